Background: an optimization exercise with open tools, aiming at small area. Do not read the settings as production practice. The RTL was checked by simulation tests, not by an equivalence proof against the original design. Runs are listed by start time; runs that overlapped did not see each other's results, and the first one shown may already differ from the original design. The series may have gaps, and a smaller design here may also do less where the tests do not look. Power figures rest on the tool's default switching activity, not on a simulated workload.

===== flow/constraint.sdc =====
create_clock -name core_clock -period 14.0 [get_ports {clk}]
set_input_delay 2.8000 -clock core_clock [delete_from_list [all_inputs] [get_ports {clk}]]
set_output_delay 2.8000 -clock core_clock [all_outputs]
set_load 0.01 [all_outputs]

===== flow/config.mk =====
export PLATFORM = sky130hd
export DESIGN_NAME = datapath_legv8
export DESIGN_NICKNAME = datapath_legv8
export VERILOG_FILES = /design/flow/design.v
export SDC_FILE = /design/flow/constraint.sdc
export NUM_CORES = 8
export LEC_CHECK = 0
export CAP_MARGIN = 20
export CORE_MARGIN = 2
export CORE_UTILIZATION = 50
export SETUP_SLACK_MARGIN = 0
export SLEW_MARGIN = 20
export SYNTH_HIERARCHICAL = 1

===== flow/design.v =====
module datapath_legv8(
	input [4:0] DA, SA, SB, FS,
	input W_reg, W_ram, c_out, B_sel, B_en, ram_en, alu_en, D_en, clk, rst,
	input [63:0] k,
	input [7:0] addr,
	output [3:0] stat,
	output [63:0] f,
	output [15:0] r0, r1, r2, r3, r4, r5, r6, r7,
	output [7:0] ram_addr,
	output ram_we,
	output [63:0] ram_wdata,
	input [63:0] ram_rdata
	);
	wire [63:0] A_bus, B_bus, D_bus, Bm_n;
	wire [127:0] r_low;
	regfile_32x64 regfile (.rdA(A_bus), .rdB(B_bus), .raA(SA), .raB(SB), .w(W_reg), .wd(D_bus),
		.wa(DA), .rst(rst), .clk(clk), .low(r_low));
	assign {r7, r6, r5, r4, r3, r2, r1, r0} = r_low;
	wire bsel_n = ~B_sel;
	genvar i;
	generate
		for (i = 0; i < 64; i = i + 1) begin : bm
			muxi u (B_sel, bsel_n, B_bus[i], k[i], Bm_n[i]);
		end
	endgenerate
	alu_legv8 alu (.A(A_bus), .Bmn(Bm_n), .FS(FS), .C0(c_out), .F(f), .status(stat));
	generate
		for (i = 0; i < 64; i = i + 1) begin : db
			wire dn;
			aoi222 u (B_en, B_bus[i], alu_en, f[i], D_en, ram_rdata[i], dn);
			invg v (dn, D_bus[i]);
		end
	endgenerate
	wire ren_n = ~ram_en;
	generate
		for (i = 0; i < 8; i = i + 1) begin : ra
			wire an;
			muxi u (ram_en, ren_n, addr[i], f[i], an);
			invg v (an, ram_addr[i]);
		end
	endgenerate
	assign ram_we = W_ram;
	assign ram_wdata = D_bus;
endmodule
module regfile_32x64(
	output [63:0] rdA,
	output [63:0] rdB,
	input [4:0] raA,
	input [4:0] raB,
	input w,
	input [63:0] wd,
	input [4:0] wa,
	input rst,
	input clk,
	output [127:0] low);
	reg [30:0] valid;
	reg [63:0] R [0:30];
	wire [30:0] we, sA, sB;
	decoder_5to32 dw (we, wa, {31{1'b1}}, w);
	decoder_5to32 da (sA, raA, valid, 1'b1);
	decoder_5to32 db (sB, raB, valid, 1'b1);
	genvar i, b;
	generate
		for (i = 0; i < 31; i = i + 1) begin : g
			always @(posedge clk)
				if (we[i]) R[i] <= wd;
			always @(posedge clk or posedge rst)
				if (rst) valid[i] <= 1'b0;
				else if (we[i]) valid[i] <= 1'b1;
		end
		for (i = 0; i < 8; i = i + 1) begin : t
			for (b = 0; b < 16; b = b + 1) begin : tb
				and2g u (valid[i], R[i][b], low[16*i + b]);
			end
		end
		for (b = 0; b < 64; b = b + 1) begin : rb
			wire [30:0] col;
			for (i = 0; i < 31; i = i + 1) begin : c
				assign col[i] = R[i][b];
			end
			rdbit ma (sA, col, rdA[b]);
			rdbit mb (sB, col, rdB[b]);
		end
	endgenerate
endmodule
module decoder_5to32(o, i, e, ce);
	input [4:0] i;
	input [30:0] e;
	input ce;
	output [30:0] o;
	wire [3:0] lo = {i[1] & i[0], i[1] & ~i[0], ~i[1] & i[0], ~i[1] & ~i[0]};
	wire [7:0] hi;
	genvar j;
	generate
		for (j = 0; j < 8; j = j + 1) begin : h
			assign hi[j] = ce & (i[4:2] == j);
		end
		for (j = 0; j < 31; j = j + 1) begin : d
			and3g u (lo[j % 4], hi[j / 4], e[j], o[j]);
		end
	endgenerate
endmodule
module rdbit(input [30:0] s, input [30:0] d, output y);
	wire [10:0] n;
	genvar i;
	generate
		for (i = 0; i < 10; i = i + 1) begin : a
			aoi222 g (s[3*i], d[3*i], s[3*i+1], d[3*i+1], s[3*i+2], d[3*i+2], n[i]);
		end
	endgenerate
	nand2g g30 (s[30], d[30], n[10]);
	wire p0, p1, p2;
	nand4g q0 (n[0], n[1], n[2], n[3], p0);
	nand4g q1 (n[4], n[5], n[6], n[7], p1);
	nand3g q2 (n[8], n[9], n[10], p2);
	or3g q3 (p0, p1, p2, y);
endmodule
module muxi(input s, sn, a, b, output y);
	assign y = ~((s | a) & (sn | b));
endmodule
module aoi222(input a0, a1, b0, b1, c0, c1, output y);
	assign y = ~((a0 & a1) | (b0 & b1) | (c0 & c1));
endmodule
module oa22(input a0, a1, b0, b1, output y);
	assign y = (a0 | a1) & (b0 | b1);
endmodule
module ao21(input a0, a1, b, output y);
	assign y = (a0 & a1) | b;
endmodule
module nand2g(input a, b, output y);
	assign y = ~(a & b);
endmodule
module nand3g(input a, b, c, output y);
	assign y = ~(a & b & c);
endmodule
module nand4g(input a, b, c, d, output y);
	assign y = ~(a & b & c & d);
endmodule
module nor2g(input a, b, output y);
	assign y = ~(a | b);
endmodule
module or3g(input a, b, c, output y);
	assign y = a | b | c;
endmodule
module or4g(input a, b, c, d, output y);
	assign y = a | b | c | d;
endmodule
module and2g(input a, b, output y);
	assign y = a & b;
endmodule
module and3g(input a, b, c, output y);
	assign y = a & b & c;
endmodule
module and4g(input a, b, c, d, output y);
	assign y = a & b & c & d;
endmodule
module xor2g(input a, b, output y);
	assign y = a ^ b;
endmodule
module invg(input a, output y);
	assign y = ~a;
endmodule
module zero64(input [63:0] f, output z);
	wire [15:0] a;
	wire [3:0] b;
	genvar j;
	generate
		for (j = 0; j < 16; j = j + 1) begin : l1
			or4g u (f[4*j], f[4*j+1], f[4*j+2], f[4*j+3], a[j]);
		end
		for (j = 0; j < 4; j = j + 1) begin : l2
			or4g u (a[4*j], a[4*j+1], a[4*j+2], a[4*j+3], b[j]);
		end
	endgenerate
	wire o;
	or4g u3 (b[0], b[1], b[2], b[3], o);
	invg u4 (o, z);
endmodule
module alu_legv8(A, Bmn, FS, C0, F, status);
	input [63:0] A;
	input [63:0] Bmn;	 
	input [4:0] FS;
	input C0;
	output [63:0] F;
	output [3:0] status;  
	wire [63:0] As, Bs, g, p, sum;
	wire C;
	wire nfs0 = ~FS[0];
	genvar i;
	generate
		for (i = 0; i < 64; i = i + 1) begin : pre
			xor2g u1 (A[i], FS[1], As[i]);
			xor2g u2 (Bmn[i], nfs0, Bs[i]);
			and2g u3 (As[i], Bs[i], g[i]);
			xor2g u4 (As[i], Bs[i], p[i]);
		end
	endgenerate
	adder_64 adder (g, p, C0, sum, C);
	wire [63:0] xn, sn;
	wire [5:0] amt = ~Bmn[5:0];
	wire fs2n = ~FS[2];
	generate
		for (i = 0; i < 64; i = i + 1) begin : rv
			muxi u (FS[2], fs2n, A[i], A[63-i], xn[i]);
		end
	endgenerate
	shifter_64 shifter (xn, amt, sn);
	wire eg = ~FS[4] & ~FS[3];
	wire ep = ~FS[4] & FS[2];
	wire es = ~FS[4] & FS[3] & ~FS[2];
	wire eln = ~(FS[4] & ~FS[3] & ~FS[2]);
	wire ern = ~(FS[4] & ~FS[3] & FS[2]);
	generate
		for (i = 0; i < 64; i = i + 1) begin : om
			wire y1, y2;
			aoi222 u1 (eg, g[i], ep, p[i], es, sum[i], y1);
			oa22 u2 (eln, sn[i], ern, sn[63-i], y2);
			nand2g u3 (y1, y2, F[i]);
		end
	endgenerate
	wire Z;
	zero64 zf (F, Z);
	wire N = F[63];
	wire V = ~(As[63] ^ Bs[63]) & (F[63] ^ As[63]);
	assign status = {V, C, N, Z};
endmodule
module gp4(input [3:0] g, p, output G, P);
	wire t1, t2;
	ao21 u1 (p[1], g[0], g[1], t1);
	ao21 u2 (p[2], t1, g[2], t2);
	ao21 u3 (p[3], t2, g[3], G);
	and4g u4 (p[0], p[1], p[2], p[3], P);
endmodule
module pfx(input G, P, Gl, Pl, output Go, Po);
	ao21 u1 (P, Gl, G, Go);
	and2g u2 (P, Pl, Po);
endmodule
module sum4(input [3:0] g, p, input c, output [3:0] s);
	wire c1, c2, c3;
	ao21 u1 (p[0], c, g[0], c1);
	ao21 u2 (p[1], c1, g[1], c2);
	ao21 u3 (p[2], c2, g[2], c3);
	xor2g x0 (p[0], c, s[0]);
	xor2g x1 (p[1], c1, s[1]);
	xor2g x2 (p[2], c2, s[2]);
	xor2g x3 (p[3], c3, s[3]);
endmodule
module adder_64(g, p, Cin, S, Cout);
	input [63:0] g, p;	 
	input Cin;
	output [63:0] S;
	output Cout;
	wire [15:0] G0, P0;
	genvar j;
	generate
		for (j = 0; j < 16; j = j + 1) begin : blk
			gp4 u (g[4*j +: 4], p[4*j +: 4], G0[j], P0[j]);
		end
	endgenerate
	wire [7:0] G1, P1;    
	wire [3:0] G2, P2;    
	wire [1:0] G3, P3;    
	wire G4, P4;          
	generate
		for (j = 0; j < 8; j = j + 1) begin : l1
			pfx u (G0[2*j+1], P0[2*j+1], G0[2*j], P0[2*j], G1[j], P1[j]);
		end
		for (j = 0; j < 4; j = j + 1) begin : l2
			pfx u (G1[2*j+1], P1[2*j+1], G1[2*j], P1[2*j], G2[j], P2[j]);
		end
		for (j = 0; j < 2; j = j + 1) begin : l3
			pfx u (G2[2*j+1], P2[2*j+1], G2[2*j], P2[2*j], G3[j], P3[j]);
		end
	endgenerate
	pfx u4 (G3[1], P3[1], G3[0], P3[0], G4, P4);
	wire [16:0] C;
	assign C[0] = Cin;
	ao21 c1  (P0[0], C[0], G0[0], C[1]);
	ao21 c2  (P1[0], C[0], G1[0], C[2]);
	ao21 c4  (P2[0], C[0], G2[0], C[4]);
	ao21 c8  (P3[0], C[0], G3[0], C[8]);
	ao21 c16 (P4, C[0], G4, C[16]);
	ao21 c3  (P0[2], C[2], G0[2], C[3]);
	ao21 c6  (P1[2], C[4], G1[2], C[6]);
	ao21 c5  (P0[4], C[4], G0[4], C[5]);
	ao21 c7  (P0[6], C[6], G0[6], C[7]);
	ao21 c12 (P2[2], C[8], G2[2], C[12]);
	ao21 c10 (P1[4], C[8], G1[4], C[10]);
	ao21 c14 (P1[6], C[12], G1[6], C[14]);
	ao21 c9  (P0[8], C[8], G0[8], C[9]);
	ao21 c11 (P0[10], C[10], G0[10], C[11]);
	ao21 c13 (P0[12], C[12], G0[12], C[13]);
	ao21 c15 (P0[14], C[14], G0[14], C[15]);
	generate
		for (j = 0; j < 16; j = j + 1) begin : sm
			sum4 u (g[4*j +: 4], p[4*j +: 4], C[j], S[4*j +: 4]);
		end
	endgenerate
	assign Cout = C[16];
endmodule
module shl_stage #(parameter D = 1, parameter POL = 0) (input [63:0] i, input s, sn, output [63:0] o);
	genvar j;
	generate
		for (j = 0; j < 64; j = j + 1) begin : b
			if (j >= D) begin : m
				muxi u (s, sn, i[j], i[j-D], o[j]);
			end else if (POL == 0) begin : f0
				nand2g u (sn, i[j], o[j]);
			end else begin : f1
				nor2g u (s, i[j], o[j]);
			end
		end
	endgenerate
endmodule
module shifter_64(An, shift_amount, Ln);
	input [63:0] An;
	input [5:0] shift_amount;
	output [63:0] Ln;
	wire [5:0] n = ~shift_amount;
	wire [63:0] t0, t1, t2, t3, t4;
	shl_stage #(1, 1)  s0 (An, shift_amount[0], n[0], t0);
	shl_stage #(2, 0)  s1 (t0, shift_amount[1], n[1], t1);
	shl_stage #(4, 1)  s2 (t1, shift_amount[2], n[2], t2);
	shl_stage #(8, 0)  s3 (t2, shift_amount[3], n[3], t3);
	shl_stage #(16, 1) s4 (t3, shift_amount[4], n[4], t4);
	shl_stage #(32, 0) s5 (t4, shift_amount[5], n[5], Ln);
endmodule

===== flow/run.sh =====
#!/bin/bash
# synth_recipe.tcl (not shown) runs the flow's synth.tcl, then flattens the netlist and writes it again
# the make line also repeats each setting of config.mk as NAME=value (left out here)
make -C /OpenROAD-flow-scripts/flow DESIGN_CONFIG=/design/flow/config.mk WORK_HOME=/design/flow/orfs CLKGATE_MAP_FILE= SYNTH_SCRIPT=/design/flow/synth_recipe.tcl finish

==> flow_metrics.env, run 1 <==
export IMPL_cts_made_buffers=203
export IMPL_die_y_um=424.1
export IMPL_pre_cts_slack_ns=-0.2540
export IMPL_core_area_mm2=0.1757
export IMPL_die_area_mm2=0.1798
export IMPL_path_clk_slew_ns=0.06
export IMPL_grt_pass1_vias=72630
export IMPL_finish_utilization=0.6312
export IMPL_fillers=13180
export IMPL_nets=7246
export IMPL_syn_area_mm2=0.08823
export IMPL_via_count=77440
export IMPL_drt_first_pass_iters=17
export IMPL_fin_crit_ns=13.61
export IMPL_hp_class="register to register"
export IMPL_cts_hold_buf=0
export IMPL_initial_core_util=0.5021
export IMPL_finClkSkew_ns=0.07552
export IMPL_ys_seq_area_frac=0.6840
export IMPL_dp_hpwl_mm=283.1
export IMPL_num_io_pins=435
export IMPL_fin_setup_tns_ns=0
export IMPL_critPathMaxFanout=23
export IMPL_synthFlopType="edfxtp_1"
export IMPL_critPathArrivalTime_ns=10.81
export IMPL_status="finished clean"
export IMPL_period_share=0.9724
export IMPL_synth_edf_count=1984
export IMPL_critPathRequiredTime_ns=11.20
export IMPL_drc=0
export IMPL_root_buffer="clkbuf_16"
export IMPL_grt_ovfl_total=0
export IMPL_syn_inst=5603
export IMPL_synth_seq_cells=2015
export IMPL_endpoint_kind="output port"
export IMPL_final_common_cell="edfxtp_1"
export IMPL_finalWirelength_mm=415.8
export IMPL_place_gp_congestion=1.019
export IMPL_cts_path_max_buffers=3
export IMPL_grt_pass1_wl_mm=563.0
export IMPL_critPathKind="primary input to output port"
export IMPL_worstMarginPinSlew_ns=1.145
export IMPL_ir_drop_uv=192.7
export IMPL_power_density_mw_per_mm2=131.0
export IMPL_area_delta_synth_final_pct=25.71
export IMPL_routedWlPerCell_um=43.28
export IMPL_track_usage=0.4472
export IMPL_final_setup_viol_count=0
export IMPL_setup_ws_ns=0.3858
export IMPL_rsz0062_at_grt="no"
export IMPL_htreeDepth=4
export IMPL_viasPerCell=8.061
export IMPL_clk_latency_ns=0.90
export IMPL_drt_iter0_drc=20340
export IMPL_die_x_um=424.1
export IMPL_maxCapViolations=0
export IMPL_io_buffers=432
export IMPL_yosys_warnings=9
export IMPL_slew_headroom=0.2366
export IMPL_numClockSinks=2015
export IMPL_yosys_cell_types_count=30
export IMPL_startpoint_type="primary input"
export IMPL_final_cell_mix="edfxtp_1 (1984), a222oi_1 (1408), buf_4 (676)"
export IMPL_max_freq_ghz=0.07345
export IMPL_finish_instance_area_mm2=0.1109
export IMPL_hold_viol_final=0
export IMPL_antenna_found_initial=22
export IMPL_async_flop_share=0.01538
export IMPL_avgSynthCellArea_um2=15.75
export IMPL_drive_gt1_frac=0.1766
export IMPL_slew_viol_final=0
export IMPL_holdWs_ns=0.5123
export IMPL_grt_max_degree=67
export IMPL_placed_area_mm2=0.1036
export IMPL_num_rows=154
export IMPL_cts_tree="done"
export IMPL_ant_nets=0
export IMPL_p_leak_uw=0.03824
worst paths after layout:
check | from | to | slack [ns] | cells past startpoint
setup / recovery | SA[4] | stat[0] | 0.39 | 28
hold / removal | regfile.valid[29]$_DFFE_PP0P_ | regfile.valid[29]$_DFFE_PP0P_ | 0.51 | 1
setup reg to reg | regfile.valid[0]$_DFFE_PP0P_ | regfile.R[12][27]$_DFFE_PP_ | 6.55 | 25
hold reg to reg | regfile.valid[29]$_DFFE_PP0P_ | regfile.valid[29]$_DFFE_PP0P_ | 0.51 | 1
max in group asynchronous | rst | regfile.valid[4]$_DFFE_PP0P_ | 11.32 | 3
min in group asynchronous | rst | regfile.valid[22]$_DFFE_PP0P_ | 2.32 | 3
metal layers:
| metal | track usage | up-vias | share of wire |
|---|---|---|---|
| met5 | 0 | - | 0.00032 |
| met4 | 0.3029 | 18 | 0.084 |
| met3 | 0.1459 | 1655 | 0.15 |
| met2 | 0.6699 | 7730 | 0.43 |
| met1 | 0.5526 | 38260 | 0.33 |
| li1 | - | 29780 | - |
per-stage QoR:
stage | instances | power (µW)
detailed placement | 9211 | 8924
global route | 9593 | 14850
finish | 9607 | 14540
CTS | 9588 | 14460
floorplan | 5649 | 7833
global placement | 9211 | 8911
modules after synthesis, one instance, submodules excluded, a selection:
module | times used | cells inside | area, µm² | flops+latches
regfile_32x64 | 1 | 2048 | 60550 | 2015
decoder_5to32 | 3 | 12 | 118.9 | 0
shifter_64 | 1 | 6 | 22.52 | 0
aoi222 | 1408 | 1 | 10.01 | 0
xor2g | 256 | 1 | 8.758 | 0
or4g | 21 | 1 | 7.507 | 0
ao21 | 127 | 1 | 7.507 | 0
muxi | 457 | 1 | 6.256 | 0
and3g | 93 | 1 | 6.256 | 0
or3g | 128 | 1 | 6.256 | 0
nand4g | 256 | 1 | 6.256 | 0
nand3g | 128 | 1 | 5.005 | 0
nor2g | 21 | 1 | 3.754 | 0
invg | 73 | 1 | 3.754 | 0
sequential cells by signal, summed over array words and instances, names as in the netlist:
register and cells:
regfile.R 1984, regfile.valid 31
power by group:
group	switching [µW]	internal [µW]	leakage, µW
logic	1240	768	0.0166
clock network	2400	3260	0.00336
registers	57.9	6810	0.0183
critical path: stages:
cell             delay (ns)
clkdlybuf4s50_1        0.68
and4bb_2               0.32
and3_4                 0.23
buf_4                  0.36
a222oi_1               0.62
nand4_1                0.36
or3_1                  0.58
xor2_1                 0.27
xor2_1                 0.14
and4_1                 0.23
and2_1                 0.17
and2_1                 0.18
a21o_1                 0.19
a21o_1                 0.19
a21o_4                 0.27
a21o_1                 0.19
a21o_1                 0.18
a21o_1                 0.17
a21o_1                 0.17
a21o_1                 0.16
xor2_1                 0.16
a222oi_1               0.30
nand2_1                0.10
or4_1                  0.51
or4_1                  0.49
or4_4                  0.49
inv_1                  0.08
dlymetal6s2s_1         0.16
Yosys cell counts (all sizes together), types with 19 or more instances:
library cell,count,area share
nor2,26,0.0011
or2,31,0.0022
dfrtp,31,0.0088
a222oi,1408,0.16
and3,93,0.0066
nand3,128,0.0073
nand4,256,0.018
o22a,64,0.0064
xor2,256,0.025
o22ai,458,0.033
and2,210,0.015
or3,128,0.0091
and4,19,0.0019
or4,21,0.0018
nand2,235,0.010
a21o,127,0.011
edfxtp,1984,0.68
inv,90,0.0038
layout make-up:
cell class,instances,area (µm²),area share
Clock inverter,121,1495,0.01348
Sequential cell,2015,60350,0.5441
Inverter,90,341.6,0.003079
Tap cell,2340,2928,0.02640
Multi-Input combinational cell,3538,28430,0.2563
Clock buffer,256,5411,0.04879
Antenna cell,15,37.54,0.0003384
Timing Repair Buffer,1232,11920,0.1075
timing repair:
action | in CTS | in global routing
setup buffers | 0 | 3
pin swaps | 2 | 32
endpoints found under the hold margin | 0 | 0
resized for setup | 11 | 37
endpoints found under the setup margin | 1 | 1
logic make-up after synthesis:
family	after synthesis	synth area share
DFF	2015	0.6840
buffers and inverters	96	0.004339
AOI/OAI and AO/OA	2057	0.2094
xor gates and xnor gates	256	0.02541
and+or+nand+nor	1178	0.07676
other	1	0.00004250
==> run 2: changes to the inputs <==
==> flow/design.v (replaced) <==
module datapath_legv8(
	input [4:0] DA, SA, SB, FS,
	input W_reg, W_ram, c_out, B_sel, B_en, ram_en, alu_en, D_en, clk, rst,
	input [63:0] k,
	input [7:0] addr,
	output [3:0] stat,
	output [63:0] f,
	output [15:0] r0, r1, r2, r3, r4, r5, r6, r7,
	output [7:0] ram_addr,
	output ram_we,
	output [63:0] ram_wdata,
	input [63:0] ram_rdata
	);
	wire [63:0] A_bus, B_bus, D_bus, Bm_n;
	wire [127:0] r_low;
	regfile_32x64 regfile (.rdA(A_bus), .rdB(B_bus), .raA(SA), .raB(SB), .w(W_reg), .wd(D_bus),
		.wa(DA), .rst(rst), .clk(clk), .low(r_low));
	assign {r7, r6, r5, r4, r3, r2, r1, r0} = r_low;
	wire bsel_n = ~B_sel;
	genvar i;
	generate
		for (i = 0; i < 64; i = i + 1) begin : bm
			muxi u (B_sel, bsel_n, B_bus[i], k[i], Bm_n[i]);
		end
	endgenerate
	wire [11:0] Ss, Ssn;
	generate
		for (i = 0; i < 12; i = i + 1) begin : ss
			ao22 u (B_sel, k[i / 2], bsel_n, B_bus[i / 2], Ss[i]);
			muxi v (B_sel, bsel_n, B_bus[i / 2], k[i / 2], Ssn[i]);
		end
	endgenerate
	alu_legv8 alu (.A(A_bus), .Bmn(Bm_n), .Ss(Ss), .Ssn(Ssn), .FS(FS), .C0(c_out), .F(f), .status(stat));
	generate
		for (i = 0; i < 64; i = i + 1) begin : db
			wire dn;
			aoi222 u (B_en, B_bus[i], alu_en, f[i], D_en, ram_rdata[i], dn);
			invg v (dn, ram_wdata[i]);
			invg w (dn, D_bus[i]);
		end
	endgenerate
	wire ren_n = ~ram_en;
	generate
		for (i = 0; i < 8; i = i + 1) begin : ra
			wire an;
			muxi u (ram_en, ren_n, addr[i], f[i], an);
			invg v (an, ram_addr[i]);
		end
	endgenerate
	assign ram_we = W_ram;
endmodule
module regfile_32x64(
	output [63:0] rdA,
	output [63:0] rdB,
	input [4:0] raA,
	input [4:0] raB,
	input w,
	input [63:0] wd,
	input [4:0] wa,
	input rst,
	input clk,
	output [127:0] low);
	reg [30:0] valid;
	reg [63:0] R [0:30];
	wire [30:0] we0, we1, sA0, sA1, sB0, sB1;
	dec_we dw (wa, w, we0, we1);
	dec_rd da (raA, valid, sA0, sA1);
	dec_rd db (raB, valid, sB0, sB1);
	genvar i, b;
	generate
		for (i = 0; i < 31; i = i + 1) begin : g
			always @(posedge clk)
				if (we0[i]) R[i][31:0] <= wd[31:0];
			always @(posedge clk)
				if (we1[i]) R[i][63:32] <= wd[63:32];
			always @(posedge clk or posedge rst)
				if (rst) valid[i] <= 1'b0;
				else if (we0[i]) valid[i] <= 1'b1;
		end
		for (i = 0; i < 8; i = i + 1) begin : t
			for (b = 0; b < 16; b = b + 1) begin : tb
				and2g u (valid[i], R[i][b], low[16*i + b]);
			end
		end
		for (b = 0; b < 64; b = b + 1) begin : rb
			wire [30:0] col;
			for (i = 0; i < 31; i = i + 1) begin : c
				assign col[i] = R[i][b];
			end
			if (b < 32) begin : l
				rdbit ma (sA0, col, rdA[b]);
				rdbit mb (sB0, col, rdB[b]);
			end else begin : h
				rdbit ma (sA1, col, rdA[b]);
				rdbit mb (sB1, col, rdB[b]);
			end
		end
	endgenerate
endmodule
module dec_we(input [4:0] i, input w, output [30:0] o0, o1);
	wire [3:0] lo = {i[1] & i[0], i[1] & ~i[0], ~i[1] & i[0], ~i[1] & ~i[0]};
	wire [7:0] hi;
	genvar j;
	generate
		for (j = 0; j < 8; j = j + 1) begin : h
			assign hi[j] = w & (i[4:2] == j);
		end
		for (j = 0; j < 31; j = j + 1) begin : d
			wire n;
			nand2g u (lo[j % 4], hi[j / 4], n);
			invg v0 (n, o0[j]);
			invg v1 (n, o1[j]);
		end
	endgenerate
endmodule
module dec_rd(input [4:0] i, input [30:0] v, output [30:0] o0, o1);
	wire [3:0] lo = {i[1] & i[0], i[1] & ~i[0], ~i[1] & i[0], ~i[1] & ~i[0]};
	wire [7:0] hi;
	genvar j;
	generate
		for (j = 0; j < 8; j = j + 1) begin : h
			assign hi[j] = (i[4:2] == j);
		end
		for (j = 0; j < 31; j = j + 1) begin : d
			wire n;
			nand3g u (lo[j % 4], hi[j / 4], v[j], n);
			invg v0 (n, o0[j]);
			invg v1 (n, o1[j]);
		end
	endgenerate
endmodule
module rdbit(input [30:0] s, input [30:0] d, output y);
	wire [10:0] n;
	genvar i;
	generate
		for (i = 0; i < 10; i = i + 1) begin : a
			aoi222 g (s[3*i], d[3*i], s[3*i+1], d[3*i+1], s[3*i+2], d[3*i+2], n[i]);
		end
	endgenerate
	nand2g g30 (s[30], d[30], n[10]);
	wire p0, p1, p2;
	nand4g q0 (n[0], n[1], n[2], n[3], p0);
	nand4g q1 (n[4], n[5], n[6], n[7], p1);
	nand3g q2 (n[8], n[9], n[10], p2);
	or3g q3 (p0, p1, p2, y);
endmodule
module muxi(input s, sn, a, b, output y);
	assign y = ~((s | a) & (sn | b));
endmodule
module aoi222(input a0, a1, b0, b1, c0, c1, output y);
	assign y = ~((a0 & a1) | (b0 & b1) | (c0 & c1));
endmodule
module oa22(input a0, a1, b0, b1, output y);
	assign y = (a0 | a1) & (b0 | b1);
endmodule
module ao22(input a0, a1, b0, b1, output y);
	assign y = (a0 & a1) | (b0 & b1);
endmodule
module ao21(input a0, a1, b, output y);
	assign y = (a0 & a1) | b;
endmodule
module nand2g(input a, b, output y);
	assign y = ~(a & b);
endmodule
module nand3g(input a, b, c, output y);
	assign y = ~(a & b & c);
endmodule
module nand4g(input a, b, c, d, output y);
	assign y = ~(a & b & c & d);
endmodule
module nor2g(input a, b, output y);
	assign y = ~(a | b);
endmodule
module or3g(input a, b, c, output y);
	assign y = a | b | c;
endmodule
module or4g(input a, b, c, d, output y);
	assign y = a | b | c | d;
endmodule
module and2g(input a, b, output y);
	assign y = a & b;
endmodule
module and3g(input a, b, c, output y);
	assign y = a & b & c;
endmodule
module and4g(input a, b, c, d, output y);
	assign y = a & b & c & d;
endmodule
module xor2g(input a, b, output y);
	assign y = a ^ b;
endmodule
module invg(input a, output y);
	assign y = ~a;
endmodule
module zero64(input [63:0] f, output z);
	assign z = ~|f;
endmodule
module alu_legv8(A, Bmn, Ss, Ssn, FS, C0, F, status);
	input [63:0] A;
	input [63:0] Bmn;	 
	input [11:0] Ss, Ssn;	 
	input [4:0] FS;
	input C0;
	output [63:0] F;
	output [3:0] status;  
	wire [63:0] As, Bs, g, p, sum;
	wire C;
	wire nfs0 = ~FS[0];
	genvar i;
	generate
		for (i = 0; i < 64; i = i + 1) begin : pre
			xor2g u1 (A[i], FS[1], As[i]);
			xor2g u2 (Bmn[i], nfs0, Bs[i]);
			and2g u3 (As[i], Bs[i], g[i]);
			xor2g u4 (As[i], Bs[i], p[i]);
		end
	endgenerate
	adder_64 adder (g, p, C0, sum, C);
	wire [63:0] xn, sn;
	wire fs2n = ~FS[2];
	generate
		for (i = 0; i < 64; i = i + 1) begin : rv
			muxi u (FS[2], fs2n, A[i], A[63-i], xn[i]);
		end
	endgenerate
	shifter_64 shifter (xn, Ss, Ssn, sn);
	wire eg = ~FS[4] & ~FS[3];
	wire ep = ~FS[4] & FS[2];
	wire es = ~FS[4] & FS[3] & ~FS[2];
	wire eln = ~(FS[4] & ~FS[3] & ~FS[2]);
	wire ern = ~(FS[4] & ~FS[3] & FS[2]);
	generate
		for (i = 0; i < 64; i = i + 1) begin : om
			wire y1, y2;
			aoi222 u1 (eg, g[i], ep, p[i], es, sum[i], y1);
			oa22 u2 (eln, sn[i], ern, sn[63-i], y2);
			nand2g u3 (y1, y2, F[i]);
		end
	endgenerate
	wire Z;
	zero64 zf (F, Z);
	wire N = F[63];
	wire V = ~(As[63] ^ Bs[63]) & (F[63] ^ As[63]);
	assign status = {V, C, N, Z};
endmodule
module adder_64(g, p, Cin, S, Cout);
	input [63:0] g, p;	 
	input Cin;
	output [63:0] S;
	output Cout;
	wire g0c;
	assign g0c = g[0] | (p[0] & Cin);
	wire [63:0] gc = {g[63:1], g0c};
	wire [15:0] G [0:4];
	wire [15:0] P [0:4];
	wire [15:0] G10, P10;
	genvar j, l;
	generate
		for (j = 0; j < 16; j = j + 1) begin : blk
			wire [3:0] gg = gc[4*j +: 4], pp = p[4*j +: 4];
			assign G10[j] = gg[1] | (pp[1] & gg[0]);
			assign P10[j] = pp[1] & pp[0];
			assign G[0][j] = gg[3] | (pp[3] & gg[2]) | (pp[3] & pp[2] & G10[j]);
			assign P[0][j] = &pp;
		end
		for (l = 1; l <= 4; l = l + 1) begin : lv
			for (j = 0; j < 16; j = j + 1) begin : b
				if (((j >> (l - 1)) & 1) == 1) begin : c
					if (j < (1 << l)) begin : z
						assign G[l][j] = G[l-1][j] | (P[l-1][j] & G[l-1][((j >> (l-1)) << (l-1)) - 1]);
						assign P[l][j] = 1'b0;
					end else begin : n
						assign G[l][j] = G[l-1][j] | (P[l-1][j] & G[l-1][((j >> (l-1)) << (l-1)) - 1]);
						assign P[l][j] = P[l-1][j] & P[l-1][((j >> (l-1)) << (l-1)) - 1];
					end
				end else begin : t
					assign G[l][j] = G[l-1][j];
					assign P[l][j] = P[l-1][j];
				end
			end
		end
	endgenerate
	wire [16:0] C = {G[4], Cin};
	generate
		for (j = 0; j < 16; j = j + 1) begin : sm
			wire [3:0] gg = gc[4*j +: 4], pp = p[4*j +: 4];
			wire c1 = gg[0] | (pp[0] & C[j]);
			wire c2 = G10[j] | (P10[j] & C[j]);
			wire c3 = gg[2] | (pp[2] & c2);
			assign S[4*j +: 4] = pp ^ {c3, c2, c1, C[j]};
		end
	endgenerate
	assign Cout = C[16];
endmodule
module shl_stage #(parameter D = 1, parameter POL = 0) (input [63:0] i, input [1:0] s, sn, output [63:0] o);
	genvar j;
	generate
		for (j = 0; j < 64; j = j + 1) begin : b
			if (j >= D) begin : m
				muxi u (s[j / 32], sn[j / 32], i[j], i[j-D], o[j]);
			end else if (POL == 0) begin : f0
				nand2g u (sn[j / 32], i[j], o[j]);
			end else begin : f1
				nor2g u (s[j / 32], i[j], o[j]);
			end
		end
	endgenerate
endmodule
module shifter_64(An, s, sn, Ln);
	input [63:0] An;
	input [11:0] s, sn;
	output [63:0] Ln;
	wire [63:0] t0, t1, t2, t3, t4;
	shl_stage #(1, 1)  s0 (An, s[1:0],   sn[1:0],   t0);
	shl_stage #(2, 0)  s1 (t0, s[3:2],   sn[3:2],   t1);
	shl_stage #(4, 1)  s2 (t1, s[5:4],   sn[5:4],   t2);
	shl_stage #(8, 0)  s3 (t2, s[7:6],   sn[7:6],   t3);
	shl_stage #(16, 1) s4 (t3, s[9:8],   sn[9:8],   t4);
	shl_stage #(32, 0) s5 (t4, s[11:10], sn[11:10], Ln);
endmodule
==> flow/flow/run.sh (new file) <==
#!/bin/bash
# Layout flow: the standard ORFS flow (standard.sh, standard synthesis),
# with these changes to how the layout is made:
#  - ports are buffered with buf_1 instead of the default delay-cell buffer;
#  - repair_design (3_4) may use buffers up to buf_4 only (flow/pre_resize.tcl);
#  - timing-driven global placement keeps none of its trial buffering
#    (GPL_KEEP_OVERFLOW=0): it only steers the placement;
#  - the flow estimates wire capacitance 30% higher than the platform's
#    setRC.tcl (flow/setRC_pess.tcl), to match the extracted parasitics;
#  - CTS uses clkbuf_8 with sinks clustered 16 per 50 um and no dummy loads.
# Each ORFS step writes its own log under orfs/logs; make's output goes to
# make_finish.log here.
set -euo pipefail
here=$(pwd)
export BUFFER_PORTS_ARGS="-buffer_cell sky130_fd_sc_hd__buf_1"
export GPL_KEEP_OVERFLOW=0
export LAYER_PARASITICS_FILE="$here/flow/setRC_pess.tcl"
export PRE_RESIZE_TCL="$here/flow/pre_resize.tcl"
export CTS_ARGS="-sink_clustering_enable -repair_clock_nets -dont_use_dummy_load -buf_list sky130_fd_sc_hd__clkbuf_8 -sink_clustering_size 16 -sink_clustering_max_diameter 50"
bash standard.sh > make_finish.log 2>&1
==> flow/flow/pre_resize.tcl (new file) <==
# Sourced by ORFS's resize step (3_4) before repair_design: keep repair_design
# from buffering the long register-file select and enable nets with the
# largest buffers; buf_4 and smaller are enough to meet the slew and
# capacitance limits.
set_dont_use {sky130_fd_sc_hd__buf_6 sky130_fd_sc_hd__buf_8 sky130_fd_sc_hd__buf_12 sky130_fd_sc_hd__buf_16 sky130_fd_sc_hd__bufbuf_8 sky130_fd_sc_hd__bufbuf_16 sky130_fd_sc_hd__bufinv_8 sky130_fd_sc_hd__bufinv_16 sky130_fd_sc_hd__clkbuf_8 sky130_fd_sc_hd__clkbuf_16}
==> flow/flow/setRC_pess.tcl (new file) <==
set_layer_rc -layer li1 -capacitance [expr {1.499e-04 * 1.3}] -resistance 7.176e-02
set_layer_rc -layer met1 -capacitance [expr {1.72375E-04 * 1.3}] -resistance 8.929e-04
set_layer_rc -layer met2 -capacitance [expr {1.36233E-04 * 1.3}] -resistance 8.929e-04
set_layer_rc -layer met3 -capacitance [expr {2.14962E-04 * 1.3}] -resistance 1.567e-04
set_layer_rc -layer met4 -capacitance [expr {1.48128E-04 * 1.3}] -resistance 1.567e-04
set_layer_rc -layer met5 -capacitance [expr {1.54087E-04 * 1.3}] -resistance 1.781e-05

set_layer_rc -via mcon -resistance 9.249146E-3
set_layer_rc -via via -resistance 4.5E-3
set_layer_rc -via via2 -resistance 3.368786E-3
set_layer_rc -via via3 -resistance 0.376635E-3
set_layer_rc -via via4 -resistance 0.00580E-3

set_wire_rc -signal -layer met1
set_wire_rc -clock -layer met3
==> flow/standard.sh (new file) <==
#!/bin/bash
# synth_recipe.tcl (not shown) runs the flow's synth.tcl, then flattens the netlist and writes it again
# the make line also repeats each setting of config.mk as NAME=value (left out here)
make -C /OpenROAD-flow-scripts/flow DESIGN_CONFIG=/design/flow/config.mk WORK_HOME=/design/flow/orfs CLKGATE_MAP_FILE= SYNTH_SCRIPT=/design/flow/synth_recipe.tcl "${@:-finish}"
--- a/flow/config.mk
+++ b/flow/config.mk
@@ -6,8 +6,9 @@
 export NUM_CORES = 8
 export LEC_CHECK = 0
-export CAP_MARGIN = 20
+export CAP_MARGIN = 5
 export CORE_MARGIN = 2
-export CORE_UTILIZATION = 50
-export SETUP_SLACK_MARGIN = 0
-export SLEW_MARGIN = 20
+export CORE_UTILIZATION = 55
+export GPL_TIMING_DRIVEN = 1
+export SETUP_SLACK_MARGIN = 0.1
+export SLEW_MARGIN = 5
 export SYNTH_HIERARCHICAL = 1
removed: flow/run.sh
==> run 2 against run 1 <==
- synthesized area up 0.89%
- die area shrank 8.2%
- utilization fell by 1.5 points
- sequential share of layout area up 6.6 points
- combinational power is 46% higher
- final cell count is 6.9% lower
- largest cell class unchanged
- fmax is 2.7% higher
- count of clock-buffer cells in the layout is 84 lower
- highest routed layer unchanged
- first-iteration DRC count is 2.6% higher
- power fell by 11%
- sequential power increased by 3%
- still clean on timing, DRC and antenna
- via count down 2.3%
==> flow_metrics.env, run 2 <==
export IMPL_finClkSkew_ns=0.1838
export IMPL_critPathMaxFanout=18
export IMPL_critPathArrivalTime_ns=10.45
export IMPL_finalWirelength_mm=405.2
export IMPL_drt_iter0_drc=20870
export IMPL_num_rows=147
export IMPL_drc=0
export IMPL_track_usage=0.4758
export IMPL_io_buffers=432
export IMPL_routedWlPerCell_um=45.32
export IMPL_drive_gt1_frac=0.1222
export IMPL_yosys_warnings=10
export IMPL_endpoint_kind="output port"
export IMPL_viasPerCell=8.466
export IMPL_final_cell_mix="edfxtp_1 (1984), a222oi_1 (1408), o22ai_1 (432)"
export IMPL_path_clk_slew_ns=0.05
export IMPL_syn_area_mm2=0.08902
export IMPL_max_freq_ghz=0.07544
export IMPL_maxCapViolations=0
export IMPL_numClockSinks=2015
export IMPL_num_io_pins=435
export IMPL_die_y_um=406.3
export IMPL_dp_cells=8702
export IMPL_largest_register_ffs=1984
export IMPL_clk_latency_ns=1.03
export IMPL_core_area_mm2=0.1606
export IMPL_htreeDepth=4
export IMPL_fin_setup_tns_ns=0
export IMPL_hold_viol_final=0
export IMPL_syn_inst=5885
export IMPL_dp_hpwl_mm=281.4
export IMPL_cts_path_max_buffers=3
export IMPL_grt_pass1_vias=68590
export IMPL_final_setup_viol_count=0
export IMPL_place_gp_congestion=1.032
export IMPL_antenna_found_initial=50
export IMPL_area_delta_synth_final_pct=11.12
export IMPL_critPathRequiredTime_ns=11.20
export IMPL_root_buffer="clkbuf_8"
export IMPL_pre_cts_slack_ns=-0.3616
export IMPL_fin_crit_ns=13.25
export IMPL_period_share=0.9468
export IMPL_reg_largest_list="regfile.R: 1984 flops, regfile.valid: 31 flops"
export IMPL_via_count=75690
export IMPL_slew_viol_final=0
export IMPL_setup_ws_ns=0.7451
export IMPL_grt_max_degree=56
export IMPL_worstMarginPinSlew_ns=1.280
export IMPL_critPathKind="primary input to output port"
export IMPL_startpoint_type="primary input"
export IMPL_ir_drop_uv=98.75
export IMPL_grt_ovfl_total=0
export IMPL_status="finished clean"
export IMPL_rsz0062_at_grt="no"
export IMPL_cts_tree="done"
export IMPL_die_x_um=406.3
export IMPL_p_leak_uw=0.03242
export IMPL_drt_first_pass_iters=15
export IMPL_avgSynthCellArea_um2=15.13
export IMPL_final_common_cell="edfxtp_1"
export IMPL_initial_core_util=0.5544
export IMPL_largest_register="regfile.R"
export IMPL_die_area_mm2=0.1651
export IMPL_stdcell_count=8941
export IMPL_grt_pass1_wl_mm=542.9
export IMPL_power_density_mw_per_mm2=131.0
export IMPL_holdWs_ns=0.5020
export IMPL_nets=6944
export IMPL_ant_nets=0
export IMPL_cts_made_buffers=172
export IMPL_slew_headroom=0.1468
export IMPL_hp_class="register to register"
run 2: changes by cell type in the layout (fill, tap and decap cells not counted), moves of 47 or more:
cell	change
conb_1	-47
a21o_1	-111
buf_4	-457
buf_12	-125
nand3_1	+63
and3_4	-93
inv_2	+168
xor2_1	-68
clkbuf_8	+163
clkbuf_16	-205
inv_1	+53
buf_1	+416
clkdlybuf4s50_1	-424
run 2: worst paths after layout:
path	startpoint	endpoint	slack (ns)	cells past startpoint
setup / recovery	SB[4]	stat[0]	0.75	27
hold / removal	regfile.valid[19]$_DFFE_PP0P_	regfile.valid[19]$_DFFE_PP0P_	0.50	1
setup reg to reg	regfile.valid[5]$_DFFE_PP0P_	regfile.R[20][15]$_DFFE_PP_	4.83	27
hold reg to reg	regfile.valid[19]$_DFFE_PP0P_	regfile.valid[19]$_DFFE_PP0P_	0.50	1
max in group asynchronous	rst	regfile.valid[17]$_DFFE_PP0P_	11.37	3
min in group asynchronous	rst	regfile.valid[3]$_DFFE_PP0P_	1.77	2
run 2: worst max-delay path: stages:
cell	delay, ns
clkbuf_2	0.21
and3b_2	0.28
nand3_1	0.20
inv_4	0.16
buf_6	0.23
a222oi_1	0.36
nand4_1	0.73
or3_4	0.70
o22ai_1	0.20
xor2_1	0.27
xor2_2	0.25
o211ai_1	0.17
a21oi_2	0.19
o2111ai_2	0.16
a211o_2	0.39
o21a_2	0.23
inv_1	0.09
a21o_1	0.15
a31o_2	0.16
ha_1	0.22
a222oi_1	0.45
nand2_4	0.16
nor4_2	0.31
buf_4	0.23
nand4_1	0.46
nor4_2	0.43
buf_4	0.22
run 2: through the flow:
| step | utilization | total power, µW | cell area [µm²] |
|---|---|---|---|
| global route | 0.6156 | 13920 | 98850 |
| CTS | 0.6091 | 13250 | 97800 |
| floorplan | - | 8549 | 89020 |
| global placement | 0.5810 | 10130 | 93300 |
| finish | 0.6160 | 12960 | 98910 |
| detailed placement | 0.5927 | 9831 | 95170 |
run 2: where the power goes:
group | internal (µW) | switching (µW) | total, µW
Clock | 1090 | 1860 | 2950
Sequential | 6970 | 92.0 | 7060
Combinational | 764 | 2180 | 2940
Total | 8830 | 4130 | 13000
run 2: layer usage:
| layer | vias to the layer above | part of all wire | wire length (µm) | track usage |
|---|---|---|---|---|
| met2 | 8118 | 0.41 | 167300 | 0.6764 |
| met4 | 40 | 0.11 | 44120 | 0.3944 |
| met5 | - | 0.0012 | 472 | 0.01070 |
| li1 | 28980 | - | - | - |
| met1 | 36890 | 0.31 | 126800 | 0.5881 |
| met3 | 1666 | 0.16 | 66540 | 0.1597 |
run 2: cell type report:
class | instances | area, µm²
Tap cell | 2160 | 2703
Clock buffer | 172 | 2367
Multi-Input combinational cell | 3530 | 28340
Inverter | 334 | 1306
Antenna cell | 38 | 95.09
Timing Repair Buffer | 692 | 3746
Fill cell | 12410 | 61660
Sequential cell | 2015 | 60360
run 2: repair_timing:
item | 4_1_cts | 5_1_grt
pin swaps | 14 | 71
buffers inserted | 9 | 16
setup endpoints to repair | 44 | 49
gates resized for setup | 45 | 181
hold buffers | 0 | 0
==> run 3: changes to the inputs <==
--- a/flow/flow/run.sh
+++ b/flow/flow/run.sh
@@ -6,5 +6,5 @@
 #  - timing-driven global placement keeps none of its trial buffering
 #    (GPL_KEEP_OVERFLOW=0): it only steers the placement;
-#  - the flow estimates wire capacitance 30% higher than the platform's
+#  - the flow estimates wire capacitance 15% higher than the platform's
 #    setRC.tcl (flow/setRC_pess.tcl), to match the extracted parasitics;
 #  - CTS uses clkbuf_8 with sinks clustered 16 per 50 um and no dummy loads.
==> flow/flow/setRC_pess.tcl (replaced) <==
set_layer_rc -layer li1 -capacitance [expr {1.499e-04 * 1.15}] -resistance 7.176e-02
set_layer_rc -layer met1 -capacitance [expr {1.72375E-04 * 1.15}] -resistance 8.929e-04
set_layer_rc -layer met2 -capacitance [expr {1.36233E-04 * 1.15}] -resistance 8.929e-04
set_layer_rc -layer met3 -capacitance [expr {2.14962E-04 * 1.15}] -resistance 1.567e-04
set_layer_rc -layer met4 -capacitance [expr {1.48128E-04 * 1.15}] -resistance 1.567e-04
set_layer_rc -layer met5 -capacitance [expr {1.54087E-04 * 1.15}] -resistance 1.781e-05

set_layer_rc -via mcon -resistance 9.249146E-3
set_layer_rc -via via -resistance 4.5E-3
set_layer_rc -via via2 -resistance 3.368786E-3
set_layer_rc -via via3 -resistance 0.376635E-3
set_layer_rc -via via4 -resistance 0.00580E-3

set_wire_rc -signal -layer met1
set_wire_rc -clock -layer met3
==> run 3 against run 2 <==
- non-clock buffer count shrank 7
- largest power group unchanged
- clock skew decreased by 0.079 ns
- synthesized cell count unchanged
- sequential share of layout area up 0.26 points
- combinational power is essentially flat
- register-to-register slack worse by 0.22 ns
- wire length is 1.7% higher
- die area did not move
- synthesized area unchanged
- sequential power is essentially flat
- largest cell class unchanged
- final cell count up 0.11%
- worst setup slack lost 0.52 ns
==> flow_metrics.env, run 3 <==
export IMPL_status="finished clean"
export IMPL_max_freq_ghz=0.07261
export IMPL_endpoint_kind="output port"
export IMPL_cts_hold_buf=0
export IMPL_pre_cts_slack_ns=-0.4413
export IMPL_num_rows=147
export IMPL_grt_ovfl_total=0
export IMPL_p_leak_uw=0.03235
export IMPL_r2r_end="regfile.R[16][18]$_DFFE_PP_"
export IMPL_cts_made_buffers=176
export IMPL_critPathRequiredTime_ns=11.20
export IMPL_rsz0062_at_grt="yes"
export IMPL_clk_latency_ns=0.99
export IMPL_drt_first_pass_iters=15
export IMPL_fin_crit_ns=13.77
export IMPL_startpoint_type="primary input"
export IMPL_final_cell_mix="edfxtp_1 (1984), a222oi_1 (1408), o22ai_1 (452)"
export IMPL_drt_iter0_drc=22730
export IMPL_yosys_warnings=10
export IMPL_reg_largest_list="regfile.R: 1984 flops, regfile.valid: 31 flops"
export IMPL_cts_path_max_buffers=3
export IMPL_drc=0
export IMPL_grt_pass1_wl_mm=548.7
export IMPL_root_buffer="clkbuf_8"
export IMPL_hold_end="regfile.valid[27]$_DFFE_PP0P_"
export IMPL_routedWlPerCell_um=46.06
export IMPL_die_y_um=406.3
export IMPL_worstMarginPinSlew_ns=1.393
export IMPL_syn_area_mm2=0.08902
export IMPL_dp_cells=8687
export IMPL_via_count=76360
export IMPL_r2r_start="regfile.valid[1]$_DFFE_PP0P_"
export IMPL_critPathArrivalTime_ns=10.97
export IMPL_io_buffers=432
export IMPL_ir_drop_uv=105.5
export IMPL_initial_core_util=0.5544
export IMPL_htreeDepth=4
export IMPL_path_buf_inv=5
export IMPL_area_delta_synth_final_pct=10.64
export IMPL_die_x_um=406.3
export IMPL_crit_path_max_incr_delay_ns=1.11
export IMPL_period_share=0.9837
export IMPL_finish_utilization=0.6134
export IMPL_largest_register="regfile.R"
export IMPL_slew_headroom=0.07158
export IMPL_final_common_cell="edfxtp_1"
export IMPL_avgSynthCellArea_um2=15.13
export IMPL_finClkSkew_ns=0.1051
export IMPL_ff2ff_path_depth=18
export IMPL_critPathKind="primary input to output port"
export IMPL_grt_pass1_vias=68100
export IMPL_core_area_mm2=0.1606
export IMPL_syn_inst=5885
export IMPL_power_density_mw_per_mm2=131.9
export IMPL_crit_slowest_cell="nand4_1"
export IMPL_drive_gt1_frac=0.1120
export IMPL_ant_nets=0
export IMPL_grt_max_degree=63
export IMPL_viasPerCell=8.531
export IMPL_cts_tree="done"
export IMPL_dp_hpwl_mm=277.3
export IMPL_r2r_setup_slack_ns=4.61
export IMPL_hold_viol_final=0
export IMPL_die_area_mm2=0.1651
export IMPL_hp_class="register to register"
export IMPL_hold_start="regfile.valid[27]$_DFFE_PP0P_"
export IMPL_place_gp_congestion=1.048
export IMPL_maxCapViolations=0
export IMPL_nets=6941
export IMPL_slew_viol_final=0
export IMPL_num_io_pins=435
export IMPL_final_setup_viol_count=0
export IMPL_largest_register_ffs=1984
export IMPL_hold_depth=1
export IMPL_setup_ws_ns=0.2278
export IMPL_finalWirelength_mm=412.2
export IMPL_stdcell_count=8951
export IMPL_critPathMaxFanout=19
export IMPL_track_usage=0.4821
export IMPL_numClockSinks=2015
export IMPL_fin_setup_tns_ns=0
export IMPL_path_clk_slew_ns=0.05
export IMPL_antenna_found_initial=52
export IMPL_critical_path_top_delay_family="simple AND/OR/NAND/NOR gates"
## run 3: metal layers
layer	GRT usage	share of wire
met1	0.6032	0.32
met2	0.6814	0.41
met3	0.1712	0.17
met4	0.3774	0.11
met5	0	0.00058
## run 3: how the worst max path moves through the flow
| stage | from | endpoint | slack (ns) | depth (start not counted) |
|---|---|---|---|---|
| 6_report | SB[4] | stat[0] | 0.23 | 29 |
| 5_1_grt | SB[4] | stat[0] | 0.02 | 26 |
| 4_1_cts | SB[3] | stat[0] | -0.22 | 24 |
| 3_5_place_dp | SB[2] | stat[0] | -0.44 | 31 |
| 3_3_place_gp | B_sel | stat[0] | -9.18 | 15 |
| 2_1_floorplan | FS[0] | stat[0] | 2.60 | 23 |
## run 3: where the power goes
part	internal, µW	switching [µW]	total [µW]
clock network	1120	1880	3000
registers	6970	95.2	7070
logic	743	2180	2920
total	8830	4150	13000
## run 3: worst reg2reg max path, delay by kind of cell, from the launching register on
kind,cells,cell delay [ns]
compound gates,10,4.35
buf+inv,4,1.75
flops,1,1.21
simple gates,4,1.62
## run 3: repair_timing
| item | 4_1_cts | 5_1_grt |
|---|---|---|
| buffers inserted | 13 | 21 |
| endpoints found under the setup margin | 24 | 38 |
| gates cloned | 0 | 0 |
| gates resized for setup | 17 | 119 |
| pin swaps | 12 | 48 |
## run 3: cell type report
| type | count | area, µm² |
|---|---|---|
| sequential | 2015 | 60360 |
| clock buffer | 176 | 2422 |
| tap | 2160 | 2703 |
| fill | 12380 | 62080 |
| timing repair buffer | 685 | 3622 |
| inverter | 334 | 1294 |
| multi-input combinational | 3530 | 27960 |
| antenna | 51 | 127.6 |
## run 3: through the flow
| stage | cell area, µm² | hold slack (ns) | power [µW] |
|---|---|---|---|
| global route | 98410 | 0.5265 | 13570 |
| floorplan | 89020 | 0.4575 | 8549 |
| detailed placement | 95050 | 0.4782 | 9825 |
| CTS | 97670 | 0.4958 | 12980 |
| global placement | 93300 | 0.4861 | 9962 |
| finish | 98490 | 0.4916 | 12990 |
==> run 4: changes to the inputs <==
--- a/flow/design.v
+++ b/flow/design.v
@@ -63,6 +63,6 @@
 	reg [30:0] valid;
 	reg [63:0] R [0:30];
-	wire [30:0] we0, we1, sA0, sA1, sB0, sB1;
-	dec_we dw (wa, w, we0, we1);
+	wire [30:0] we0, we1, wen0, wen1, sA0, sA1, sB0, sB1;
+	dec_we dw (wa, w, we0, we1, wen0, wen1);
 	dec_rd da (raA, valid, sA0, sA1);
 	dec_rd db (raB, valid, sB0, sB1);
@@ -70,8 +70,14 @@
 	generate
 		for (i = 0; i < 31; i = i + 1) begin : g
+			wire [63:0] nx;
+			for (b = 0; b < 64; b = b + 1) begin : m
+				if (b < 32) begin : l
+					ao22 u (we0[i], wd[b], wen0[i], R[i][b], nx[b]);
+				end else begin : h
+					ao22 u (we1[i], wd[b], wen1[i], R[i][b], nx[b]);
+				end
+			end
 			always @(posedge clk)
-				if (we0[i]) R[i][31:0] <= wd[31:0];
-			always @(posedge clk)
-				if (we1[i]) R[i][63:32] <= wd[63:32];
+				R[i] <= nx;
 			always @(posedge clk or posedge rst)
 				if (rst) valid[i] <= 1'b0;
@@ -98,5 +104,5 @@
 	endgenerate
 endmodule
-module dec_we(input [4:0] i, input w, output [30:0] o0, o1);
+module dec_we(input [4:0] i, input w, output [30:0] o0, o1, on0, on1);
 	wire [3:0] lo = {i[1] & i[0], i[1] & ~i[0], ~i[1] & i[0], ~i[1] & ~i[0]};
 	wire [7:0] hi;
@@ -111,4 +117,8 @@
 			invg v0 (n, o0[j]);
 			invg v1 (n, o1[j]);
+			wire p;
+			and2g x (lo[j % 4], hi[j / 4], p);
+			invg w0 (p, on0[j]);
+			invg w1 (p, on1[j]);
 		end
 	endgenerate
--- a/flow/flow/run.sh
+++ b/flow/flow/run.sh
@@ -6,5 +6,5 @@
 #  - timing-driven global placement keeps none of its trial buffering
 #    (GPL_KEEP_OVERFLOW=0): it only steers the placement;
-#  - the flow estimates wire capacitance 15% higher than the platform's
+#  - the flow estimates wire capacitance 30% higher than the platform's
 #    setRC.tcl (flow/setRC_pess.tcl), to match the extracted parasitics;
 #  - CTS uses clkbuf_8 with sinks clustered 16 per 50 um and no dummy loads.
==> flow/flow/setRC_pess.tcl (replaced) <==
set_layer_rc -layer li1 -capacitance [expr {1.499e-04 * 1.3}] -resistance 7.176e-02
set_layer_rc -layer met1 -capacitance [expr {1.72375E-04 * 1.3}] -resistance 8.929e-04
set_layer_rc -layer met2 -capacitance [expr {1.36233E-04 * 1.3}] -resistance 8.929e-04
set_layer_rc -layer met3 -capacitance [expr {2.14962E-04 * 1.3}] -resistance 1.567e-04
set_layer_rc -layer met4 -capacitance [expr {1.48128E-04 * 1.3}] -resistance 1.567e-04
set_layer_rc -layer met5 -capacitance [expr {1.54087E-04 * 1.3}] -resistance 1.781e-05

set_layer_rc -via mcon -resistance 9.249146E-3
set_layer_rc -via via -resistance 4.5E-3
set_layer_rc -via via2 -resistance 3.368786E-3
set_layer_rc -via via3 -resistance 0.376635E-3
set_layer_rc -via via4 -resistance 0.00580E-3

set_wire_rc -signal -layer met1
set_wire_rc -clock -layer met3
==> run 4 against run 3 <==
- still clean
- register-to-register slack worse by 0.11 ns
- final area shrank 1.8%
- power increased by 18%
- combinational power rose by 41%
- sequential power is 15% higher
- sequential cell count unchanged
- final cell count up 22%
- synthesized cell count grew 35%
- die area is 2.3% lower
- clock skew up 0.027 ns
- via count increased by 25%
- largest power group unchanged
- highest routed layer unchanged
==> flow_metrics.env, run 4 <==
export IMPL_grt_pass1_wl_mm=634.2
export IMPL_io_buffers=432
export IMPL_die_area_mm2=0.1613
export IMPL_cts_tree="done"
export IMPL_setup_ws_ns=0.7413
export IMPL_r2r_setup_slack_ns=4.50
export IMPL_root_buffer="clkbuf_8"
export IMPL_cts_made_buffers=173
export IMPL_hold_viol_final=0
export IMPL_pwr_share_clk=0.198
export IMPL_finalWirelength_mm=455.7
export IMPL_die_x_um=401.6
export IMPL_place_gp_congestion=1.089
export IMPL_syn_area_mm2=0.08696
export IMPL_finish_utilization=0.6177
export IMPL_status="finished clean"
export IMPL_num_rows=145
export IMPL_holdWs_ns=0.4983
export IMPL_seqPwrFrac=0.531
export IMPL_via_count=95660
export IMPL_cts_path_max_buffers=3
export IMPL_track_usage=0.5294
export IMPL_largest_register_ffs=1984
export IMPL_p_leak_uw=0.03879
export IMPL_core_area_mm2=0.1566
export IMPL_area_delta_synth_final_pct=11.22
export IMPL_numClockSinks=2015
export IMPL_drt_first_pass_iters=17
export IMPL_endpoint_kind="output port"
export IMPL_reg_largest_list="regfile.R: 1984 flops, regfile.valid: 31 flops"
export IMPL_internal_power_uw=9697
export IMPL_grt_pass1_vias=86350
export IMPL_grt_max_degree=61
export IMPL_critPathMaxFanout=17
export IMPL_critPathRequiredTime_ns=11.20
export IMPL_final_cell_mix="a22o_1 (1991), dfxtp_1 (1984), a222oi_1 (1408)"
export IMPL_syn_inst=7962
export IMPL_startpoint_type="primary input"
export IMPL_drt_iter0_drc=27980
export IMPL_combPwrFrac=0.270
export IMPL_p_total_uw=15270
export IMPL_initial_core_util=0.5554
export IMPL_fillers=13060
export IMPL_crit_slowest_cell="or3_4"
export IMPL_rsz0062_at_grt="yes"
export IMPL_netSwitchingFraction=0.3650
export IMPL_worstMarginPinSlew_ns=1.247
export IMPL_slew_viol_final=0
export IMPL_cts_hold_buf=0
export IMPL_nets=9035
export IMPL_final_setup_viol_count=0
export IMPL_final_common_cell="a22o_1"
export IMPL_clk_latency_ns=1.04
export IMPL_die_y_um=401.6
export IMPL_slew_headroom=0.1639
export IMPL_drive_gt1_frac=0.09814
export IMPL_pre_cts_slack_ns=-0.3617
export IMPL_viasPerCell=8.738
export IMPL_antenna_found_initial=51
export IMPL_path_clk_slew_ns=0.08
export IMPL_max_freq_ghz=0.07542
export IMPL_grt_ovfl_total=0
export IMPL_ant_nets=0
export IMPL_critPathKind="primary input to output port"
export IMPL_htreeDepth=4
export IMPL_crit_path_max_incr_delay_ns=0.63
export IMPL_yosys_warnings=10
export IMPL_ir_drop_uv=131.2
export IMPL_period_share=0.9470
export IMPL_finClkSkew_ns=0.1324
export IMPL_dp_hpwl_mm=300.6
export IMPL_drc=0
export IMPL_power_switching_uw=5573
export IMPL_largest_register="regfile.R"
export IMPL_num_io_pins=435
export IMPL_critPathArrivalTime_ns=10.46
export IMPL_avgSynthCellArea_um2=10.92
export IMPL_fin_crit_ns=13.26
export IMPL_power_density_mw_per_mm2=157.9
export IMPL_routedWlPerCell_um=41.62
export IMPL_hp_class="register to register"
export IMPL_maxCapViolations=0
[run 4: critical path: cells and delay by family]
kind | cells | cell delay, ns
AOI/OAI and AO/OA | 9 | 2.12
adders and majority gates | 1 | 0.16
buffers and inverters | 6 | 1.27
and+or+nand+nor | 11 | 3.39
xor gates and xnor gates | 3 | 0.71
[run 4: final timing paths]
| path | start | endpoint | depth (start not counted) |
|---|---|---|---|
| min in group asynchronous | rst | regfile.valid[6]$_DFFE_PP0P_ | 2 |
| worst min-delay path | regfile.R[30][39]$_DFF_P_ | regfile.R[30][39]$_DFF_P_ | 1 |
| max in group asynchronous | rst | regfile.valid[29]$_DFFE_PP0P_ | 3 |
| worst max register to register | regfile.valid[2]$_DFFE_PP0P_ | regfile.R[18][41]$_DFF_P_ | 27 |
| worst min register to register | regfile.R[30][39]$_DFF_P_ | regfile.R[30][39]$_DFF_P_ | 1 |
| worst max-delay path | SB[4] | stat[0] | 30 |
[run 4: repair_timing]
item / 4_1_cts / 5_1_grt
pin swaps: 11 / 47
endpoints found under the hold margin: 0 / 0
buffers inserted: 4 / 11
endpoints found under the setup margin: 57 / 38
resized for setup: 31 / 142
gates cloned: 0 / 0
[run 4: power by group through the flow]
stage / clock network, µW / logic (µW) / registers, µW
3_5_place_dp: 0 / 3760 / 8130
4_1_cts: 3240 / 4140 / 8120
3_3_place_gp: 0 / 3980 / 8140
2_1_floorplan: 0 / 2490 / 7810
6_report: 3030 / 4130 / 8110
5_1_grt: 3510 / 4690 / 8380
[run 4: metrics by stage]
stage           TNS, ns  instances  cell area (µm²)
6_report              0      10950            96720
3_3_place_gp   -9576.94      10450            91110
4_1_cts               0      10870            95650
3_5_place_dp    -0.5131      10690            93100
5_1_grt        -0.05841      10920            96660
2_1_floorplan         0       7962            86960
[run 4: per-layer routing]
metal | vias to the layer above | share of wire | track usage | routed length [µm]
met1 | 45610 | 0.33 | 0.6461 | 151800
met3 | 2402 | 0.17 | 0.2198 | 76960
met2 | 10310 | 0.39 | 0.7138 | 175600
li1 | 37300 | - | - | -
met4 | 33 | 0.11 | 0.4540 | 51050
met5 | - | 0.00056 | 0.004163 | 254
[run 4: area by class of cell]
cell class,count,area [µm²],area share
Sequential cell,2015,40490,0.4187
Antenna cell,56,140.1,0.001449
Inverter,396,1610,0.01665
Multi-Input combinational cell,5545,45580,0.4713
Tap cell,2058,2575,0.02662
Clock buffer,173,2381,0.02462
Timing Repair Buffer,705,3938,0.04071
==> run 5: changes to the inputs <==
--- a/flow/design.v
+++ b/flow/design.v
@@ -78,6 +78,14 @@
 				end
 			end
-			always @(posedge clk)
-				R[i] <= nx;
+			if (i < 8) begin : rl
+				always @(posedge clk or posedge rst)
+					if (rst) R[i][15:0] <= 16'b0;
+					else R[i][15:0] <= nx[15:0];
+				always @(posedge clk)
+					R[i][63:16] <= nx[63:16];
+			end else begin : rh
+				always @(posedge clk)
+					R[i] <= nx;
+			end
 			always @(posedge clk or posedge rst)
 				if (rst) valid[i] <= 1'b0;
@@ -85,7 +93,5 @@
 		end
 		for (i = 0; i < 8; i = i + 1) begin : t
-			for (b = 0; b < 16; b = b + 1) begin : tb
-				and2g u (valid[i], R[i][b], low[16*i + b]);
-			end
+			assign low[16*i +: 16] = R[i][15:0];
 		end
 		for (b = 0; b < 64; b = b + 1) begin : rb
@@ -113,12 +119,8 @@
 		end
 		for (j = 0; j < 31; j = j + 1) begin : d
-			wire n;
-			nand2g u (lo[j % 4], hi[j / 4], n);
-			invg v0 (n, o0[j]);
-			invg v1 (n, o1[j]);
-			wire p;
-			and2g x (lo[j % 4], hi[j / 4], p);
-			invg w0 (p, on0[j]);
-			invg w1 (p, on1[j]);
+			and2g v0 (lo[j % 4], hi[j / 4], o0[j]);
+			and2g v1 (lo[j % 4], hi[j / 4], o1[j]);
+			nand2g w0 (lo[j % 4], hi[j / 4], on0[j]);
+			nand2g w1 (lo[j % 4], hi[j / 4], on1[j]);
 		end
 	endgenerate
--- a/flow/flow/run.sh
+++ b/flow/flow/run.sh
@@ -6,5 +6,5 @@
 #  - timing-driven global placement keeps none of its trial buffering
 #    (GPL_KEEP_OVERFLOW=0): it only steers the placement;
-#  - the flow estimates wire capacitance 30% higher than the platform's
+#  - the flow estimates wire capacitance 20% higher than the platform's
 #    setRC.tcl (flow/setRC_pess.tcl), to match the extracted parasitics;
 #  - CTS uses clkbuf_8 with sinks clustered 16 per 50 um and no dummy loads.
==> flow/flow/setRC_pess.tcl (replaced) <==
set_layer_rc -layer li1 -capacitance [expr {1.499e-04 * 1.2}] -resistance 7.176e-02
set_layer_rc -layer met1 -capacitance [expr {1.72375E-04 * 1.2}] -resistance 8.929e-04
set_layer_rc -layer met2 -capacitance [expr {1.36233E-04 * 1.2}] -resistance 8.929e-04
set_layer_rc -layer met3 -capacitance [expr {2.14962E-04 * 1.2}] -resistance 1.567e-04
set_layer_rc -layer met4 -capacitance [expr {1.48128E-04 * 1.2}] -resistance 1.567e-04
set_layer_rc -layer met5 -capacitance [expr {1.54087E-04 * 1.2}] -resistance 1.781e-05

set_layer_rc -via mcon -resistance 9.249146E-3
set_layer_rc -via via -resistance 4.5E-3
set_layer_rc -via via2 -resistance 3.368786E-3
set_layer_rc -via via3 -resistance 0.376635E-3
set_layer_rc -via via4 -resistance 0.00580E-3

set_wire_rc -signal -layer met1
set_wire_rc -clock -layer met3
==> run 5 against run 4 <==
- fmax is 2.2% lower
- register-to-register slack better by 0.34 ns
- clock skew is 0.0068 ns higher
- power is 0.78% higher
- hold slack worse by 0.0022 ns
- worst setup slack worse by 0.29 ns
- sequential share of layout area is 0.65 points higher
- critical path depth is 4 lower
- largest power group unchanged
==> flow_metrics.env, run 5 <==
export IMPL_status="finished clean"
export IMPL_die_area_mm2=0.1626
export IMPL_core_area_mm2=0.1584
export IMPL_fin_setup_tns_ns=0
export IMPL_clk_latency_ns=1.04
export IMPL_r2r_end="regfile.R[3][31]$_DFF_P_"
export IMPL_cts_hold_buf=0
export IMPL_crit_path_max_incr_delay_ns=0.87
export IMPL_syn_inst=7918
export IMPL_grt_max_degree=101
export IMPL_cts_made_buffers=176
export IMPL_largest_register_ffs=1984
export IMPL_yosys_warnings=9
export IMPL_io_buffers=432
export IMPL_stdcell_count=10810
export IMPL_placed_area_mm2=0.09335
export IMPL_syn_area_mm2=0.08764
export IMPL_drive_gt1_frac=0.1007
export IMPL_finClkSkew_ns=0.1392
export IMPL_fin_crit_ns=13.55
export IMPL_final_cell_mix="a22o_1 (1990), dfxtp_1 (1856), a222oi_1 (1408)"
export IMPL_final_common_cell="a22o_1"
export IMPL_endpoint_kind="output port"
export IMPL_die_x_um=403.2
export IMPL_nets=8883
export IMPL_max_freq_ghz=0.07380
export IMPL_r2r_start="regfile.valid[27]$_DFFE_PP0P_"
export IMPL_drc=0
export IMPL_maxCapViolations=0
export IMPL_cts_path_max_buffers=3
export IMPL_holdWs_ns=0.4961
export IMPL_hold_start="regfile.valid[1]$_DFFE_PP0P_"
export IMPL_ant_nets=0
export IMPL_routedWlPerCell_um=45.39
export IMPL_drt_iter0_drc=29950
export IMPL_hp_class="register to register"
export IMPL_dp_hpwl_mm=322.7
export IMPL_finalWirelength_mm=490.4
export IMPL_ff2ff_path_depth=25
export IMPL_power_density_mw_per_mm2=159.1
export IMPL_num_io_pins=435
export IMPL_num_rows=146
export IMPL_reg_largest_list="regfile.R: 1984 flops, regfile.valid: 31 flops"
export IMPL_root_buffer="clkbuf_8"
export IMPL_grt_ovfl_total=0
export IMPL_p_total_uw=15390
export IMPL_ir_drop_uv=122.8
export IMPL_hold_viol_final=0
export IMPL_cts_tree="done"
export IMPL_worstMarginPinSlew_ns=1.381
export IMPL_finish_instance_area_mm2=0.09675
export IMPL_htreeDepth=4
export IMPL_critPathKind="primary input to output port"
export IMPL_hold_depth=1
export IMPL_startpoint_type="primary input"
export IMPL_path_clk_slew_ns=0.07
export IMPL_slew_headroom=0.07917
export IMPL_track_usage=0.5688
export IMPL_avgSynthCellArea_um2=11.07
export IMPL_drt_first_pass_iters=17
export IMPL_critPathMaxFanout=24
export IMPL_r2r_setup_slack_ns=4.84
export IMPL_period_share=0.9679
export IMPL_die_y_um=403.2
export IMPL_p_leak_uw=0.03888
export IMPL_grt_pass1_wl_mm=674.0
export IMPL_grt_pass1_vias=88490
export IMPL_slew_viol_final=0
export IMPL_area_delta_synth_final_pct=10.40
export IMPL_dp_cells=10560
export IMPL_via_count=97780
export IMPL_viasPerCell=9.049
export IMPL_numClockSinks=2015
export IMPL_critPathRequiredTime_ns=11.20
export IMPL_critPathArrivalTime_ns=10.75
export IMPL_antenna_found_initial=50
export IMPL_largest_register="regfile.R"
export IMPL_final_setup_viol_count=0
export IMPL_place_gp_congestion=1.124
export IMPL_hold_end="regfile.valid[1]$_DFFE_PP0P_"
export IMPL_fillers=13180
export IMPL_crit_slowest_cell="or3_1"
export IMPL_initial_core_util=0.5533
[run 5: changes by cell type in the layout (fill, tap and decap cells not counted), sizes merged, moves of 6 or more]
cell	before	now
buf	692	716
dfxtp	1984	1856
and2	228	133
dfrtp	31	159
a21oi	21	30
nand2	290	320
nor2	65	71
inv	380	256
o21ai	17	23
[run 5: where the power goes]
part | internal [µW] | switching (µW) | total [µW]
Combinational | 1570 | 2660 | 4230
Clock | 1120 | 1970 | 3090
Sequential | 6990 | 1080 | 8070
[run 5: layout make-up]
cell class / instances / area [µm²] / area share
repair buffers: 722 / 3996 / 0.04131
multi-input cells: 5499 / 45330 / 0.4686
diodes: 51 / 127.6 / 0.001319
inverters: 270 / 1139 / 0.01177
clock buffers: 176 / 2422 / 0.02504
well taps: 2072 / 2592 / 0.02680
flip-flops and latches: 2015 / 41130 / 0.4252
[run 5: critical path: cells and delay by family]
family / cells / cell delay [ns]
and+or+nand+nor: 13 / 4.59
xor gates and xnor gates: 2 / 0.35
buffers and inverters: 4 / 0.97
adders and majority gates: 1 / 0.18
AOI/OAI and AO/OA: 6 / 1.75
[run 5: worst max path at each step]
stage	start	endpoint	slack, ns	cells past startpoint
after global placement	B_sel	stat[0]	-11.26	15
final	SA[0]	stat[0]	0.45	26
after detailed placement	SB[0]	stat[0]	-0.15	29
after CTS	SB[4]	stat[0]	0.12	30
after floorplan	FS[0]	stat[0]	2.53	23
after global routing	SA[0]	stat[0]	-0.1	26
[run 5: per-stage QoR]
| step | setup slack [ns] | util |
|---|---|---|
| finish | 0.4500 | 0.6109 |
| CTS | 0.1195 | 0.6053 |
| detailed placement | -0.1480 | 0.5894 |
| global placement | -11.26 | 0.5736 |
| floorplan | 2.529 | - |
| global route | -0.09850 | 0.6105 |
[run 5: per-layer routing]
layer / GRT usage / wire length (µm)
met3: 0.2739 / 87420
met2: 0.7588 / 185300
met1: 0.6624 / 156700
met4: 0.5234 / 60310
met5: 0.02200 / 741
[run 5: repair_timing]
action	CTS	global route
endpoints found under the setup margin	4	31
cloned	0	0
resized for setup	34	106
pin swaps	1	41
setup buffers	0	11
==> run 6: changes to the inputs <==
--- a/flow/config.mk
+++ b/flow/config.mk
@@ -8,6 +8,7 @@
 export CAP_MARGIN = 5
 export CORE_MARGIN = 2
-export CORE_UTILIZATION = 55
+export CORE_UTILIZATION = 62
 export GPL_TIMING_DRIVEN = 1
+export PLACE_DENSITY = 0.68
 export SETUP_SLACK_MARGIN = 0.1
 export SLEW_MARGIN = 5
==> run 6 against run 5 <==
- die area decreased by 11%
- still clean on timing, DRC and antenna
- sequential cell count unchanged
- synthesized cell count unchanged
==> flow_metrics.env, run 6 <==
export IMPL_status="finished clean"
export IMPL_fin_crit_ns=13.67
export IMPL_final_common_cell="a22o_1"
export IMPL_cts_path_max_buffers=3
export IMPL_drc=0
export IMPL_critPathMaxFanout=15
export IMPL_endpoint_kind="output port"
export IMPL_ir_drop_uv=129.8
export IMPL_area_delta_synth_final_pct=9.636
export IMPL_hold_viol_final=0
export IMPL_cts_made_buffers=166
export IMPL_largest_register="regfile.R"
export IMPL_slew_viol_final=0
export IMPL_power_switching_uw=5586
export IMPL_grt_pass1_vias=87660
export IMPL_num_rows=137
export IMPL_io_buffers=432
export IMPL_yosys_warnings=9
export IMPL_netSwitchingFraction=0.3674
export IMPL_die_y_um=380.0
export IMPL_grt_ovfl_total=0
export IMPL_critPathKind="primary input to output port"
export IMPL_ant_nets=0
export IMPL_p_leak_uw=0.03861
export IMPL_drt_first_pass_iters=23
export IMPL_power_density_mw_per_mm2=158.2
export IMPL_grt_pass1_wl_mm=629.0
export IMPL_via_count=97430
export IMPL_track_usage=0.5837
export IMPL_path_clk_slew_ns=0.09
export IMPL_cts_tree="done"
export IMPL_cts_hold_buf=0
export IMPL_root_buffer="clkbuf_8"
export IMPL_stdcell_count=10590
export IMPL_maxCapViolations=0
export IMPL_reg_largest_list="regfile.R: 1984 flops, regfile.valid: 31 flops"
export IMPL_slew_headroom=0.1313
export IMPL_max_freq_ghz=0.07313
export IMPL_critPathRequiredTime_ns=11.20
export IMPL_largest_register_ffs=1984
export IMPL_final_cell_mix="a22o_1 (1993), dfxtp_1 (1856), a222oi_1 (1408)"
export IMPL_hp_class="register to register"
export IMPL_fin_setup_tns_ns=0
export IMPL_grt_max_degree=100
export IMPL_finClkSkew_ns=0.1673
export IMPL_avgSynthCellArea_um2=11.07
export IMPL_finish_utilization=0.6869
export IMPL_holdWs_ns=0.5000
export IMPL_dp_cells=10300
export IMPL_die_x_um=380.0
export IMPL_dp_hpwl_mm=285.5
export IMPL_die_area_mm2=0.1444
export IMPL_worstMarginPinSlew_ns=1.303
export IMPL_num_io_pins=435
export IMPL_final_setup_viol_count=0
export IMPL_critPathArrivalTime_ns=10.87
export IMPL_core_area_mm2=0.1399
export IMPL_finalWirelength_mm=449.8
export IMPL_internal_power_uw=9617
export IMPL_setup_ws_ns=0.3260
export IMPL_pwr_share_clk=0.195
export IMPL_numClockSinks=2015
export IMPL_combPwrFrac=0.274
export IMPL_routedWlPerCell_um=42.48
export IMPL_viasPerCell=9.202
export IMPL_syn_inst=7918
export IMPL_period_share=0.9767
export IMPL_drive_gt1_frac=0.09429
export IMPL_startpoint_type="primary input"
export IMPL_seqPwrFrac=0.532
export IMPL_nets=8845
export IMPL_initial_core_util=0.6265
export IMPL_antenna_found_initial=65
export IMPL_place_gp_congestion=1.184
export IMPL_syn_area_mm2=0.08764
export IMPL_drt_iter0_drc=29960
export IMPL_clk_latency_ns=1.03
export IMPL_htreeDepth=4
export IMPL_pre_cts_slack_ns=-0.7577
==> run 6: layout make-up <==
cell class | instances | area (µm²)
Inverter | 270 | 1100
Timing Repair Buffer | 690 | 3821
Antenna cell | 68 | 170.2
Sequential cell | 2015 | 41130
Multi-Input combinational cell | 5499 | 45190
Fill cell | 10930 | 43790
Clock buffer | 166 | 2285
Timing Repair inverter | 4 | 30.03
Tap cell | 1876 | 2347
==> run 6: worst paths after layout <==
kind,startpoint,endpoint,cells past startpoint,slack (ns)
setup / recovery,SA[0],stat[0],21,0.33
hold / removal,regfile.valid[24]$_DFFE_PP0P_,regfile.valid[24]$_DFFE_PP0P_,1,0.50
setup reg to reg,regfile.valid[9]$_DFFE_PP0P_,regfile.R[30][41]$_DFF_P_,23,5.08
hold reg to reg,regfile.valid[24]$_DFFE_PP0P_,regfile.valid[24]$_DFFE_PP0P_,1,0.50
max in group asynchronous,rst,regfile.valid[10]$_DFFE_PP0P_,4,10.37
min in group asynchronous,rst,regfile.R[6][15]$_DFF_PP0_,3,2.15
==> run 6: metal layers <==
layer	vias up	GRT usage	part of all wire
met1	45480	0.6949	0.32
met5	-	0.01356	0.00038
met4	22	0.5238	0.12
met2	11770	0.7686	0.38
met3	3265	0.2810	0.19
li1	36900	-	-
==> run 6: metrics by stage <==
step                      cell area [µm²]  total power (µW)
after floorplan                     87640             10390
after global placement              90600             11920
after detailed placement            92590             11870
after CTS                           95070             15140
after global routing                95970             16140
final                               96080             15200
==> run 6: repair_timing <==
action,in CTS,in global routing
gates cloned,4,0
pin swaps,9,33
setup buffers,8,27
resized for setup,34,91
setup endpoints to repair,16,30
==> run 6: power by group through the flow <==
stage	Sequential (µW)	Combinational, µW	Clock, µW
after floorplan	7810	2580	0
after global placement	8070	3860	0
after detailed placement	8100	3760	0
after CTS	8060	4020	3060
after global routing	8290	4530	3320
final	8080	4160	2960
==> run 6: critical path, stage by stage <==
cell,delay (ns)
buf_1,0.15
and2_1,0.32
nand3_2,0.26
clkinvlp_4,0.23
buf_4,0.27
a222oi_1,0.42
nand4_1,0.98
or3_1,0.99
o22ai_1,0.32
o22ai_1,0.15
o22ai_1,0.31
o22ai_1,0.20
o22ai_1,0.34
o22ai_1,0.25
o22ai_1,0.28
o22a_1,0.43
nand2_1,0.61
nor4_1,0.49
nand4_1,0.44
nor4_2,0.37
buf_4,0.22
==> run 7: changes to the inputs <==
--- a/flow/flow/run.sh
+++ b/flow/flow/run.sh
@@ -6,5 +6,5 @@
 #  - timing-driven global placement keeps none of its trial buffering
 #    (GPL_KEEP_OVERFLOW=0): it only steers the placement;
-#  - the flow estimates wire capacitance 20% higher than the platform's
+#  - the flow estimates wire capacitance 15% higher than the platform's
 #    setRC.tcl (flow/setRC_pess.tcl), to match the extracted parasitics;
 #  - CTS uses clkbuf_8 with sinks clustered 16 per 50 um and no dummy loads.
==> flow/flow/setRC_pess.tcl (replaced) <==
set_layer_rc -layer li1 -capacitance [expr {1.499e-04 * 1.15}] -resistance 7.176e-02
set_layer_rc -layer met1 -capacitance [expr {1.72375E-04 * 1.15}] -resistance 8.929e-04
set_layer_rc -layer met2 -capacitance [expr {1.36233E-04 * 1.15}] -resistance 8.929e-04
set_layer_rc -layer met3 -capacitance [expr {2.14962E-04 * 1.15}] -resistance 1.567e-04
set_layer_rc -layer met4 -capacitance [expr {1.48128E-04 * 1.15}] -resistance 1.567e-04
set_layer_rc -layer met5 -capacitance [expr {1.54087E-04 * 1.15}] -resistance 1.781e-05

set_layer_rc -via mcon -resistance 9.249146E-3
set_layer_rc -via via -resistance 4.5E-3
set_layer_rc -via via2 -resistance 3.368786E-3
set_layer_rc -via via3 -resistance 0.376635E-3
set_layer_rc -via via4 -resistance 0.00580E-3

set_wire_rc -signal -layer met1
set_wire_rc -clock -layer met3
--- a/flow/config.mk
+++ b/flow/config.mk
@@ -8,7 +8,6 @@
 export CAP_MARGIN = 5
 export CORE_MARGIN = 2
-export CORE_UTILIZATION = 62
+export CORE_UTILIZATION = 55
 export GPL_TIMING_DRIVEN = 1
-export PLACE_DENSITY = 0.68
 export SETUP_SLACK_MARGIN = 0.1
 export SLEW_MARGIN = 5
==> run 7 against run 6 <==
- critical path depth up 6
- combinational power grew 2%
- register-to-register slack got worse by 0.62 ns
- synthesized area unchanged
- die area up 13%
- final cell count rose by 1.7%
- power increased by 1.6%
- hold slack lost 0.0021 ns
- first-iteration DRC count down 4.4%
- wire length is 8.6% higher
- largest cell class unchanged
==> flow_metrics.env, run 7 <==
export IMPL_htreeDepth=4
export IMPL_via_count=97400
export IMPL_path_clk_slew_ns=0.05
export IMPL_clk_latency_ns=1.09
export IMPL_placed_area_mm2=0.09307
export IMPL_fillers=13330
export IMPL_largest_register="regfile.R"
export IMPL_root_buffer="clkbuf_8"
export IMPL_largest_register_ffs=1984
export IMPL_syn_inst=7918
export IMPL_antenna_found_initial=50
export IMPL_finalWirelength_mm=488.6
export IMPL_die_y_um=403.2
export IMPL_grt_pass1_vias=87710
export IMPL_avgSynthCellArea_um2=11.07
export IMPL_syn_area_mm2=0.08764
export IMPL_slew_viol_final=0
export IMPL_startpoint_type="primary input"
export IMPL_seqPwrFrac=0.522
export IMPL_power_density_mw_per_mm2=160.0
export IMPL_final_cell_mix="a22o_1 (1989), dfxtp_1 (1856), a222oi_1 (1408)"
export IMPL_num_rows=146
export IMPL_dp_hpwl_mm=318.4
export IMPL_worstMarginPinSlew_ns=1.477
export IMPL_internal_power_uw=9719
export IMPL_status="finished clean"
export IMPL_stdcell_count=10760
export IMPL_drt_first_pass_iters=17
export IMPL_max_freq_ghz=0.07319
export IMPL_grt_max_degree=102
export IMPL_fin_crit_ns=13.66
export IMPL_ir_drop_uv=125.9
export IMPL_grt_pass1_wl_mm=670.3
export IMPL_area_delta_synth_final_pct=10.14
export IMPL_power_switching_uw=5724
export IMPL_finish_utilization=0.6094
export IMPL_reg_largest_list="regfile.R: 1984 flops, regfile.valid: 31 flops"
export IMPL_hold_viol_final=0
export IMPL_nets=8847
export IMPL_yosys_warnings=9
export IMPL_numClockSinks=2015
export IMPL_ant_nets=0
export IMPL_viasPerCell=9.050
export IMPL_combPwrFrac=0.275
export IMPL_endpoint_kind="output port"
export IMPL_hp_class="register to register"
export IMPL_finClkSkew_ns=0.1587
export IMPL_track_usage=0.5657
export IMPL_startpoint="SB[2]"
export IMPL_grt_ovfl_total=0
export IMPL_r2r_start="regfile.valid[3]$_DFFE_PP0P_"
export IMPL_maxCapViolations=0
export IMPL_drt_iter0_drc=28630
export IMPL_critPathKind="primary input to output port"
export IMPL_initial_core_util=0.5533
export IMPL_routedWlPerCell_um=45.39
export IMPL_rsz0062_at_grt="no"
export IMPL_hold_start="regfile.R[30][58]$_DFF_P_"
export IMPL_cts_tree="done"
export IMPL_die_x_um=403.2
export IMPL_drive_gt1_frac=0.09079
export IMPL_cts_made_buffers=180
export IMPL_netSwitchingFraction=0.3707
export IMPL_pre_cts_slack_ns=-0.1372
export IMPL_die_area_mm2=0.1626
export IMPL_setup_ws_ns=0.3369
export IMPL_dp_cells=10520
export IMPL_slew_headroom=0.01535
export IMPL_finish_instance_area_mm2=0.09652
export IMPL_io_buffers=432
export IMPL_period_share=0.9759
export IMPL_pwr_share_clk=0.203
export IMPL_p_leak_uw=0.03879
export IMPL_place_gp_congestion=1.119
export IMPL_fin_setup_tns_ns=0
export IMPL_final_common_cell="a22o_1"
export IMPL_critPathArrivalTime_ns=10.86
export IMPL_cts_hold_buf=0
export IMPL_cts_path_max_buffers=3
export IMPL_drc=0
export IMPL_critPathRequiredTime_ns=11.20
export IMPL_num_io_pins=435
export IMPL_core_area_mm2=0.1584
export IMPL_final_setup_viol_count=0
export IMPL_critPathMaxFanout=17
run 7: per-stage QoR:
| step | total power (µW) | hold WS, ns |
|---|---|---|
| finish | 15440 | 0.4979 |
| global route | 16260 | 0.5181 |
| CTS | 15260 | 0.4972 |
| detailed placement | 11910 | 0.4754 |
| global placement | 11940 | 0.4740 |
| floorplan | 10390 | 0.4575 |
run 7: worst paths after layout:
| check | to | slack, ns | cells past startpoint |
|---|---|---|---|
| worst max-delay path | stat[0] | 0.34 | 27 |
| worst min-delay path | regfile.R[30][58]$_DFF_P_ | 0.50 | 1 |
| worst max register to register | regfile.R[6][41]$_DFF_P_ | 4.46 | 21 |
| worst min register to register | regfile.R[30][58]$_DFF_P_ | 0.50 | 1 |
| max in group asynchronous | regfile.valid[27]$_DFFE_PP0P_ | 10.76 | 4 |
| min in group asynchronous | regfile.R[4][10]$_DFF_PP0_ | 1.92 | 3 |
run 7: timing repair:
item,in CTS,in global routing
pin swaps,0,10
gates resized for setup,26,77
setup buffers,0,0
setup endpoints to repair,1,18
run 7: routing by layer:
layer	track usage	wire [µm]
met5	0.03063	678
met4	0.5191	61840
met3	0.2638	86550
met2	0.7599	183700
met1	0.6597	155800
run 7: area by class of cell:
class	count	area (µm²)	area share
Clock buffer	180	2477	0.02567
Antenna cell	45	112.6	0.001167
Multi-Input combinational cell	5499	45160	0.4679
Inverter	270	1134	0.01174
Sequential cell	2015	41130	0.4262
Tap cell	2072	2592	0.02686
Timing Repair Buffer	682	3906	0.04047
run 7: critical path: stages:
cell and delay [ns]:
buf_1 0.24, nor3b_1 0.57, nand3_1 0.38, inv_2 0.53, buf_4 0.41, a222oi_1 0.13, nand4_1 0.32, or3_1 0.44
o22ai_1 0.18, xor2_1 0.36, xor2_1 0.22, a21oi_1 0.24, o21ai_0 0.18, a211oi_1 0.48, a311oi_2 0.24, or3_1 0.40
a21oi_1 0.22, nor2b_1 0.08, ha_1 0.19, nor2_1 0.19, xnor2_1 0.09, a222oi_1 0.32, nand2_1 0.32, nor4_4 0.61
nand4_1 0.24, nor4_2 0.21, clkbuf_2 0.25
run 7: power by group through the flow:
stage	registers (µW)	clock network [µW]	logic [µW]
after CTS	8020	3220	4020
after global routing	8250	3460	4550
after global placement	8050	0	3890
final	8060	3140	4240
after detailed placement	8090	0	3820
after floorplan	7810	0	2580

separate check: timing with driven ports:
The results above use ideal ports. As a check the final layouts listed here were re-extracted and re-timed, cells and wires unchanged.
Step 1 sets driving cells, clkbuf_16 on the clock port and buf_2 on the other inputs (assumed; they add their load-dependent delay and slew).
Step 2 moves the port delays by t, midway between the first and last clock arrival at a register: inputs arrive t later, outputs are due t later. That takes back most of the time a late clock gives input paths.
Three values: no drivers, after step 1, after step 2; two values: the first two.
| run | shift t [ns] | setup slack, ns | worst setup path at the end | latest minus earliest clock arrival (ns) |
|---|---|---|---|---|
| run 1 | 0.952 | 0.386 / 0.360 / 0.360 | input to output | 0.076 / 0.076 |
| run 2 | 1.034 | 0.745 / 0.584 / 0.584 | input to output | 0.183 / 0.183 |
| run 3 | 1.041 | 0.228 / 0.054 / 0.054 | input to output | 0.106 / 0.106 |
| run 4 | 1.065 | 0.741 / 0.556 / 0.556 | input to output | 0.133 / 0.132 |
| run 5 | 1.072 | 0.450 / 0.285 / 0.285 | input to output | 0.140 / 0.139 |
| run 6 | 1.038 | 0.326 / 0.206 / 0.206 | input to output | 0.168 / 0.167 |
| run 7 | 1.111 | 0.337 / 0.132 / 0.132 | input to output | 0.159 / 0.159 |
After both steps setup and hold are still met in every run listed. For run 7, which loses most, drivers alone change the setup slack by -0.205 ns; drivers and shift together by -0.205 ns.
